Context: an optimization exercise on an open-source flow, tuned for a short achievable clock period and few clock cycles. The choices shown serve that exercise and are no tape-out recipe.
In this exercise RTL edits were held to simulation tests only and were not proved equivalent to the original.
Runs are listed by start time; runs that overlapped did not see each other's results, and the first one shown may already differ from the original design.
Not every run is shown, and edits may drop behaviour that the tests do not exercise.
Power is estimated from default activity; no workload was simulated.

==> flow/design.v <==
module core (
    input  logic CLK, RST_N,
    input  logic Empty, Full,
    input  logic [7:0] fifo_data_out,
    output logic RE_fifo, WE_fifo,
    output logic [7:0] fifo_data_in
);
    function automatic logic [31:0] rom(input logic [5:0] a);
        case (a)
            6'd0:  rom = 32'h3fc00493;
            6'd1:  rom = 32'h0004a183;
            6'd2:  rom = 32'h0004a203;
            6'd3:  rom = 32'h0004a283;
            6'd4:  rom = 32'h0004a303;
            6'd5:  rom = 32'h00821213;
            6'd6:  rom = 32'h004181b3;
            6'd7:  rom = 32'h01029293;
            6'd8:  rom = 32'h005181b3;
            6'd9:  rom = 32'h01831313;
            6'd10: rom = 32'h006181b3;
            6'd11: rom = 32'h00000413;
            6'd12: rom = 32'h0004a203;
            6'd13: rom = 32'h0004a283;
            6'd14: rom = 32'h0004a303;
            6'd15: rom = 32'h0004a383;
            6'd16: rom = 32'h00829293;
            6'd17: rom = 32'h00520233;
            6'd18: rom = 32'h01031313;
            6'd19: rom = 32'h00620233;
            6'd20: rom = 32'h01839393;
            6'd21: rom = 32'h00720233;
            6'd22: rom = 32'h10442023;
            6'd23: rom = 32'h00440413;
            6'd24: rom = 32'hfc8198e3;
            6'd25: rom = 32'h00000213;
            6'd26: rom = 32'h00000293;
            6'd27: rom = 32'h00000313;
            6'd28: rom = 32'h00000393;
            6'd29: rom = 32'h00000413;
            6'd30: rom = 32'h00000493;
            6'd31: rom = 32'h0840006f;
            default: rom = 32'h00000000;
        endcase
    endfunction
    logic [31:0] imem [0:63];    
    logic [31:0] dmem [0:31];    
    logic [31:0] rf   [1:31];    
    logic       lre_q;           
    logic       lgot_q;          
    logic [8:0] pcnt_q;          
    logic [8:0] rcnt_q;          
    logic [8:0] nlen_q;          
    logic       ldone;           
    logic       lpop;
    logic [8:0] pcnt_n;
    logic [9:0] lim;
    assign ldone  = ~lre_q & ~lgot_q;
    assign lpop   = lre_q & ~Empty;
    assign pcnt_n = pcnt_q + {8'd0, lpop};
    assign lim    = {1'b0, nlen_q} + 10'd4;
    always_ff @(posedge CLK or negedge RST_N) begin
        if (!RST_N) begin
            lre_q  <= 1'b1;
            lgot_q <= 1'b0;
            pcnt_q <= 9'd0;
            rcnt_q <= 9'd0;
            nlen_q <= 9'd0;
        end else begin
            lgot_q <= lpop;
            pcnt_q <= pcnt_n;
            if (lre_q)
                lre_q <= (pcnt_n < 9'd8) || ({1'b0, pcnt_n} < lim);
            if (lgot_q) begin
                rcnt_q <= rcnt_q + 9'd1;
                if (rcnt_q == 9'd0) nlen_q[7:0] <= fifo_data_out;
                if (rcnt_q == 9'd1) nlen_q[8]   <= fifo_data_out[0];
            end
        end
    end
    logic [6:0]  pc_q;           
    logic [31:0] iw;
    logic        fv;             
    assign iw = pc_q[6] ? imem[pc_q[5:0]] : rom(pc_q[5:0]);
    assign fv = ~pc_q[6] | ldone | ({2'b00, pc_q[5:0]} + 8'd1 < {1'b0, rcnt_q[8:2]});
    logic [4:0] opc;
    logic [2:0] f3;
    logic [4:0] rs1, rs2, rd;
    assign opc = iw[6:2];
    assign f3  = iw[14:12];
    assign rs1 = iw[19:15];
    assign rs2 = iw[24:20];
    assign rd  = iw[11:7];
    logic d_lui, d_auipc, d_jal, d_jalr, d_br, d_ld, d_st, d_opi, d_op;
    assign d_lui   = (opc == 5'b01101);
    assign d_auipc = (opc == 5'b00101);
    assign d_jal   = (opc == 5'b11011);
    assign d_jalr  = (opc == 5'b11001);
    assign d_br    = (opc == 5'b11000);
    assign d_ld    = (opc == 5'b00000);
    assign d_st    = (opc == 5'b01000);
    assign d_opi   = (opc == 5'b00100);
    assign d_op    = (opc == 5'b01100);
    logic [31:0] imm_i, imm_s, imm_u;
    assign imm_i = {{21{iw[31]}}, iw[30:20]};
    assign imm_s = {{21{iw[31]}}, iw[30:25], iw[11:7]};
    assign imm_u = {iw[31:12], 12'd0};
    logic        ex_fwd;
    logic [4:0]  ex_rd;
    logic [31:0] ex_res;
    logic [31:0] r1, r2;
    always_comb begin
        r1 = (rs1 == 5'd0) ? 32'd0 : rf[rs1];
        r2 = (rs2 == 5'd0) ? 32'd0 : rf[rs2];
        if (ex_fwd && ex_rd == rs1) r1 = ex_res;
        if (ex_fwd && ex_rd == rs2) r2 = ex_res;
    end
    logic       if_pred;
    logic [6:0] if_off, if_tgt, if_next;
    assign if_pred = d_br & iw[31];
    assign if_off  = d_jal ? iw[28:22] : {iw[28:25], iw[11:9]};
    assign if_tgt  = pc_q + if_off;
    assign if_next = (d_jal | if_pred) ? if_tgt : pc_q + 7'd1;
    logic c_sub, c_sra;
    logic s_add, s_slt, s_sltu, s_sll, s_sr, s_xor, s_or, s_and, s_link, s_ld;
    logic alu_rr;
    assign alu_rr = d_op | d_opi;
    always_comb begin
        s_add  = d_lui | d_auipc | (alu_rr & f3 == 3'b000);
        s_slt  = alu_rr & (f3 == 3'b010);
        s_sltu = alu_rr & (f3 == 3'b011);
        s_xor  = alu_rr & (f3 == 3'b100);
        s_or   = alu_rr & (f3 == 3'b110);
        s_and  = alu_rr & (f3 == 3'b111);
        s_sll  = alu_rr & (f3 == 3'b001);
        s_sr   = alu_rr & (f3 == 3'b101);
        s_link = d_jal | d_jalr;
        s_ld   = d_ld;
        c_sub  = d_br | s_slt | s_sltu | (d_op & f3 == 3'b000 & iw[30]);
        c_sra  = iw[30];
    end
    logic [31:0] a_n, b_n;
    assign a_n = d_lui ? 32'd0 : d_auipc ? {23'd0, pc_q, 2'b00} : r1;
    assign b_n = (d_op | d_br) ? r2 :
                 (d_lui | d_auipc) ? imm_u :
                 d_st ? imm_s : imm_i;
    logic        ex_v, ex_wen, ex_br, ex_pred, ex_jalr, ex_ld, ex_st, ex_sub, ex_sra;
    logic        ex_add, ex_slt, ex_sltu, ex_sll, ex_sr, ex_xor, ex_or, ex_and, ex_link;
    logic [2:0]  ex_f3;
    logic [6:0]  ex_tgt;
    logic [7:0]  ex_pcn;
    logic [31:0] ex_a, ex_b, ex_sd;
    logic        cgot_q;         
    logic [31:0] bx, sum, sll_r, sr_r;
    logic [32:0] sum33;
    logic        eq, lts, ltu, cond, taken;
    assign bx    = ex_sub ? ~ex_b : ex_b;
    assign sum33 = {1'b0, ex_a} + {1'b0, bx} + {32'd0, ex_sub};
    assign sum   = sum33[31:0];
    assign ltu   = ~sum33[32];
    assign lts   = (ex_a[31] ^ ex_b[31]) ? ex_a[31] : sum[31];
    assign eq    = (ex_a == ex_b);
    assign sll_r = ex_a << ex_b[4:0];
    assign sr_r  = 32'($signed({ex_sra & ex_a[31], ex_a}) >>> ex_b[4:0]);
    assign cond  = ex_f3[2] ? (ex_f3[1] ? ltu : lts) : eq;
    assign taken = cond ^ ex_f3[0];
    logic is_uart, is_dm, is_im;
    assign is_uart = (sum[9:2] == 8'hff);
    assign is_dm   = sum[9] & ~is_uart;
    assign is_im   = (sum[9:8] == 2'b01);
    logic [31:0] ld_val;
    assign ld_val = is_uart ? {24'd0, fifo_data_out} : dmem[sum[6:2]];
    always_comb begin
        ex_res = 32'd0;
        if (ex_add)  ex_res = ex_res | sum;
        if (ex_slt)  ex_res = ex_res | {31'd0, lts};
        if (ex_sltu) ex_res = ex_res | {31'd0, ltu};
        if (ex_sll)  ex_res = ex_res | sll_r;
        if (ex_sr)   ex_res = ex_res | sr_r;
        if (ex_xor)  ex_res = ex_res | (ex_a ^ ex_b);
        if (ex_or)   ex_res = ex_res | (ex_a | ex_b);
        if (ex_and)  ex_res = ex_res | (ex_a & ex_b);
        if (ex_link) ex_res = ex_res | {22'd0, ex_pcn, 2'b00};
        if (ex_ld)   ex_res = ex_res | ld_val;
    end
    localparam int QD = 8;
    logic [7:0] oq [0:QD-1];
    logic [3:0] oq_cnt;
    logic       oq_ne, oq_full, oq_pop, oq_push, wr_direct;
    logic u_rd, u_wr, ex_stall, adv, redirect;
    logic [6:0] rtgt;
    assign u_rd     = ex_v & ex_ld & is_uart;
    assign u_wr     = ex_v & ex_st & is_uart;
    assign oq_ne    = (oq_cnt != 4'd0);
    assign oq_full  = (oq_cnt == 4'(QD));
    assign oq_pop   = ldone & oq_ne & ~Full;
    assign wr_direct = u_wr & ldone & ~oq_ne & ~Full;
    assign oq_push  = u_wr & ~wr_direct & ~oq_full;
    assign ex_stall = (u_rd & ~cgot_q) | (u_wr & ~wr_direct & oq_full) | (ex_v & ex_st & is_im & ~ldone);
    assign adv      = ~ex_stall;
    assign ex_fwd   = ex_v & ex_wen;
    assign redirect = ex_v & (ex_jalr | (ex_br & (taken ^ ex_pred)));
    assign rtgt     = ex_jalr ? sum[8:2] : taken ? ex_tgt : ex_pcn[6:0];
    assign RE_fifo      = lre_q | (u_rd & ~cgot_q & ldone & ~oq_ne);
    assign WE_fifo      = oq_pop | wr_direct;
    assign fifo_data_in = oq_ne ? oq[0] : ex_sd[7:0];
    always_ff @(posedge CLK or negedge RST_N) begin
        if (!RST_N) begin
            cgot_q <= 1'b0;
            oq_cnt <= 4'd0;
        end else begin
            cgot_q <= u_rd & ~cgot_q & ldone & ~oq_ne & ~Empty;
            oq_cnt <= oq_cnt + {3'd0, oq_push} - {3'd0, oq_pop};
        end
    end
    always_ff @(posedge CLK) begin
        for (int i = 0; i < QD; i++) begin
            if (oq_push && 4'(i) == oq_cnt - {3'd0, oq_pop})
                oq[i] <= ex_sd[7:0];
            else if (oq_pop && i < QD - 1)
                oq[i] <= oq[i + 1];
        end
    end
    always_ff @(posedge CLK or negedge RST_N) begin
        if (!RST_N) begin
            pc_q    <= 7'h40;
            ex_v    <= 1'b0;
            ex_wen  <= 1'b0;
            ex_br   <= 1'b0;
            ex_pred <= 1'b0;
            ex_jalr <= 1'b0;
            ex_ld   <= 1'b0;
            ex_st   <= 1'b0;
            ex_sub  <= 1'b0;
            ex_sra  <= 1'b0;
            ex_add  <= 1'b0;
            ex_slt  <= 1'b0;
            ex_sltu <= 1'b0;
            ex_sll  <= 1'b0;
            ex_sr   <= 1'b0;
            ex_xor  <= 1'b0;
            ex_or   <= 1'b0;
            ex_and  <= 1'b0;
            ex_link <= 1'b0;
            ex_f3   <= 3'd0;
            ex_rd   <= 5'd0;
            ex_tgt  <= 7'd0;
            ex_pcn  <= 8'd0;
            ex_a    <= 32'd0;
            ex_b    <= 32'd0;
            ex_sd   <= 32'd0;
        end else if (adv) begin
            if (redirect) begin
                pc_q <= rtgt;
                ex_v <= 1'b0;
            end else if (fv) begin
                pc_q <= if_next;
                ex_v <= 1'b1;
            end else begin
                ex_v <= 1'b0;
            end
            ex_wen  <= (d_lui | d_auipc | d_jal | d_jalr | d_ld | d_opi | d_op) & (rd != 5'd0);
            ex_br   <= d_br;
            ex_pred <= if_pred;
            ex_jalr <= d_jalr;
            ex_ld   <= d_ld;
            ex_st   <= d_st;
            ex_sub  <= c_sub;
            ex_sra  <= c_sra;
            ex_add  <= s_add;
            ex_slt  <= s_slt;
            ex_sltu <= s_sltu;
            ex_sll  <= s_sll;
            ex_sr   <= s_sr;
            ex_xor  <= s_xor;
            ex_or   <= s_or;
            ex_and  <= s_and;
            ex_link <= s_link;
            ex_f3   <= f3;
            ex_rd   <= rd;
            ex_tgt  <= if_tgt;
            ex_pcn  <= {1'b0, pc_q} + 8'd1;
            ex_a    <= a_n;
            ex_b    <= b_n;
            ex_sd   <= r2;
        end
    end
    logic rf_we;
    assign rf_we = ex_fwd & adv;
    always_ff @(posedge CLK or negedge RST_N) begin
        if (!RST_N) begin
            for (int i = 1; i < 32; i++)
                rf[i] <= (i == 2) ? 32'd1016 : 32'd0;
        end else begin
            if (rf_we)
                rf[ex_rd] <= ex_res;
            if (lgot_q && rcnt_q[8:2] == 7'd0)
                rf[3][8*rcnt_q[1:0] +: 8] <= fifo_data_out;
        end
    end
    logic [5:0] lw_idx;
    assign lw_idx = rcnt_q[7:2] - 6'd1;
    always_ff @(posedge CLK) begin
        if (lgot_q && rcnt_q[8:2] != 7'd0)
            imem[lw_idx][8*rcnt_q[1:0] +: 8] <= fifo_data_out;
        else if (ex_v && ex_st && is_im && ldone)
            imem[sum[7:2]] <= ex_sd;
    end
    always_ff @(posedge CLK) begin
        if (ex_v && ex_st && is_dm)
            dmem[sum[6:2]] <= ex_sd;
    end
endmodule
==> flow/run.sh <==
#!/bin/bash
# synth_recipe.tcl (not shown) runs the flow's synth.tcl, then flattens the netlist and writes it again
# the make line also repeats each setting of config.mk as NAME=value (left out here)
make -C /OpenROAD-flow-scripts/flow DESIGN_CONFIG=/design/flow/config.mk WORK_HOME=/design/flow/orfs CLKGATE_MAP_FILE= SYNTH_SCRIPT=/design/flow/synth_recipe.tcl finish
==> flow/config.mk <==
export PLATFORM = sky130hd
export DESIGN_NAME = core
export DESIGN_NICKNAME = core
export VERILOG_FILES = /design/flow/design.v
export SDC_FILE = /design/flow/constraint.sdc
export NUM_CORES = 4
export LEC_CHECK = 0
export CAP_MARGIN = 20
export CORE_MARGIN = 2
export CORE_UTILIZATION = 25
export PLACE_DENSITY = 0.4
export SLEW_MARGIN = 20
==> flow/constraint.sdc <==
create_clock -name core_clock -period 14.5 [get_ports {CLK}]
set_input_delay 2.9000 -clock core_clock [delete_from_list [all_inputs] [get_ports {CLK}]]
set_output_delay 2.9000 -clock core_clock [all_outputs]
set_load 0.01 [all_outputs]
==> results of run 1 <==
-- power by group through the flow --
stage | Combinational (W) | Sequential (W) | Clock (W)
after floorplan | 0.0131 | 0.0156 | 0
after global placement | 0.0248 | 0.0167 | 0
after detailed placement | 0.0248 | 0.0166 | 0
final | 0.0255 | 0.0165 | 0.0118
after CTS | 0.0249 | 0.0164 | 0.0120
after global routing | 0.0260 | 0.0166 | 0.0124
-- layout make-up --
cell class	count	area (sq um)	share of cell area, %
clock inverter	235	2230	1.05
sequential	4178	120000	56.0
tap	9827	12300	5.76
timing repair buffer	583	4770	2.23
antenna	28	70.1	0.0328
multi-input combinational	7421	61300	28.7
inverter	150	578	0.271
clock buffer	619	12600	5.91
-- metrics by stage --
step	setup slack (ps)	util, %	hold slack [ps]	cells
after global placement	5820	27.0	474	22154
after detailed placement	5830	27.0	472	22158
final	5300	29.1	492	23041
after floorplan	6670	-	440	12767
after CTS	5090	29.0	487	23012
after global routing	5020	29.1	525	23021
-- worst max-delay path by stage --
| stage | cells past startpoint | slack (ps) | to | from |
|---|---|---|---|---|
| 3_3_place_gp | 4 | 5820 | WE_fifo | Full |
| 5_1_grt | 15 | 5020 | WE_fifo | ex_b[0] |
| 3_5_place_dp | 4 | 5830 | WE_fifo | Full |
| 4_1_cts | 15 | 5090 | WE_fifo | ex_b[0] |
| 2_1_floorplan | 19 | 6670 | imem[0][10] | ex_b[1] |
| 6_report | 15 | 5300 | WE_fifo | ex_b[0] |
-- synthesized netlist by cell type, types with 27 or more instances --
library cell	n	area, sq um
a221o_1	53	531
a21o_1	39	293
or3_1	51	319
dfrtp_1	1161	29100
nor4_1	70	438
a211oi_1	37	278
o22ai_1	188	1180
edfxtp_1	3008	90300
nor3_1	135	676
o31ai_1	48	360
nand2b_1	27	169
o211ai_1	39	293
a21oi_1	999	5000
and3_1	59	369
nand2_1	563	2110
buf_4	71	533
nor2b_1	28	175
a211o_1	33	289
o21ai_1	28	140
a31oi_1	43	269
buf_2	222	1110
a22o_1	178	1560
a22oi_1	350	2630
ha_1	151	1890
mux2i_1	347	3470
o21a_1	28	210
and2_1	29	181
o21ai_0	255	1280
inv_1	140	526
o221ai_1	103	902
a221oi_1	207	1810
clkbuf_1	589	2210
buf_1	98	368
nand3_1	206	1030
a32o_1	59	591
nand4_1	120	751
xor2_1	52	455
xnor2_1	51	447
mux2_2	358	4030
nor2_1	1364	5120
a32oi_1	76	666
mux4_2	721	16200
-- state kept, by name, summed over array words and instances (netlist names), 32 cells and up --
name	cells
ex_sd	32
ex_b	32
rf	992
ex_a	32
imem	1920
oq	64
dmem	1024
-- worst max-delay path, stage by stage (launching register included) --
cell	delay, ps
dfrtp_4	880
mux2_2	460
inv_1	80
fa_1	350
nor2b_1	130
o2111a_1	260
o21ai_1	370
nand4_1	200
nor2_1	130
buf_4	240
nand3_1	140
nor3_1	170
buf_4	200
nand3_1	90
a21boi_1	790
clkdlybuf4s50_1	700
-- cells by family (layout without fill, tap and decap cells) --
family / count (synthesis) / count (layout) / synth area share [%]
flops: 4178 / 4178 / 65.0
compound gates: 2975 / 2975 / 11.0
simple gates: 2759 / 2759 / 6.69
mux: 1430 / 1430 / 12.9
buf+inv: 1168 / 1587 / 2.86
fa+ha+maj: 154 / 154 / 1.06
xor+xnor: 103 / 103 / 0.490
other cells: 0 / 28 / 0
-- layout by cell type, fill, tap and decap left out, types with 195 or more instances in the layout --
master,count
clkbuf_16,468
nand3_1,195
nor2_1,1286
o21ai_0,251
edfxtp_1,3008
a221oi_1,203
mux4_2,721
buf_4,535
mux2_2,358
dfrtp_1,1137
nand2_1,555
mux2i_1,347
a21oi_1,985
a22oi_1,350
-- layer usage --
layer  up-vias  share of wire, %
li1      50358                 -
met1     66808                42
met2      7219                43
met3      2092               9.0
met4        42               6.0
met5         -             0.049
==> results.py, run 1 <==
metrics = {
    "pwr": {
        "p_leak_nw": 77.1,
        "switching_share_pct": 46.5,
        "cellPowerDensity_nw_per_um2": 252,
        "pwr-share-seq_pct": 30.7,
        "power_frac_comb_pct": 47.4,
        "p_total_w": 0.0538,
        "irDropWorstVdd_mv": 0.367,
        "power.internal_w": 0.0288,
        "p_switching_w": 0.0250,
        "pwr-share-clk_pct": 21.9,
    },
    "die": {
        "die_y_microns": 862,
        "std_cell_rows": 315,
        "io_pins": 22,
        "start_util_pct": 25.1,
        "dieWidth_microns": 862,
        "core_region_area_sq_um": 735000,
        "die_area_sq_um": 743000,
    },
    "place": {
        "place_area_sq_um": 199000,
        "dpl.hpwl_mm": 529,
        "portBuffers": 21,
        "gp_congestion": 0.973,
    },
    "status": {
        "status": "no timing/DRC/antenna violations",
    },
    "cts": {
        "clockBufferDepth": 4,
        "clk_pin_slew_worst_paths_ps": 60,
        "htreeDepth": 5,
        "clk_latency_ps": 1090,
        "numCtsBuffers": 465,
        "tritoncts": "done",
        "postCtsSetupBuffers": 0,
        "cts_sinks": 4178,
        "hold_buffers": 0,
        "post_cts_resized": 0,
        "root_buffer": "clkbuf_16",
    },
    "routing": {
        "wl_per_cell_microns": 36.0,
        "antenna_left": 0,
        "drt-vias-per-instance": 5.49,
        "drcViolationCount": 0,
        "wl_mm": 830,
        "num_vias": 126519,
        "first_pass_iters": 9,
        "dr.first_iter.drc_count": 18560,
    },
    "timing": {
        "slew_headroom_pct": 11.1,
        "fin_setup_tns_ps": 0,
        "hold_violations": 0,
        "layout_worst_path_cycle_share_pct": 63.5,
        "rsz0062_at_grt": "no",
        "setup_viol": 0,
        "max_freq_mhz": 109,
        "finalMaxSlewViolations": 0,
        "min_period_ps": 9200,
        "skew_ps": 96.4,
        "worst_slew_pin_slew_ps": 1330,
    },
    "yosys": {
        "async_reset_ff_share_pct": 28.0,
        "synth_cell_types": 104,
        "synthFlopType": "edfxtp_1",
        "yosysWarnings": 3,
        "synth_enable_flop_cells": 3008,
        "syn_area_sq_um": 184000,
        "ys_seq_area_share_pct": 65.0,
        "ys_ff_latch": 4178,
        "syn_inst": 12767,
        "syn_area_per_cell_sq_um": 14.4,
        "syn_nets": 12933,
    },
    "hold_path": {
        "hold_start": "ex_tgt[4]",
        "hp-class": "reg2reg",
        "hold_depth": 2,
        "holdPathEnd": "ex_tgt[4]",
    },
    "worst_setup_path": {
        "critical_path_class": "reg2out",
        "rr_endpoint": "ex_sd[2]",
        "cp.required_ps": 11600,
        "start_kind": "flip-flop",
        "arrival_ps": 6300,
        "ff2ff_setup_slack_ps": 5880,
        "cp_max_fo": 39,
        "reg2regPathDepth": 17,
        "reg2reg_from": "pc_q[0]",
        "cp-end-kind": "output port",
    },
    "global_routing": {
        "grt_usage_pct": 21.6,
        "met1_usage_pct": 29.2,
        "antenna_found_initial": 64,
        "grt_pass1_vias": 123474,
        "grt_pass1_wl_mm": 1120,
        "grt_max_degree": 154,
        "use_met2_pct": 32.4,
        "grtUsageMet3_pct": 5.41,
        "grt.busiest_layer": "met2",
        "grt_overflow": 0,
    },
    "layout": {
        "fillers": 74173,
        "drive_above_1_share_pct": 20.3,
        "num-nets-final": 12965,
        "area_growth_pct": 16.0,
        "postLayoutCellArea_sq_um": 213000,
    },
    "run": {
        "maxCapViolCount": 0,
    },
}
Testbench counts, summed over its fixed seeds: cycles 35,766.
==> run 2: changes to the inputs <==
--- a/flow/design.v
+++ b/flow/design.v
@@ -50,10 +50,12 @@
     logic [8:0] pcnt_q;          
     logic [8:0] rcnt_q;          
     logic [8:0] nlen_q;          
+    logic       pdone;           
     logic       ldone;           
     logic       lpop;
     logic [8:0] pcnt_n;
     logic [9:0] lim;
+    assign pdone  = ~lre_q;
     assign ldone  = ~lre_q & ~lgot_q;
     assign lpop   = lre_q & ~Empty;
     assign pcnt_n = pcnt_q + {8'd0, lpop};
@@ -82,14 +84,25 @@
     logic        fv;             
     assign iw = pc_q[6] ? imem[pc_q[5:0]] : rom(pc_q[5:0]);
     assign fv = ~pc_q[6] | ldone | ({2'b00, pc_q[5:0]} + 8'd1 < {1'b0, rcnt_q[8:2]});
+    logic       f_jal, f_br, f_pred;
+    logic [6:0] f_off, f_tgt, f_next;
+    assign f_jal  = (iw[6:2] == 5'b11011);
+    assign f_br   = (iw[6:2] == 5'b11000);
+    assign f_pred = f_jal | (f_br & iw[31]);
+    assign f_off  = f_jal ? iw[28:22] : {iw[28:25], iw[11:9]};
+    assign f_tgt  = pc_q + f_off;
+    assign f_next = f_pred ? f_tgt : pc_q + 7'd1;
+    logic        id_v, id_pred;
+    logic [31:0] id_ir;
+    logic [6:0]  id_pc, id_tgt;
     logic [4:0] opc;
     logic [2:0] f3;
     logic [4:0] rs1, rs2, rd;
-    assign opc = iw[6:2];
-    assign f3  = iw[14:12];
-    assign rs1 = iw[19:15];
-    assign rs2 = iw[24:20];
-    assign rd  = iw[11:7];
+    assign opc = id_ir[6:2];
+    assign f3  = id_ir[14:12];
+    assign rs1 = id_ir[19:15];
+    assign rs2 = id_ir[24:20];
+    assign rd  = id_ir[11:7];
     logic d_lui, d_auipc, d_jal, d_jalr, d_br, d_ld, d_st, d_opi, d_op;
     assign d_lui   = (opc == 5'b01101);
     assign d_auipc = (opc == 5'b00101);
@@ -101,9 +114,9 @@
     assign d_opi   = (opc == 5'b00100);
     assign d_op    = (opc == 5'b01100);
     logic [31:0] imm_i, imm_s, imm_u;
-    assign imm_i = {{21{iw[31]}}, iw[30:20]};
-    assign imm_s = {{21{iw[31]}}, iw[30:25], iw[11:7]};
-    assign imm_u = {iw[31:12], 12'd0};
+    assign imm_i = {{21{id_ir[31]}}, id_ir[30:20]};
+    assign imm_s = {{21{id_ir[31]}}, id_ir[30:25], id_ir[11:7]};
+    assign imm_u = {id_ir[31:12], 12'd0};
     logic        ex_fwd;
     logic [4:0]  ex_rd;
     logic [31:0] ex_res;
@@ -114,14 +127,10 @@
         if (ex_fwd && ex_rd == rs1) r1 = ex_res;
         if (ex_fwd && ex_rd == rs2) r2 = ex_res;
     end
-    logic       if_pred;
-    logic [6:0] if_off, if_tgt, if_next;
-    assign if_pred = d_br & iw[31];
-    assign if_off  = d_jal ? iw[28:22] : {iw[28:25], iw[11:9]};
-    assign if_tgt  = pc_q + if_off;
-    assign if_next = (d_jal | if_pred) ? if_tgt : pc_q + 7'd1;
-    logic c_sub, c_sra;
-    logic s_add, s_slt, s_sltu, s_sll, s_sr, s_xor, s_or, s_and, s_link, s_ld;
+    logic [9:0] maddr;
+    assign maddr = r1[9:0] + (d_st ? imm_s[9:0] : imm_i[9:0]);
+    logic c_sub;
+    logic s_add, s_slt, s_sltu, s_sll, s_sr, s_xor, s_or, s_and;
     logic alu_rr;
     assign alu_rr = d_op | d_opi;
     always_comb begin
@@ -133,18 +142,17 @@
         s_and  = alu_rr & (f3 == 3'b111);
         s_sll  = alu_rr & (f3 == 3'b001);
         s_sr   = alu_rr & (f3 == 3'b101);
-        s_link = d_jal | d_jalr;
-        s_ld   = d_ld;
-        c_sub  = d_br | s_slt | s_sltu | (d_op & f3 == 3'b000 & iw[30]);
-        c_sra  = iw[30];
+        c_sub  = d_br | s_slt | s_sltu | (d_op & f3 == 3'b000 & id_ir[30]);
     end
     logic [31:0] a_n, b_n;
-    assign a_n = d_lui ? 32'd0 : d_auipc ? {23'd0, pc_q, 2'b00} : r1;
+    assign a_n = d_lui ? 32'd0 : d_auipc ? {23'd0, id_pc, 2'b00} : r1;
     assign b_n = (d_op | d_br) ? r2 :
                  (d_lui | d_auipc) ? imm_u :
                  d_st ? imm_s : imm_i;
     logic        ex_v, ex_wen, ex_br, ex_pred, ex_jalr, ex_ld, ex_st, ex_sub, ex_sra;
     logic        ex_add, ex_slt, ex_sltu, ex_sll, ex_sr, ex_xor, ex_or, ex_and, ex_link;
+    logic        ex_uart, ex_dm, ex_im;
+    logic [5:0]  ex_idx;
     logic [2:0]  ex_f3;
     logic [6:0]  ex_tgt;
     logic [7:0]  ex_pcn;
@@ -163,12 +171,8 @@
     assign sr_r  = 32'($signed({ex_sra & ex_a[31], ex_a}) >>> ex_b[4:0]);
     assign cond  = ex_f3[2] ? (ex_f3[1] ? ltu : lts) : eq;
     assign taken = cond ^ ex_f3[0];
-    logic is_uart, is_dm, is_im;
-    assign is_uart = (sum[9:2] == 8'hff);
-    assign is_dm   = sum[9] & ~is_uart;
-    assign is_im   = (sum[9:8] == 2'b01);
     logic [31:0] ld_val;
-    assign ld_val = is_uart ? {24'd0, fifo_data_out} : dmem[sum[6:2]];
+    assign ld_val = ex_uart ? {24'd0, fifo_data_out} : dmem[ex_idx[4:0]];
     always_comb begin
         ex_res = 32'd0;
         if (ex_add)  ex_res = ex_res | sum;
@@ -188,19 +192,19 @@
     logic       oq_ne, oq_full, oq_pop, oq_push, wr_direct;
     logic u_rd, u_wr, ex_stall, adv, redirect;
     logic [6:0] rtgt;
-    assign u_rd     = ex_v & ex_ld & is_uart;
-    assign u_wr     = ex_v & ex_st & is_uart;
-    assign oq_ne    = (oq_cnt != 4'd0);
-    assign oq_full  = (oq_cnt == 4'(QD));
-    assign oq_pop   = ldone & oq_ne & ~Full;
-    assign wr_direct = u_wr & ldone & ~oq_ne & ~Full;
-    assign oq_push  = u_wr & ~wr_direct & ~oq_full;
-    assign ex_stall = (u_rd & ~cgot_q) | (u_wr & ~wr_direct & oq_full) | (ex_v & ex_st & is_im & ~ldone);
-    assign adv      = ~ex_stall;
-    assign ex_fwd   = ex_v & ex_wen;
-    assign redirect = ex_v & (ex_jalr | (ex_br & (taken ^ ex_pred)));
-    assign rtgt     = ex_jalr ? sum[8:2] : taken ? ex_tgt : ex_pcn[6:0];
-    assign RE_fifo      = lre_q | (u_rd & ~cgot_q & ldone & ~oq_ne);
+    assign u_rd      = ex_v & ex_ld & ex_uart;
+    assign u_wr      = ex_v & ex_st & ex_uart;
+    assign oq_ne     = (oq_cnt != 4'd0);
+    assign oq_full   = (oq_cnt == 4'(QD));
+    assign oq_pop    = pdone & oq_ne & ~Full;
+    assign wr_direct = u_wr & pdone & ~oq_ne & ~Full;
+    assign oq_push   = u_wr & ~wr_direct & ~oq_full;
+    assign ex_stall  = (u_rd & ~cgot_q) | (u_wr & oq_full) | (ex_v & ex_st & ex_im & ~ldone);
+    assign adv       = ~ex_stall;
+    assign ex_fwd    = ex_v & ex_wen;
+    assign redirect  = ex_v & (ex_jalr | (ex_br & (taken ^ ex_pred)));
+    assign rtgt      = ex_jalr ? sum[8:2] : taken ? ex_tgt : ex_pcn[6:0];
+    assign RE_fifo      = lre_q | (u_rd & ~cgot_q & pdone & ~oq_ne);
     assign WE_fifo      = oq_pop | wr_direct;
     assign fifo_data_in = oq_ne ? oq[0] : ex_sd[7:0];
     always_ff @(posedge CLK or negedge RST_N) begin
@@ -208,7 +212,7 @@
             cgot_q <= 1'b0;
             oq_cnt <= 4'd0;
         end else begin
-            cgot_q <= u_rd & ~cgot_q & ldone & ~oq_ne & ~Empty;
+            cgot_q <= u_rd & ~cgot_q & pdone & ~oq_ne & ~Empty;
             oq_cnt <= oq_cnt + {3'd0, oq_push} - {3'd0, oq_pop};
         end
     end
@@ -223,6 +227,29 @@
     always_ff @(posedge CLK or negedge RST_N) begin
         if (!RST_N) begin
             pc_q    <= 7'h40;
+            id_v    <= 1'b0;
+            id_pred <= 1'b0;
+            id_ir   <= 32'd0;
+            id_pc   <= 7'd0;
+            id_tgt  <= 7'd0;
+        end else if (adv) begin
+            if (redirect) begin
+                pc_q <= rtgt;
+                id_v <= 1'b0;
+            end else if (fv) begin
+                pc_q <= f_next;
+                id_v <= 1'b1;
+            end else begin
+                id_v <= 1'b0;
+            end
+            id_pred <= f_pred;
+            id_ir   <= iw;
+            id_pc   <= pc_q;
+            id_tgt  <= f_tgt;
+        end
+    end
+    always_ff @(posedge CLK or negedge RST_N) begin
+        if (!RST_N) begin
             ex_v    <= 1'b0;
             ex_wen  <= 1'b0;
             ex_br   <= 1'b0;
@@ -241,6 +268,10 @@
             ex_or   <= 1'b0;
             ex_and  <= 1'b0;
             ex_link <= 1'b0;
+            ex_uart <= 1'b0;
+            ex_dm   <= 1'b0;
+            ex_im   <= 1'b0;
+            ex_idx  <= 6'd0;
             ex_f3   <= 3'd0;
             ex_rd   <= 5'd0;
             ex_tgt  <= 7'd0;
@@ -249,23 +280,15 @@
             ex_b    <= 32'd0;
             ex_sd   <= 32'd0;
         end else if (adv) begin
-            if (redirect) begin
-                pc_q <= rtgt;
-                ex_v <= 1'b0;
-            end else if (fv) begin
-                pc_q <= if_next;
-                ex_v <= 1'b1;
-            end else begin
-                ex_v <= 1'b0;
-            end
+            ex_v    <= id_v & ~redirect;
             ex_wen  <= (d_lui | d_auipc | d_jal | d_jalr | d_ld | d_opi | d_op) & (rd != 5'd0);
             ex_br   <= d_br;
-            ex_pred <= if_pred;
+            ex_pred <= id_pred;
             ex_jalr <= d_jalr;
             ex_ld   <= d_ld;
             ex_st   <= d_st;
             ex_sub  <= c_sub;
-            ex_sra  <= c_sra;
+            ex_sra  <= id_ir[30];
             ex_add  <= s_add;
             ex_slt  <= s_slt;
             ex_sltu <= s_sltu;
@@ -274,11 +297,15 @@
             ex_xor  <= s_xor;
             ex_or   <= s_or;
             ex_and  <= s_and;
-            ex_link <= s_link;
+            ex_link <= d_jal | d_jalr;
+            ex_uart <= (maddr[9:2] == 8'hff);
+            ex_dm   <= maddr[9] & (maddr[9:2] != 8'hff);
+            ex_im   <= (maddr[9:8] == 2'b01);
+            ex_idx  <= maddr[7:2];
             ex_f3   <= f3;
             ex_rd   <= rd;
-            ex_tgt  <= if_tgt;
-            ex_pcn  <= {1'b0, pc_q} + 8'd1;
+            ex_tgt  <= id_tgt;
+            ex_pcn  <= {1'b0, id_pc} + 8'd1;
             ex_a    <= a_n;
             ex_b    <= b_n;
             ex_sd   <= r2;
@@ -302,11 +329,11 @@
     always_ff @(posedge CLK) begin
         if (lgot_q && rcnt_q[8:2] != 7'd0)
             imem[lw_idx][8*rcnt_q[1:0] +: 8] <= fifo_data_out;
-        else if (ex_v && ex_st && is_im && ldone)
-            imem[sum[7:2]] <= ex_sd;
+        else if (ex_v && ex_st && ex_im && ldone)
+            imem[ex_idx] <= ex_sd;
     end
     always_ff @(posedge CLK) begin
-        if (ex_v && ex_st && is_dm)
-            dmem[sum[6:2]] <= ex_sd;
+        if (ex_v && ex_st && ex_dm)
+            dmem[ex_idx[4:0]] <= ex_sd;
     end
 endmodule
==> flow/flow/run.sh (new file) <==
#!/bin/bash
# The standard layout, with timing repair asked to leave 8.5 ns of setup slack
# at the design's 14.5 ns clock, so that the layout is optimised for speed.
set -euo pipefail
export SETUP_SLACK_MARGIN=8.5
bash standard.sh > standard_make.log 2>&1
==> flow/standard.sh (new file) <==
#!/bin/bash
# synth_recipe.tcl (not shown) runs the flow's synth.tcl, then flattens the netlist and writes it again
# the make line also repeats each setting of config.mk as NAME=value (left out here)
make -C /OpenROAD-flow-scripts/flow DESIGN_CONFIG=/design/flow/config.mk WORK_HOME=/design/flow/orfs CLKGATE_MAP_FILE= SYNTH_SCRIPT=/design/flow/synth_recipe.tcl "${@:-finish}"
--- a/flow/config.mk
+++ b/flow/config.mk
@@ -5,8 +5,9 @@
 export SDC_FILE = /design/flow/constraint.sdc
 export NUM_CORES = 4
 export LEC_CHECK = 0
+export ABC_CLOCK_PERIOD_IN_PS = 4000
 export CAP_MARGIN = 20
 export CORE_MARGIN = 2
-export CORE_UTILIZATION = 25
-export PLACE_DENSITY = 0.4
+export CORE_UTILIZATION = 40
+export PLACE_DENSITY = 0.55
 export SLEW_MARGIN = 20
removed: flow/run.sh
==> run 2 against run 1 <==
  * Fmax up 47%
  * Non-clock buffer count decreased by 119
  * Area after synthesis fell by 0.20%
  * Die area down 37%
  * Global-route usage rose by 7.1 points
  * Critical path type is now in2out
  * Worst setup slack improved by 2900 ps
  * Cell area is 2.8% lower
  * Sequential cell count rose by 55
  * Routed wire length fell by 18%
  * First-iteration DRC count rose by 8.6%
==> results.py, run 2 <==
metrics = {
    "cts": {
        "hold_buffers": 0,
        "clk_pin_slew_worst_paths_ps": 60,
        "htreeDepth": 5,
        "root_buffer": "clkbuf_16",
        "numCtsBuffers": 434,
        "clockBufferDepth": 4,
        "clk_latency_ps": 1060,
        "tritoncts": "done",
        "cts_sinks": 4233,
    },
    "die": {
        "core_region_area_sq_um": 457000,
        "io_pins": 22,
        "die_area_sq_um": 465000,
        "start_util_pct": 40.2,
        "std_cell_rows": 248,
        "dieWidth_microns": 682,
        "die_y_microns": 682,
    },
    "timing": {
        "min_period_ps": 6280,
        "slew_headroom_pct": 11.8,
        "holdWs_ps": 474,
        "skew_ps": 101,
        "rsz0062_at_grt": "yes",
        "finalMaxSlewViolations": 0,
        "fin_setup_tns_ps": 0,
        "hold_violations": 0,
        "max_freq_mhz": 159,
        "layout_worst_path_cycle_share_pct": 43.3,
        "setup_viol": 0,
        "setup_ws_ps": 8220,
        "worst_slew_pin_slew_ps": 1310,
    },
    "worst_setup_path": {
        "cp.required_ps": 11600,
        "critPathSlowestCell": "a21boi_4",
        "worst_path_largest_cell_delay_ps": 170,
        "critical_path_class": "in2out",
        "crit_path_cell_trace": "buf_6 -> nor2_4 -> a21boi_4 -> buf_2",
        "arrival_ps": 3380,
        "crit_buf_inv": 2,
        "cp_max_fo": 2,
        "start_kind": "input pin",
        "cp-end-kind": "output port",
        "crit_family": "buffers and inverters",
    },
    "yosys": {
        "synth_largest_area_cell": "edfxtp_1",
        "synthXorXnorAreaFrac_pct": 0.552,
        "synthFlopType": "edfxtp_1",
        "async_reset_ff_share_pct": 28.9,
        "synth_enable_flop_cells": 3008,
        "yosysWarnings": 3,
        "synthSimpleGateAreaFrac_pct": 7.01,
        "synth_top_area_share_pct": 49.2,
        "yosysMostFrequentCell": "edfxtp_1",
        "syn_nets": 13490,
        "synth_compound_area_share_pct": 12.3,
        "synthAdderAreaFrac_pct": 1.13,
        "ys_seq_area_share_pct": 65.9,
        "synth_cell_types": 103,
        "ys_ff_latch": 4233,
        "synth_common_cells": "3008 x edfxtp_1, 1407 x nor2_1, 1216 x dfrtp_1, 1136 x a21oi_1, 872 x nand2_1",
        "syn_area_per_cell_sq_um": 13.8,
        "synth_top_family_by_area": "compound AO/OA/AOI/OAI gates",
        "syn_inst": 13314,
        "synthMuxAreaShare_pct": 10.5,
        "syn_area_sq_um": 184000,
        "synth_area_leaders": "edfxtp_1 49%, dfrtp_1 17%, mux4_2 7.1%",
    },
    "routing": {
        "wl_per_cell_microns": 34.7,
        "first_pass_iters": 10,
        "antenna_left": 0,
        "wl_mm": 684,
        "dr.first_iter.drc_count": 20164,
        "drcViolationCount": 0,
        "drt-vias-per-instance": 6.41,
        "num_vias": 126339,
    },
    "layout": {
        "area_growth_pct": 12.9,
        "final_cell_mix": "3008 x edfxtp_1, 1293 x nor2_1, 1186 x dfrtp_1",
        "drive_above_1_share_pct": 15.3,
        "num-nets-final": 13358,
        "mostFrequentLayoutCell": "edfxtp_1",
        "fillers": 40788,
        "largest_reg_flops": 1920,
        "fin_util_pct": 45.4,
    },
    "hold_path": {
        "hp-class": "reg2reg",
    },
    "global_routing": {
        "grt_max_degree": 180,
        "grt_pass1_vias": 120924,
        "grt_pass1_wl_mm": 952,
        "antenna_found_initial": 31,
        "grt_usage_pct": 28.7,
        "grt_overflow": 0,
    },
    "status": {
        "status": "no timing/DRC/antenna violations",
    },
    "place": {
        "dp_slack_ps": 7400,
        "dpl.hpwl_mm": 408,
        "portBuffers": 21,
        "gp_congestion": 0.976,
    },
    "run": {
        "maxCapViolCount": 0,
    },
    "pwr": {
        "irDropWorstVdd_mv": 0.174,
        "p_leak_nw": 70.5,
        "cellPowerDensity_nw_per_um2": 216,
    },
}
-- run 2: layer usage --
layer,share of wire (%),up-vias,GRT usage [%]
li1,-,51531,-
met1,39,64477,38.9
met2,44,8168,43.0
met3,11,2137,7.57
met4,5.7,26,13.7
met5,0.040,-,0.146
-- run 2: timing repair --
item | in CTS | in global routing
gates cloned | 1 | 2
buffers inserted | 10 | 21
pin swaps | 6 | 5
hold endpoints to repair | 0 | 0
resized for setup | 45 | 44
setup endpoints to repair | 320 | 15
-- run 2: power breakdown --
| group | switching (W) | leakage, nW | internal [W] |
|---|---|---|---|
| sequential | 0.00180 | 40.5 | 0.0148 |
| combinational | 0.0114 | 23.0 | 0.00545 |
| clock | 0.00492 | 7.01 | 0.00651 |
-- run 2: worst reg2reg max path, stage by stage, from the launching register on --
cell	delay, ps
dfrtp_2	630
buf_8	380
nand2_8	380
buf_12	350
o221ai_1	1070
o22ai_1	150
a21oi_1	290
o21ai_0	300
or3_1	520
a31oi_1	220
ha_1	300
a21o_1	200
a21oi_1	220
o21bai_1	90
a21oi_1	190
xor2_1	260
nor2_1	70
a21oi_1	130
o221a_2	190
-- run 2: final cells by class --
class,count,area [sq um],share of cell area (%)
clock buffers,571,11800,5.68
inverters,119,468,0.226
multi-input cells,7930,59800,28.8
well taps,6125,7660,3.69
repair buffers,464,4080,1.97
flip-flops and latches,4233,121000,58.4
clock inverters,236,2520,1.22
diodes,20,50.0,0.0241
-- run 2: logic make-up (layout without fill, tap and decap cells) --
| family | Yosys count | count (layout) |
|---|---|---|
| AO/OA/AOI/OAI | 3438 | 3438 |
| XOR/XNOR | 115 | 115 |
| adder cells (fa/ha/maj) | 164 | 164 |
| buffers and inverters | 1151 | 1390 |
| flip-flops | 4233 | 4233 |
| multiplexers | 1196 | 1196 |
| other | 0 | 20 |
| AND/OR/NAND/NOR | 3017 | 3017 |
-- run 2: through the flow --
stage	power [W]	cell area (sq um)	std cells
after floorplan	0.0261	184000	13314
after global placement	0.0328	192000	18831
after detailed placement	0.0329	192000	18835
after CTS	0.0443	207000	19653
after global routing	0.0463	207000	19680
final	0.0449	207000	19698
-- run 2: path summary, 6_finish.rpt --
path | start | end | slack [ps] | depth (start not counted)
worst max-delay path | Full | WE_fifo | 8220 | 4
worst min-delay path | id_tgt[1] | ex_tgt[1] | 470 | 2
worst max register to register | pc_q[2] | pc_q[6] | 8510 | 18
worst min register to register | id_tgt[1] | ex_tgt[1] | 470 | 2
max in group asynchronous | RST_N | rf[14][3] | 9620 | 4
min in group asynchronous | RST_N | ex_b[13] | 1890 | 1
Testbench counts for the RTL of run 2, summed over its fixed seeds: cycles 35,944.
==> run 3: changes to the inputs <==
--- a/flow/design.v
+++ b/flow/design.v
@@ -52,7 +52,7 @@
     logic [8:0] nlen_q;          
     logic       pdone;           
     logic       ldone;           
-    logic       lpop;
+    logic       lpop, lre_n;
     logic [8:0] pcnt_n;
     logic [9:0] lim;
     assign pdone  = ~lre_q;
@@ -70,8 +70,7 @@
         end else begin
             lgot_q <= lpop;
             pcnt_q <= pcnt_n;
-            if (lre_q)
-                lre_q <= (pcnt_n < 9'd8) || ({1'b0, pcnt_n} < lim);
+            lre_q  <= lre_n;
             if (lgot_q) begin
                 rcnt_q <= rcnt_q + 9'd1;
                 if (rcnt_q == 9'd0) nlen_q[7:0] <= fifo_data_out;
@@ -204,25 +203,51 @@
     assign ex_fwd    = ex_v & ex_wen;
     assign redirect  = ex_v & (ex_jalr | (ex_br & (taken ^ ex_pred)));
     assign rtgt      = ex_jalr ? sum[8:2] : taken ? ex_tgt : ex_pcn[6:0];
-    assign RE_fifo      = lre_q | (u_rd & ~cgot_q & pdone & ~oq_ne);
-    assign WE_fifo      = oq_pop | wr_direct;
-    assign fifo_data_in = oq_ne ? oq[0] : ex_sd[7:0];
+    logic       re_q, we_q;
+    logic [7:0] dout_q;
+    assign RE_fifo      = re_q;
+    assign WE_fifo      = we_q & ~Full;
+    assign fifo_data_in = dout_q;
+    logic       cgot_n, ex_v_n, ex_st_n, ex_ld_n, ex_uart_n;
+    logic [7:0] ex_sd7_n;
+    logic [3:0] oq_cnt_n;
+    logic [7:0] oq_n [0:QD-1];
+    assign lre_n     = lre_q & ((pcnt_n < 9'd8) || ({1'b0, pcnt_n} < lim));
+    assign cgot_n    = u_rd & ~cgot_q & pdone & ~oq_ne & ~Empty;
+    assign oq_cnt_n  = oq_cnt + {3'd0, oq_push} - {3'd0, oq_pop};
+    assign ex_v_n    = adv ? (id_v & ~redirect) : ex_v;
+    assign ex_st_n   = adv ? d_st : ex_st;
+    assign ex_ld_n   = adv ? d_ld : ex_ld;
+    assign ex_uart_n = adv ? (maddr[9:2] == 8'hff) : ex_uart;
+    assign ex_sd7_n  = adv ? r2[7:0] : ex_sd[7:0];
+    always_comb begin
+        for (int i = 0; i < QD; i++) begin
+            if (oq_push && 4'(i) == oq_cnt - {3'd0, oq_pop})
+                oq_n[i] = ex_sd[7:0];
+            else if (oq_pop && i < QD - 1)
+                oq_n[i] = oq[i + 1];
+            else
+                oq_n[i] = oq[i];
+        end
+    end
     always_ff @(posedge CLK or negedge RST_N) begin
         if (!RST_N) begin
             cgot_q <= 1'b0;
             oq_cnt <= 4'd0;
+            re_q   <= 1'b1;
+            we_q   <= 1'b0;
+            dout_q <= 8'd0;
         end else begin
-            cgot_q <= u_rd & ~cgot_q & pdone & ~oq_ne & ~Empty;
-            oq_cnt <= oq_cnt + {3'd0, oq_push} - {3'd0, oq_pop};
+            cgot_q <= cgot_n;
+            oq_cnt <= oq_cnt_n;
+            re_q   <= lre_n | (ex_v_n & ex_ld_n & ex_uart_n & ~cgot_n & ~lre_n & (oq_cnt_n == 4'd0));
+            we_q   <= ~lre_n & ((oq_cnt_n != 4'd0) | (ex_v_n & ex_st_n & ex_uart_n));
+            dout_q <= (oq_cnt_n != 4'd0) ? oq_n[0] : ex_sd7_n;
         end
     end
     always_ff @(posedge CLK) begin
-        for (int i = 0; i < QD; i++) begin
-            if (oq_push && 4'(i) == oq_cnt - {3'd0, oq_pop})
-                oq[i] <= ex_sd[7:0];
-            else if (oq_pop && i < QD - 1)
-                oq[i] <= oq[i + 1];
-        end
+        for (int i = 0; i < QD; i++)
+            oq[i] <= oq_n[i];
     end
     always_ff @(posedge CLK or negedge RST_N) begin
         if (!RST_N) begin
==> flow/flow/run.sh (replaced) <==
#!/bin/bash
# The standard layout, with timing repair asked to leave 8.5 ns of setup slack
# at the design's 14.5 ns clock, so that the layout is optimised for speed,
# and with Full and WE_fifo placed next to each other.
set -euo pipefail
export SETUP_SLACK_MARGIN=8.5
export IO_CONSTRAINTS="$PWD/flow/io.tcl"
bash standard.sh > standard_make.log 2>&1
==> flow/flow/io.tcl (new file) <==
# Keep Full and WE_fifo side by side: WE_fifo is Full gated by one register,
# and this input-to-output path sets the clock period.
set_io_pin_constraint -group -order -pin_names {Full WE_fifo}
==> run 3 against run 2 <==
  * Clock-buffer cell count increased by 9
  * Via count increased by 0.96%
  * Final cell count increased by 1.2%
  * Fmax increased by 2.4%
  * Power decreased by 1.3%
  * Non-clock buffer count increased by 24
==> results.py, run 3 <==
metrics = {
    "place": {
        "place_area_sq_um": 193000,
        "gp_congestion": 0.986,
        "portBuffers": 21,
        "dpl.hpwl_mm": 409,
    },
    "timing": {
        "setup_viol": 0,
        "holdWs_ps": 458,
        "layout_worst_path_cycle_share_pct": 42.3,
        "skew_ps": 130,
        "hold_violations": 0,
        "min_period_ps": 6130,
        "max_freq_mhz": 163,
        "finalMaxSlewViolations": 0,
        "rsz0062_at_grt": "yes",
        "slew_headroom_pct": 15.5,
        "fin_setup_tns_ps": 0,
        "worst_slew_pin_slew_ps": 1260,
    },
    "yosys": {
        "synth_area_leaders": "edfxtp_1 49%, dfrtp_1 17%, mux4_2 6.8%",
        "async_reset_ff_share_pct": 29.1,
        "synthFlopType": "edfxtp_1",
        "ys_ff_latch": 4243,
        "ys_seq_area_share_pct": 65.7,
        "synth_cell_types": 99,
        "yosysWarnings": 4,
        "yosysMostFrequentCell": "edfxtp_1",
        "synth_largest_area_cell": "edfxtp_1",
        "syn_area_sq_um": 185000,
        "synth_common_cells": "3000 x edfxtp_1, 1267 x nand2_1, 1225 x dfrtp_1, 1087 x nor2_1, 881 x a21oi_1",
        "synth_enable_flop_cells": 3000,
        "synth_top_area_share_pct": 48.8,
        "syn_area_per_cell_sq_um": 13.7,
        "syn_inst": 13514,
        "syn_nets": 13690,
    },
    "global_routing": {
        "grt_overflow": 0,
        "grtUsageMet3_pct": 7.43,
        "grt_max_degree": 166,
        "grt_pass1_vias": 121814,
        "use_met2_pct": 42.2,
        "met1_usage_pct": 39.4,
        "antenna_found_initial": 28,
        "grt.busiest_layer": "met2",
        "grt_usage_pct": 28.7,
        "grt_pass1_wl_mm": 960,
    },
    "worst_setup_path": {
        "reg2reg_from": "id_ir[18]",
        "arrival_ps": 3230,
        "ff2ff_setup_slack_ps": 8510,
        "cp-end-kind": "output port",
        "reg2regPathDepth": 19,
        "rr_endpoint": "we_q",
        "cp.required_ps": 11600,
        "start_kind": "input pin",
        "critical_path_class": "in2out",
        "cp_max_fo": 2,
    },
    "cts": {
        "clockBufferDepth": 4,
        "htreeDepth": 5,
        "clk_pin_slew_worst_paths_ps": 60,
        "tritoncts": "done",
        "hold_buffers": 0,
        "root_buffer": "clkbuf_16",
        "clk_latency_ps": 1090,
        "numCtsBuffers": 435,
        "cts_sinks": 4243,
    },
    "layout": {
        "final_cell_mix": "3000 x edfxtp_1, 1242 x nand2_1, 1199 x dfrtp_1",
        "postLayoutCellArea_sq_um": 209000,
        "drive_above_1_share_pct": 15.4,
        "fin_util_pct": 45.4,
        "area_growth_pct": 13.2,
        "mostFrequentLayoutCell": "edfxtp_1",
        "fillers": 40635,
        "largest_reg_flops": 1920,
        "num-nets-final": 13560,
    },
    "pwr": {
        "irDropWorstVdd_mv": 0.196,
        "p_switching_w": 0.0178,
        "power_frac_comb_pct": 36.8,
        "switching_share_pct": 40.1,
        "cellPowerDensity_nw_per_um2": 212,
        "pwr-share-clk_pct": 26.0,
        "power.internal_w": 0.0265,
        "p_leak_nw": 70.9,
        "pwr-share-seq_pct": 37.2,
    },
    "die": {
        "core_region_area_sq_um": 460000,
        "die_area_sq_um": 467000,
        "die_y_microns": 683,
        "std_cell_rows": 249,
        "start_util_pct": 40.2,
        "dieWidth_microns": 683,
        "io_pins": 22,
    },
    "routing": {
        "wl_mm": 689,
        "dr.first_iter.drc_count": 19807,
        "drt-vias-per-instance": 6.40,
        "wl_per_cell_microns": 34.6,
        "antenna_left": 0,
        "first_pass_iters": 12,
        "num_vias": 127552,
        "drcViolationCount": 0,
    },
    "hold_path": {
        "hp-class": "reg2reg",
        "holdPathEnd": "ex_tgt[6]",
        "hold_depth": 2,
        "hold_start": "id_tgt[6]",
    },
    "status": {
        "status": "no timing/DRC/antenna violations",
    },
    "run": {
        "maxCapViolCount": 0,
    },
}
[run 3: cell types whose count changed after synthesis, sizes merged, moves of 35 or more]
cell	delta
a21oi	-256
a22oi	-61
mux2i	+35
nand2	+395
nand3	+42
nor2	-319
o21ai	+313
o221ai	-46
[run 3: power by group through the flow]
stage	clock, W	combinational, W	sequential, W
6_report	0.0115	0.0163	0.0165
3_3_place_gp	0	0.0153	0.0167
3_5_place_dp	0	0.0154	0.0167
5_1_grt	0.0121	0.0171	0.0166
4_1_cts	0.0116	0.0157	0.0164
2_1_floorplan	0	0.00949	0.0159
[run 3: per-stage QoR]
step	setup WS [ps]	total power [W]	std cells
detailed placement	6320	0.0320	19045
floorplan	8060	0.0254	13514
finish	8370	0.0443	19926
global route	8350	0.0458	19910
global placement	6230	0.0320	19043
CTS	8370	0.0438	19880
[run 3: worst max-delay path: stages]
cell     delay [ps]
buf_12          100
nor2b_1          90
buf_2           140
[run 3: logic make-up (layout without fill, tap and decap cells)]
logic type	Yosys count	count (layout)	synth area share, %
xor gates and xnor gates	106	106	0.507
buffers and inverters	1191	1434	2.69
DFF	4243	4243	65.7
other	0	18	0
muxes	1230	1230	10.6
adders and majority gates	164	164	1.12
AOI/OAI and AO/OA	3488	3489	12.3
and+or+nand+nor	3092	3093	7.13
[run 3: worst max path at each step]
| stage | endpoint | cells after the start | start | slack, ps |
|---|---|---|---|---|
| after floorplan | imem[0][28] | 2 | fifo_data_out[4] | 8060 |
| after global placement | we_q | 18 | fifo_data_out[4] | 6230 |
| after detailed placement | we_q | 18 | fifo_data_out[4] | 6320 |
| after CTS | WE_fifo | 3 | Full | 8370 |
| after global routing | WE_fifo | 3 | Full | 8350 |
| final | WE_fifo | 3 | Full | 8370 |
[run 3: routing by layer]
| layer | wire length (microns) | vias to the layer above | part of all wire (%) |
|---|---|---|---|
| li1 | - | 52060 | - |
| met4 | 42800 | 22 | 6.2 |
| met3 | 75700 | 2093 | 11 |
| met5 | 194 | - | 0.028 |
| met1 | 274000 | 65128 | 40 |
| met2 | 297000 | 8249 | 43 |
[run 3: layout make-up]
| cell class | count | area (sq um) | share of cell area, % |
|---|---|---|---|
| Timing Repair Buffer | 488 | 4430 | 2.12 |
| Inverter | 134 | 517 | 0.247 |
| Clock buffer | 580 | 12000 | 5.74 |
| Sequential cell | 4243 | 121000 | 58.1 |
| Multi-Input combinational cell | 8082 | 60400 | 28.9 |
| Antenna cell | 18 | 45.0 | 0.0216 |
| Tap cell | 6149 | 7690 | 3.68 |
| Clock inverter | 232 | 2510 | 1.20 |
[run 3: what timing repair did]
| action | 4_1_cts | 5_1_grt |
|---|---|---|
| buffers inserted | 18 | 22 |
| pin swaps | 1 | 5 |
| cloned | 5 | 4 |
| endpoints found under the setup margin | 425 | 24 |
| resized for setup | 88 | 57 |
Testbench counts for the RTL of run 3, summed over its fixed seeds: cycles 35,944.
==> run 4: changes to the inputs <==
--- a/flow/design.v
+++ b/flow/design.v
@@ -143,6 +143,14 @@
         s_sr   = alu_rr & (f3 == 3'b101);
         c_sub  = d_br | s_slt | s_sltu | (d_op & f3 == 3'b000 & id_ir[30]);
     end
+    logic       hz, p_v;
+    logic [4:0] p_rd;
+    assign p_v  = pend_v | u_rd;
+    assign p_rd = pend_v ? pend_rd : ex_rd;
+    assign hz   = id_v & p_v & (p_rd != 5'd0) &
+                  ((~(d_lui | d_auipc | d_jal) & rs1 == p_rd) |
+                   ((d_op | d_st | d_br) & rs2 == p_rd) |
+                   ((d_lui | d_auipc | d_jal | d_jalr | d_ld | d_opi | d_op) & rd == p_rd));
     logic [31:0] a_n, b_n;
     assign a_n = d_lui ? 32'd0 : d_auipc ? {23'd0, id_pc, 2'b00} : r1;
     assign b_n = (d_op | d_br) ? r2 :
@@ -157,6 +165,8 @@
     logic [7:0]  ex_pcn;
     logic [31:0] ex_a, ex_b, ex_sd;
     logic        cgot_q;         
+    logic        pend_v;         
+    logic [4:0]  pend_rd;        
     logic [31:0] bx, sum, sll_r, sr_r;
     logic [32:0] sum33;
     logic        eq, lts, ltu, cond, taken;
@@ -171,7 +181,7 @@
     assign cond  = ex_f3[2] ? (ex_f3[1] ? ltu : lts) : eq;
     assign taken = cond ^ ex_f3[0];
     logic [31:0] ld_val;
-    assign ld_val = ex_uart ? {24'd0, fifo_data_out} : dmem[ex_idx[4:0]];
+    assign ld_val = dmem[ex_idx[4:0]];
     always_comb begin
         ex_res = 32'd0;
         if (ex_add)  ex_res = ex_res | sum;
@@ -196,11 +206,11 @@
     assign oq_ne     = (oq_cnt != 4'd0);
     assign oq_full   = (oq_cnt == 4'(QD));
     assign oq_pop    = pdone & oq_ne & ~Full;
-    assign wr_direct = u_wr & pdone & ~oq_ne & ~Full;
-    assign oq_push   = u_wr & ~wr_direct & ~oq_full;
-    assign ex_stall  = (u_rd & ~cgot_q) | (u_wr & oq_full) | (ex_v & ex_st & ex_im & ~ldone);
+    assign wr_direct = u_wr & ~pend_v & pdone & ~oq_ne & ~Full;
+    assign oq_push   = u_wr & ~pend_v & ~wr_direct & ~oq_full;
+    assign ex_stall  = (u_rd & pend_v) | (u_wr & (pend_v | oq_full)) | (ex_v & ex_st & ex_im & ~ldone);
     assign adv       = ~ex_stall;
-    assign ex_fwd    = ex_v & ex_wen;
+    assign ex_fwd    = ex_v & ex_wen & ~(ex_ld & ex_uart);
     assign redirect  = ex_v & (ex_jalr | (ex_br & (taken ^ ex_pred)));
     assign rtgt      = ex_jalr ? sum[8:2] : taken ? ex_tgt : ex_pcn[6:0];
     logic       re_q, we_q;
@@ -208,14 +218,15 @@
     assign RE_fifo      = re_q;
     assign WE_fifo      = we_q & ~Full;
     assign fifo_data_in = dout_q;
-    logic       cgot_n, ex_v_n, ex_st_n, ex_ld_n, ex_uart_n;
+    logic       cgot_n, pend_v_n, ex_v_n, ex_st_n, ex_ld_n, ex_uart_n;
     logic [7:0] ex_sd7_n;
     logic [3:0] oq_cnt_n;
     logic [7:0] oq_n [0:QD-1];
     assign lre_n     = lre_q & ((pcnt_n < 9'd8) || ({1'b0, pcnt_n} < lim));
-    assign cgot_n    = u_rd & ~cgot_q & pdone & ~oq_ne & ~Empty;
+    assign cgot_n    = re_q & ~lre_q & ~Empty;
+    assign pend_v_n  = (pend_v & ~cgot_q) | (u_rd & ~pend_v);
     assign oq_cnt_n  = oq_cnt + {3'd0, oq_push} - {3'd0, oq_pop};
-    assign ex_v_n    = adv ? (id_v & ~redirect) : ex_v;
+    assign ex_v_n    = adv ? (id_v & ~redirect & ~hz) : ex_v;
     assign ex_st_n   = adv ? d_st : ex_st;
     assign ex_ld_n   = adv ? d_ld : ex_ld;
     assign ex_uart_n = adv ? (maddr[9:2] == 8'hff) : ex_uart;
@@ -233,15 +244,19 @@
     always_ff @(posedge CLK or negedge RST_N) begin
         if (!RST_N) begin
             cgot_q <= 1'b0;
+            pend_v <= 1'b0;
+            pend_rd <= 5'd0;
             oq_cnt <= 4'd0;
             re_q   <= 1'b1;
             we_q   <= 1'b0;
             dout_q <= 8'd0;
         end else begin
             cgot_q <= cgot_n;
+            pend_v <= pend_v_n;
+            if (u_rd & ~pend_v) pend_rd <= ex_rd;
             oq_cnt <= oq_cnt_n;
-            re_q   <= lre_n | (ex_v_n & ex_ld_n & ex_uart_n & ~cgot_n & ~lre_n & (oq_cnt_n == 4'd0));
-            we_q   <= ~lre_n & ((oq_cnt_n != 4'd0) | (ex_v_n & ex_st_n & ex_uart_n));
+            re_q   <= lre_n | ((pend_v_n | (ex_v_n & ex_ld_n & ex_uart_n)) & ~cgot_n & ~lre_n & (oq_cnt_n == 4'd0));
+            we_q   <= ~lre_n & ((oq_cnt_n != 4'd0) | (ex_v_n & ex_st_n & ex_uart_n & ~pend_v_n));
             dout_q <= (oq_cnt_n != 4'd0) ? oq_n[0] : ex_sd7_n;
         end
     end
@@ -261,16 +276,14 @@
             if (redirect) begin
                 pc_q <= rtgt;
                 id_v <= 1'b0;
-            end else if (fv) begin
-                pc_q <= f_next;
-                id_v <= 1'b1;
-            end else begin
-                id_v <= 1'b0;
+            end else if (!hz) begin
+                pc_q    <= fv ? f_next : pc_q;
+                id_v    <= fv;
+                id_pred <= f_pred;
+                id_ir   <= iw;
+                id_pc   <= pc_q;
+                id_tgt  <= f_tgt;
             end
-            id_pred <= f_pred;
-            id_ir   <= iw;
-            id_pc   <= pc_q;
-            id_tgt  <= f_tgt;
         end
     end
     always_ff @(posedge CLK or negedge RST_N) begin
@@ -305,7 +318,7 @@
             ex_b    <= 32'd0;
             ex_sd   <= 32'd0;
         end else if (adv) begin
-            ex_v    <= id_v & ~redirect;
+            ex_v    <= id_v & ~redirect & ~hz;
             ex_wen  <= (d_lui | d_auipc | d_jal | d_jalr | d_ld | d_opi | d_op) & (rd != 5'd0);
             ex_br   <= d_br;
             ex_pred <= id_pred;
@@ -345,6 +358,8 @@
         end else begin
             if (rf_we)
                 rf[ex_rd] <= ex_res;
+            if (cgot_q && pend_rd != 5'd0)
+                rf[pend_rd] <= {24'd0, fifo_data_out};
             if (lgot_q && rcnt_q[8:2] == 7'd0)
                 rf[3][8*rcnt_q[1:0] +: 8] <= fifo_data_out;
         end
==> run 4 against run 3 <==
  * Largest power group is now combinational cells
  * Clock power is essentially flat
  * Still clean
  * Critical path depth is the same
  * Register-to-register slack lost 80 ps
  * Synthesized cell count grew 3.2%
  * Die area grew 2.5%
  * Critical path type unchanged
  * Clock skew grew 5.6 ps
==> results.py, run 4 <==
metrics = {
    "layout": {
        "postLayoutCellArea_sq_um": 214000,
        "drive_above_1_share_pct": 16.1,
        "num-nets-final": 13897,
        "final_cell_mix": "3000 x edfxtp_1, 1441 x nor2_1, 1207 x dfrtp_1",
        "mostFrequentLayoutCell": "edfxtp_1",
        "fin_util_pct": 45.4,
        "largest_reg_flops": 1920,
        "area_growth_pct": 13.1,
    },
    "yosys": {
        "synth_top_area_share_pct": 47.6,
        "synth_enable_flop_cells": 3000,
        "syn_inst": 13949,
        "yosysWarnings": 4,
        "ys_ff_latch": 4249,
        "synth_cell_types": 97,
        "syn_nets": 14122,
        "syn_area_sq_um": 189000,
        "synth_common_cells": "3000 x edfxtp_1, 1587 x nor2_1, 1231 x dfrtp_1, 1024 x nand2_1, 879 x clkbuf_1",
        "yosysMostFrequentCell": "edfxtp_1",
        "ys_seq_area_share_pct": 64.1,
        "synth_largest_area_cell": "edfxtp_1",
        "async_reset_ff_share_pct": 29.2,
        "synth_area_leaders": "edfxtp_1 48%, dfrtp_1 16%, mux4_2 7.7%",
        "syn_area_per_cell_sq_um": 13.6,
        "synthFlopType": "edfxtp_1",
    },
    "worst_setup_path": {
        "crit_path_cell_trace": "buf_12 -> nor2b_4 -> buf_6",
        "arrival_ps": 3200,
        "critical_path_class": "in2out",
        "cp-end-kind": "output port",
        "reg2reg_from": "id_ir[17]",
        "start_kind": "input pin",
        "crit_buf_inv": 2,
        "cp.required_ps": 11600,
        "critPathSlowestCell": "buf_12",
        "cp_max_fo": 2,
        "worstSetupStartpoint": "Full",
        "worst_path_largest_cell_delay_ps": 100,
        "crit_family": "buffers and inverters",
    },
    "timing": {
        "layout_worst_path_cycle_share_pct": 42.1,
        "max_freq_mhz": 164,
        "min_period_ps": 6100,
        "slew_headroom_pct": 8.13,
        "finalMaxSlewViolations": 0,
        "holdWs_ps": 480,
        "rsz0062_at_grt": "yes",
        "skew_ps": 136,
        "fin_setup_tns_ps": 0,
        "hold_violations": 0,
        "setup_viol": 0,
        "worst_slew_pin_slew_ps": 1370,
    },
    "cts": {
        "clockBufferDepth": 4,
        "numCtsBuffers": 449,
        "tritoncts": "done",
        "root_buffer": "clkbuf_16",
        "clk_latency_ps": 1080,
        "htreeDepth": 5,
        "cts_sinks": 4249,
        "clk_pin_slew_worst_paths_ps": 60,
    },
    "routing": {
        "drt-vias-per-instance": 6.65,
        "wl_mm": 747,
        "topRoutingLayerUsed": "met5",
        "drcViolationCount": 0,
        "route.met3.wl_mm": 92.9,
        "num_vias": 135421,
        "wl_met2_mm": 313,
        "dr.first_iter.drc_count": 23928,
        "wl_per_cell_microns": 36.7,
        "first_pass_iters": 13,
        "antenna_left": 0,
        "met1_length_mm": 292,
    },
    "global_routing": {
        "grt_usage_pct": 30.3,
        "antenna_found_initial": 37,
        "grt_overflow": 0,
        "grt_pass1_wl_mm": 1030,
        "grt_pass1_vias": 127613,
        "grt_max_degree": 161,
    },
    "pwr": {
        "p_total_w": 0.0451,
        "p_leak_nw": 72.7,
        "irDropWorstVdd_mv": 0.172,
        "cellPowerDensity_nw_per_um2": 211,
    },
    "status": {
        "status": "no timing/DRC/antenna violations",
    },
    "place": {
        "portBuffers": 21,
        "place_area_sq_um": 198000,
        "dpl.hpwl_mm": 428,
        "gp_congestion": 0.984,
    },
    "die": {
        "die_area_sq_um": 478000,
        "core_region_area_sq_um": 471000,
        "std_cell_rows": 252,
        "start_util_pct": 40.2,
        "dieWidth_microns": 692,
        "io_pins": 22,
        "die_y_microns": 692,
    },
    "run": {
        "maxCapViolCount": 0,
    },
    "hold_path": {
        "hold_start": "ex_tgt[3]",
        "hp-class": "reg2reg",
    },
}
-- run 4: per-stage QoR --
stage	instances	setup WS [ps]
6_report	20363	8400
5_1_grt	20329	8380
4_1_cts	20305	8360
3_5_place_dp	19463	6810
3_3_place_gp	19456	6710
2_1_floorplan	13949	7820
-- run 4: area by class of cell --
class | instances | area (sq um)
repair buffers | 481 | 4340
diodes | 37 | 92.6
fillers | 41860 | 257000
clock inverters | 244 | 2590
flip-flops and latches | 4249 | 121000
multi-input cells | 8418 | 64900
clock buffers | 586 | 12400
inverters | 125 | 479
well taps | 6223 | 7790
-- run 4: tightest hold or removal path: stages (launching register included) --
cell	delay, ps
dfrtp_1	350
nand2_1	50
nand2_1	50
-- run 4: what timing repair did --
action	CTS	global route
setup buffers	7	10
resized for setup	46	45
pin swaps	0	4
gates cloned	5	4
endpoints found under the setup margin	47	56
hold buffers	0	0
-- run 4: where the power goes --
part	leakage, nW	internal [W]	switching, W
logic	22.6	0.00548	0.0112
clock network	7.34	0.00676	0.00503
registers	42.7	0.0148	0.00186
-- run 4: per-layer routing --
layer  vias to the layer above  track usage (%)
met5                         -            0.890
met4                        24             15.6
met3                      2660             10.1
met2                      9886             42.9
met1                     68990             41.4
li1                      53861                -
-- run 4: cells by family (layout without fill, tap and decap cells) --
family	after synthesis	after routing	synth area share [%]
AO/OA/AOI/OAI	3406	3406	12.6
XOR/XNOR	131	131	0.610
adder cells (fa/ha/maj)	161	161	1.08
buffers and inverters	1285	1436	2.74
flip-flops	4249	4249	64.1
multiplexers	1297	1297	11.2
other	0	37	0
AND/OR/NAND/NOR	3420	3423	7.65
-- run 4: final timing paths --
kind,endpoint,slack (ps),depth (start not counted)
worst max-delay path,WE_fifo,8400,3
worst min-delay path,ex_tgt[3],480,2
worst max register to register,ex_dm,8430,19
worst min register to register,ex_tgt[3],480,2
max in group asynchronous,rf[22][4],9560,4
min in group asynchronous,ex_b[17],1920,1
Testbench counts for the RTL of run 4, summed over its fixed seeds: cycles 35,627.
==> run 5: changes to the inputs <==
--- a/flow/design.v
+++ b/flow/design.v
@@ -198,17 +198,19 @@
     localparam int QD = 8;
     logic [7:0] oq [0:QD-1];
     logic [3:0] oq_cnt;
-    logic       oq_ne, oq_full, oq_pop, oq_push, wr_direct;
+    logic       oq_ne, oq_full, oq_pop, oq_push, wr_direct, oq_blk;
+    logic [3:0] pre_cnt;
     logic u_rd, u_wr, ex_stall, adv, redirect;
     logic [6:0] rtgt;
     assign u_rd      = ex_v & ex_ld & ex_uart;
     assign u_wr      = ex_v & ex_st & ex_uart;
     assign oq_ne     = (oq_cnt != 4'd0);
     assign oq_full   = (oq_cnt == 4'(QD));
-    assign oq_pop    = pdone & oq_ne & ~Full;
+    assign oq_blk    = pend_v & ~cgot_q & (pre_cnt == 4'd0);
+    assign oq_pop    = pdone & oq_ne & ~oq_blk & ~Full;
     assign wr_direct = u_wr & ~pend_v & pdone & ~oq_ne & ~Full;
-    assign oq_push   = u_wr & ~pend_v & ~wr_direct & ~oq_full;
-    assign ex_stall  = (u_rd & pend_v) | (u_wr & (pend_v | oq_full)) | (ex_v & ex_st & ex_im & ~ldone);
+    assign oq_push   = u_wr & ~wr_direct & ~oq_full;
+    assign ex_stall  = (u_rd & pend_v) | (u_wr & oq_full) | (ex_v & ex_st & ex_im & ~ldone);
     assign adv       = ~ex_stall;
     assign ex_fwd    = ex_v & ex_wen & ~(ex_ld & ex_uart);
     assign redirect  = ex_v & (ex_jalr | (ex_br & (taken ^ ex_pred)));
@@ -218,13 +220,16 @@
     assign RE_fifo      = re_q;
     assign WE_fifo      = we_q & ~Full;
     assign fifo_data_in = dout_q;
-    logic       cgot_n, pend_v_n, ex_v_n, ex_st_n, ex_ld_n, ex_uart_n;
+    logic       cgot_n, pend_v_n, oq_blk_n, ex_v_n, ex_st_n, ex_ld_n, ex_uart_n;
     logic [7:0] ex_sd7_n;
-    logic [3:0] oq_cnt_n;
+    logic [3:0] oq_cnt_n, pre_cnt_n;
     logic [7:0] oq_n [0:QD-1];
     assign lre_n     = lre_q & ((pcnt_n < 9'd8) || ({1'b0, pcnt_n} < lim));
     assign cgot_n    = re_q & ~lre_q & ~Empty;
     assign pend_v_n  = (pend_v & ~cgot_q) | (u_rd & ~pend_v);
+    assign pre_cnt_n = (u_rd & ~pend_v) ? oq_cnt - {3'd0, oq_pop} :
+                       (pre_cnt != 4'd0) ? pre_cnt - {3'd0, oq_pop} : pre_cnt;
+    assign oq_blk_n  = pend_v_n & ~cgot_n & (pre_cnt_n == 4'd0);
     assign oq_cnt_n  = oq_cnt + {3'd0, oq_push} - {3'd0, oq_pop};
     assign ex_v_n    = adv ? (id_v & ~redirect & ~hz) : ex_v;
     assign ex_st_n   = adv ? d_st : ex_st;
@@ -245,6 +250,7 @@
         if (!RST_N) begin
             cgot_q <= 1'b0;
             pend_v <= 1'b0;
+            pre_cnt <= 4'd0;
             pend_rd <= 5'd0;
             oq_cnt <= 4'd0;
             re_q   <= 1'b1;
@@ -253,10 +259,12 @@
         end else begin
             cgot_q <= cgot_n;
             pend_v <= pend_v_n;
+            pre_cnt <= pre_cnt_n;
             if (u_rd & ~pend_v) pend_rd <= ex_rd;
             oq_cnt <= oq_cnt_n;
-            re_q   <= lre_n | ((pend_v_n | (ex_v_n & ex_ld_n & ex_uart_n)) & ~cgot_n & ~lre_n & (oq_cnt_n == 4'd0));
-            we_q   <= ~lre_n & ((oq_cnt_n != 4'd0) | (ex_v_n & ex_st_n & ex_uart_n & ~pend_v_n));
+            re_q   <= lre_n | (((pend_v_n & (pre_cnt_n == 4'd0)) | (ex_v_n & ex_ld_n & ex_uart_n & (oq_cnt_n == 4'd0)))
+                               & ~cgot_n & ~lre_n);
+            we_q   <= ~lre_n & (((oq_cnt_n != 4'd0) & ~oq_blk_n) | (ex_v_n & ex_st_n & ex_uart_n & ~pend_v_n));
             dout_q <= (oq_cnt_n != 4'd0) ? oq_n[0] : ex_sd7_n;
         end
     end
==> run 5 against run 4 <==
  * Final cell count is 0.20% lower
  * Clock skew is 13 ps higher
  * Fmax is 0.61% lower
  * Die area hardly changed
  * Clock-buffer cell count is 14 higher
  * Area after synthesis hardly changed
  * Global-route usage is 0.29 points higher
  * Routed wire length is 1.3% higher
  * Largest cell class unchanged
==> results.py, run 5 <==
metrics = {
    "timing": {
        "finalMaxSlewViolations": 0,
        "setup_ws_ps": 8360,
        "min_period_ps": 6140,
        "layout_worst_path_cycle_share_pct": 42.3,
        "skew_ps": 148,
        "setup_viol": 0,
        "holdWs_ps": 474,
        "slew_headroom_pct": 9.47,
        "worst_slew_pin_slew_ps": 1350,
        "rsz0062_at_grt": "yes",
        "fin_setup_tns_ps": 0,
        "hold_violations": 0,
        "max_freq_mhz": 163,
    },
    "yosys": {
        "yosysWarnings": 4,
        "syn_area_sq_um": 189000,
        "async_reset_ff_share_pct": 29.3,
        "ys_seq_area_share_pct": 64.2,
        "syn_inst": 13879,
        "syn_area_per_cell_sq_um": 13.6,
        "synth_largest_area_cell": "edfxtp_1",
        "yosysMostFrequentCell": "edfxtp_1",
        "synth_area_leaders": "edfxtp_1 48%, dfrtp_1 16%, mux4_2 7.3%",
        "synth_common_cells": "3000 x edfxtp_1, 1692 x nor2_1, 1235 x dfrtp_1, 841 x clkbuf_1, 715 x nand2_1",
        "syn_nets": 14054,
        "synth_cell_types": 95,
        "ys_ff_latch": 4253,
        "synth_top_area_share_pct": 47.6,
        "synthFlopType": "edfxtp_1",
        "synth_enable_flop_cells": 3000,
    },
    "die": {
        "core_region_area_sq_um": 471000,
        "start_util_pct": 40.2,
        "io_pins": 22,
        "die_y_microns": 692,
        "std_cell_rows": 252,
        "dieWidth_microns": 692,
        "die_area_sq_um": 479000,
    },
    "global_routing": {
        "antenna_found_initial": 61,
        "grt_overflow": 0,
        "grt_usage_pct": 30.6,
        "grt_max_degree": 162,
        "grt_pass1_wl_mm": 1040,
        "grt_pass1_vias": 128408,
    },
    "routing": {
        "num_vias": 135891,
        "wl_mm": 757,
        "drt-vias-per-instance": 6.69,
        "wl_per_cell_microns": 37.2,
        "antenna_left": 0,
        "drcViolationCount": 0,
        "first_pass_iters": 14,
        "dr.first_iter.drc_count": 23440,
    },
    "pwr": {
        "p_total_w": 0.0454,
        "irDropWorstVdd_mv": 0.156,
        "p_leak_nw": 70.6,
        "cellPowerDensity_nw_per_um2": 212,
    },
    "place": {
        "gp_congestion": 1.01,
        "dp_slack_ps": 7230,
        "portBuffers": 21,
        "dpl.hpwl_mm": 445,
        "place_area_sq_um": 198000,
    },
    "cts": {
        "tritoncts": "done",
        "cts_sinks": 4253,
        "htreeDepth": 5,
        "clk_latency_ps": 1130,
        "hold_buffers": 0,
        "clk_pin_slew_worst_paths_ps": 60,
        "root_buffer": "clkbuf_16",
        "clockBufferDepth": 4,
        "numCtsBuffers": 448,
    },
    "worst_setup_path": {
        "worstSetupStartpoint": "ex_v",
        "reg2reg_from": "ex_v",
        "start_kind": "flip-flop",
        "critical_path_class": "reg2reg",
        "arrival_ps": 6770,
        "cp-end-kind": "flip-flop",
        "cp.required_ps": 15140,
        "cp_max_fo": 35,
    },
    "layout": {
        "final_cell_mix": "3000 x edfxtp_1, 1520 x nor2_1, 1210 x dfrtp_1",
        "drive_above_1_share_pct": 16.1,
        "postLayoutCellArea_sq_um": 214000,
        "num-nets-final": 13860,
        "largest_reg_flops": 1920,
        "area_growth_pct": 13.1,
        "mostFrequentLayoutCell": "edfxtp_1",
    },
    "hold_path": {
        "hp-class": "reg2reg",
        "hold_start": "ex_tgt[3]",
    },
    "status": {
        "status": "no timing/DRC/antenna violations",
    },
    "run": {
        "maxCapViolCount": 0,
    },
}
run 5: cell count changes after synthesis, moves of 34 or more:
cell,previous run,this run
a211oi_1,647,612
a21oi_1,512,546
buf_2,90,137
clkbuf_1,879,841
mux2_2,129,94
mux2i_1,520,634
nand2_1,1024,715
nor2_1,1587,1692
nor3_1,234,311
o21ai_0,597,514
run 5: final timing paths:
path / end / slack, ps / depth (start not counted)
worst max-delay path: imem[13][16] / 8360 / 8
worst min-delay path: ex_tgt[3] / 470 / 2
worst max register to register: imem[13][16] / 8360 / 8
worst min register to register: ex_tgt[3] / 470 / 2
max in group asynchronous: rf[15][8] / 9680 / 4
min in group asynchronous: rf[20][12] / 1850 / 1
run 5: logic make-up after synthesis:
| family | after synthesis | synth area share, % |
|---|---|---|
| mux | 1354 | 11.3 |
| compound gates | 3412 | 12.7 |
| buf+inv | 1296 | 2.75 |
| simple gates | 3274 | 7.39 |
| flops | 4253 | 64.2 |
| fa+ha+maj | 163 | 1.09 |
| xor+xnor | 127 | 0.599 |
run 5: worst max-delay path, stage by stage (launching register included):
cell	delay, ps
dfrtp_1	920
nand3_1	320
nor3_2	880
buf_4	590
nand3b_1	230
o21ai_0	160
nor2b_1	810
nand2_1	850
nor2_1	900
run 5: area by class of cell:
class / count / area [sq um]
multi-input combinational: 8330 / 64900
clock inverter: 216 / 2280
clock buffer: 600 / 12300
sequential: 4253 / 121000
tap: 6223 / 7790
inverter: 128 / 492
timing repair buffer: 524 / 4760
antenna: 49 / 123
fill: 41949 / 257000
run 5: through the flow:
step	utilization, %	std cells
4_1_cts	45.3	20250
3_5_place_dp	42.1	19418
3_3_place_gp	42.1	19417
6_report	45.4	20323
2_1_floorplan	-	13879
5_1_grt	45.4	20287
run 5: power breakdown:
group          total, W  internal [W]  switching, W
combinational    0.0171       0.00558        0.0115
sequential       0.0167        0.0149       0.00189
clock            0.0116       0.00651       0.00505
run 5: what timing repair did:
action                                  in CTS  in global routing
endpoints found under the setup margin     117                130
pin swaps                                    1                  6
buffers inserted                            13                 15
gates resized for setup                     71                 84
cloned                                       3                  5
run 5: layer usage:
metal | up-vias | global-route usage (%) | part of all wire, % | wire length [microns]
met1 | 68975 | 39.4 | 38 | 284000
met3 | 3041 | 10.8 | 12 | 93000
met2 | 9963 | 44.8 | 43 | 324000
met4 | 42 | 17.3 | 7.2 | 54300
li1 | 53870 | - | - | -
met5 | - | 1.35 | 0.15 | 1150
Testbench counts for the RTL of run 5, summed over its fixed seeds: cycles 35,171.
==> run 6: changes to the inputs <==
--- a/flow/design.v
+++ b/flow/design.v
@@ -143,14 +143,17 @@
         s_sr   = alu_rr & (f3 == 3'b101);
         c_sub  = d_br | s_slt | s_sltu | (d_op & f3 == 3'b000 & id_ir[30]);
     end
-    logic       hz, p_v;
-    logic [4:0] p_rd;
-    assign p_v  = pend_v | u_rd;
-    assign p_rd = pend_v ? pend_rd : ex_rd;
-    assign hz   = id_v & p_v & (p_rd != 5'd0) &
-                  ((~(d_lui | d_auipc | d_jal) & rs1 == p_rd) |
-                   ((d_op | d_st | d_br) & rs2 == p_rd) |
-                   ((d_lui | d_auipc | d_jal | d_jalr | d_ld | d_opi | d_op) & rd == p_rd));
+    logic        hz;
+    logic [31:0] rdp;            
+    always_comb begin
+        rdp = rpend;
+        if (u_rd) rdp[ex_rd] = 1'b1;
+        if (cgot_q) rdp[got_rd] = 1'b1;
+        rdp[0] = 1'b0;
+    end
+    assign hz = id_v & ((~(d_lui | d_auipc | d_jal) & rdp[rs1]) |
+                        ((d_op | d_st | d_br) & rdp[rs2]) |
+                        ((d_lui | d_auipc | d_jal | d_jalr | d_ld | d_opi | d_op) & rdp[rd]));
     logic [31:0] a_n, b_n;
     assign a_n = d_lui ? 32'd0 : d_auipc ? {23'd0, id_pc, 2'b00} : r1;
     assign b_n = (d_op | d_br) ? r2 :
@@ -165,8 +168,8 @@
     logic [7:0]  ex_pcn;
     logic [31:0] ex_a, ex_b, ex_sd;
     logic        cgot_q;         
-    logic        pend_v;         
-    logic [4:0]  pend_rd;        
+    logic [4:0]  got_rd;         
+    logic [31:0] rpend;          
     logic [31:0] bx, sum, sll_r, sr_r;
     logic [32:0] sum33;
     logic        eq, lts, ltu, cond, taken;
@@ -195,22 +198,26 @@
         if (ex_link) ex_res = ex_res | {22'd0, ex_pcn, 2'b00};
         if (ex_ld)   ex_res = ex_res | ld_val;
     end
-    localparam int QD = 8;
-    logic [7:0] oq [0:QD-1];
-    logic [3:0] oq_cnt;
-    logic       oq_ne, oq_full, oq_pop, oq_push, wr_direct, oq_blk;
-    logic [3:0] pre_cnt;
+    localparam int QD = 16;
+    logic       uq_r [0:QD-1];   
+    logic [7:0] uq_d [0:QD-1];   
+    logic [4:0] uq_cnt;
+    logic       uq_ne, uq_full, h_wr, h_rd, wr_direct, rd_direct, deq, enq;
     logic u_rd, u_wr, ex_stall, adv, redirect;
     logic [6:0] rtgt;
+    logic       cpu_re;
     assign u_rd      = ex_v & ex_ld & ex_uart;
     assign u_wr      = ex_v & ex_st & ex_uart;
-    assign oq_ne     = (oq_cnt != 4'd0);
-    assign oq_full   = (oq_cnt == 4'(QD));
-    assign oq_blk    = pend_v & ~cgot_q & (pre_cnt == 4'd0);
-    assign oq_pop    = pdone & oq_ne & ~oq_blk & ~Full;
-    assign wr_direct = u_wr & ~pend_v & pdone & ~oq_ne & ~Full;
-    assign oq_push   = u_wr & ~wr_direct & ~oq_full;
-    assign ex_stall  = (u_rd & pend_v) | (u_wr & oq_full) | (ex_v & ex_st & ex_im & ~ldone);
+    assign uq_ne     = (uq_cnt != 5'd0);
+    assign uq_full   = (uq_cnt == 5'(QD));
+    assign cpu_re    = re_q & ~lre_q;                  
+    assign h_wr      = uq_ne & ~uq_r[0] & pdone & ~Full;
+    assign h_rd      = uq_ne & uq_r[0] & cpu_re & ~Empty;
+    assign wr_direct = u_wr & ~uq_ne & pdone & ~Full;
+    assign rd_direct = u_rd & ~uq_ne & cpu_re & ~Empty;
+    assign deq       = h_wr | h_rd;
+    assign enq       = ((u_wr & ~wr_direct) | (u_rd & ~rd_direct)) & ~uq_full;
+    assign ex_stall  = ((u_rd | u_wr) & uq_full) | (ex_v & ex_st & ex_im & ~ldone);
     assign adv       = ~ex_stall;
     assign ex_fwd    = ex_v & ex_wen & ~(ex_ld & ex_uart);
     assign redirect  = ex_v & (ex_jalr | (ex_br & (taken ^ ex_pred)));
@@ -220,57 +227,60 @@
     assign RE_fifo      = re_q;
     assign WE_fifo      = we_q & ~Full;
     assign fifo_data_in = dout_q;
-    logic       cgot_n, pend_v_n, oq_blk_n, ex_v_n, ex_st_n, ex_ld_n, ex_uart_n;
+    logic       cgot_n, ex_v_n, ex_st_n, ex_ld_n, ex_uart_n;
     logic [7:0] ex_sd7_n;
-    logic [3:0] oq_cnt_n, pre_cnt_n;
-    logic [7:0] oq_n [0:QD-1];
+    logic [4:0] uq_cnt_n;
+    logic       uq_r_n [0:QD-1];
+    logic [7:0] uq_d_n [0:QD-1];
+    logic [7:0] enq_d;
     assign lre_n     = lre_q & ((pcnt_n < 9'd8) || ({1'b0, pcnt_n} < lim));
-    assign cgot_n    = re_q & ~lre_q & ~Empty;
-    assign pend_v_n  = (pend_v & ~cgot_q) | (u_rd & ~pend_v);
-    assign pre_cnt_n = (u_rd & ~pend_v) ? oq_cnt - {3'd0, oq_pop} :
-                       (pre_cnt != 4'd0) ? pre_cnt - {3'd0, oq_pop} : pre_cnt;
-    assign oq_blk_n  = pend_v_n & ~cgot_n & (pre_cnt_n == 4'd0);
-    assign oq_cnt_n  = oq_cnt + {3'd0, oq_push} - {3'd0, oq_pop};
+    assign cgot_n    = h_rd | rd_direct;
+    assign uq_cnt_n  = uq_cnt + {4'd0, enq} - {4'd0, deq};
     assign ex_v_n    = adv ? (id_v & ~redirect & ~hz) : ex_v;
     assign ex_st_n   = adv ? d_st : ex_st;
     assign ex_ld_n   = adv ? d_ld : ex_ld;
     assign ex_uart_n = adv ? (maddr[9:2] == 8'hff) : ex_uart;
     assign ex_sd7_n  = adv ? r2[7:0] : ex_sd[7:0];
+    assign enq_d     = u_rd ? {3'd0, ex_rd} : ex_sd[7:0];
     always_comb begin
         for (int i = 0; i < QD; i++) begin
-            if (oq_push && 4'(i) == oq_cnt - {3'd0, oq_pop})
-                oq_n[i] = ex_sd[7:0];
-            else if (oq_pop && i < QD - 1)
-                oq_n[i] = oq[i + 1];
-            else
-                oq_n[i] = oq[i];
+            if (enq && 5'(i) == uq_cnt - {4'd0, deq}) begin
+                uq_r_n[i] = u_rd;
+                uq_d_n[i] = enq_d;
+            end else if (deq && i < QD - 1) begin
+                uq_r_n[i] = uq_r[i + 1];
+                uq_d_n[i] = uq_d[i + 1];
+            end else begin
+                uq_r_n[i] = uq_r[i];
+                uq_d_n[i] = uq_d[i];
+            end
         end
     end
     always_ff @(posedge CLK or negedge RST_N) begin
         if (!RST_N) begin
             cgot_q <= 1'b0;
-            pend_v <= 1'b0;
-            pre_cnt <= 4'd0;
-            pend_rd <= 5'd0;
-            oq_cnt <= 4'd0;
+            got_rd <= 5'd0;
+            rpend  <= 32'd0;
+            uq_cnt <= 5'd0;
             re_q   <= 1'b1;
             we_q   <= 1'b0;
             dout_q <= 8'd0;
         end else begin
             cgot_q <= cgot_n;
-            pend_v <= pend_v_n;
-            pre_cnt <= pre_cnt_n;
-            if (u_rd & ~pend_v) pend_rd <= ex_rd;
-            oq_cnt <= oq_cnt_n;
-            re_q   <= lre_n | (((pend_v_n & (pre_cnt_n == 4'd0)) | (ex_v_n & ex_ld_n & ex_uart_n & (oq_cnt_n == 4'd0)))
-                               & ~cgot_n & ~lre_n);
-            we_q   <= ~lre_n & (((oq_cnt_n != 4'd0) & ~oq_blk_n) | (ex_v_n & ex_st_n & ex_uart_n & ~pend_v_n));
-            dout_q <= (oq_cnt_n != 4'd0) ? oq_n[0] : ex_sd7_n;
+            got_rd <= rd_direct ? ex_rd : uq_d[0][4:0];
+            if (cgot_q) rpend[got_rd] <= 1'b0;
+            if (u_rd & ~rd_direct & ~uq_full) rpend[ex_rd] <= 1'b1;
+            uq_cnt <= uq_cnt_n;
+            re_q   <= lre_n | (~lre_n & ((uq_cnt_n != 5'd0) ? uq_r_n[0] : (ex_v_n & ex_ld_n & ex_uart_n)));
+            we_q   <= ~lre_n & ((uq_cnt_n != 5'd0) ? ~uq_r_n[0] : (ex_v_n & ex_st_n & ex_uart_n));
+            dout_q <= (uq_cnt_n != 5'd0) ? uq_d_n[0] : ex_sd7_n;
         end
     end
     always_ff @(posedge CLK) begin
-        for (int i = 0; i < QD; i++)
-            oq[i] <= oq_n[i];
+        for (int i = 0; i < QD; i++) begin
+            uq_r[i] <= uq_r_n[i];
+            uq_d[i] <= uq_d_n[i];
+        end
     end
     always_ff @(posedge CLK or negedge RST_N) begin
         if (!RST_N) begin
@@ -366,8 +376,8 @@
         end else begin
             if (rf_we)
                 rf[ex_rd] <= ex_res;
-            if (cgot_q && pend_rd != 5'd0)
-                rf[pend_rd] <= {24'd0, fifo_data_out};
+            if (cgot_q && got_rd != 5'd0)
+                rf[got_rd] <= {24'd0, fifo_data_out};
             if (lgot_q && rcnt_q[8:2] == 7'd0)
                 rf[3][8*rcnt_q[1:0] +: 8] <= fifo_data_out;
         end
==> run 6 against run 5 <==
  * Global-route usage increased by 0.50 points
  * Routed wire length up 5.7%
  * Die area up 3.9%
  * Non-clock buffer count grew 36
  * Clock skew is 25 ps lower
  * Area after synthesis rose by 4.0%
  * Sequential share of layout area decreased by 0.76 points
  * Largest cell class unchanged
  * Largest power group unchanged
==> results.py, run 6 <==
metrics = {
    "timing": {
        "rsz0062_at_grt": "yes",
        "worst_slew_pin_slew_ps": 1380,
        "slew_headroom_pct": 6.96,
        "skew_ps": 123,
        "max_freq_mhz": 159,
        "setup_ws_ps": 8190,
        "hold_violations": 0,
        "setup_viol": 0,
        "min_period_ps": 6310,
        "finalMaxSlewViolations": 0,
        "fin_setup_tns_ps": 0,
        "layout_worst_path_cycle_share_pct": 43.5,
    },
    "cts": {
        "tritoncts": "done",
        "clockBufferDepth": 4,
        "hold_buffers": 0,
        "cts_sinks": 4360,
        "root_buffer": "clkbuf_16",
        "numCtsBuffers": 453,
        "clk_latency_ps": 1130,
        "clk_pin_slew_worst_paths_ps": 60,
        "htreeDepth": 5,
    },
    "yosys": {
        "synth_common_cells": "3079 x edfxtp_1, 1529 x nor2_1, 1262 x dfrtp_1, 1085 x nand2_1, 969 x clkbuf_1",
        "syn_nets": 14908,
        "yosysWarnings": 6,
        "syn_area_per_cell_sq_um": 13.4,
        "synthFlopType": "edfxtp_1",
        "synth_area_leaders": "edfxtp_1 47%, dfrtp_1 16%, mux4_2 8.0%",
        "synth_largest_area_cell": "edfxtp_1",
        "ys_ff_latch": 4360,
        "yosysMostFrequentCell": "edfxtp_1",
        "syn_inst": 14723,
        "synth_enable_flop_cells": 3079,
        "ys_seq_area_share_pct": 63.3,
        "synth_cell_types": 105,
        "syn_area_sq_um": 197000,
        "synth_top_area_share_pct": 47.0,
        "async_reset_ff_share_pct": 29.2,
    },
    "routing": {
        "drt-vias-per-instance": 6.65,
        "drcViolationCount": 0,
        "num_vias": 142327,
        "first_pass_iters": 10,
        "wl_mm": 800,
        "dr.first_iter.drc_count": 22244,
        "antenna_left": 0,
        "wl_per_cell_microns": 37.4,
    },
    "layout": {
        "postLayoutCellArea_sq_um": 222000,
        "num-nets-final": 14671,
        "largest_reg_flops": 1920,
        "mostFrequentLayoutCell": "edfxtp_1",
        "fillers": 43674,
        "final_cell_mix": "3079 x edfxtp_1, 1423 x nor2_1, 1231 x dfrtp_1",
        "drive_above_1_share_pct": 16.1,
        "area_growth_pct": 13.1,
    },
    "place": {
        "place_area_sq_um": 206000,
        "dpl.hpwl_mm": 480,
        "portBuffers": 21,
        "dp_slack_ps": 6380,
        "gp_congestion": 1.00,
    },
    "worst_setup_path": {
        "arrival_ps": 7250,
        "critical_path_class": "reg2reg",
        "start_kind": "flip-flop",
        "reg2reg_from": "id_ir[15]",
        "worstSetupStartpoint": "id_ir[15]",
        "cp-end-kind": "flip-flop",
        "cp_max_fo": 43,
        "reg2regPathDepth": 19,
        "rr_endpoint": "ex_dm",
        "ff2ff_setup_slack_ps": 8190,
        "crit_end": "ex_dm",
        "cp.required_ps": 15440,
    },
    "die": {
        "io_pins": 22,
        "die_y_microns": 705,
        "die_area_sq_um": 498000,
        "core_region_area_sq_um": 490000,
        "start_util_pct": 40.2,
        "dieWidth_microns": 705,
        "std_cell_rows": 257,
    },
    "run": {
        "maxCapViolCount": 0,
    },
    "global_routing": {
        "grt_max_degree": 160,
        "grt_pass1_vias": 134379,
        "grt_usage_pct": 31.1,
        "grt_pass1_wl_mm": 1100,
        "antenna_found_initial": 64,
        "grt_overflow": 0,
    },
    "pwr": {
        "irDropWorstVdd_mv": 0.231,
        "p_leak_nw": 72.6,
        "p_total_w": 0.0452,
        "cellPowerDensity_nw_per_um2": 203,
    },
    "status": {
        "status": "no timing/DRC/antenna violations",
    },
    "hold_path": {
        "hp-class": "reg2reg",
    },
}
## run 6: cell count changes in the layout (fill, tap and decap cells not counted), sizes merged, moves of 79 or more
cell,before,now
mux4,616,701
nor3,311,214
a21oi,549,636
nand2,715,1085
o21ai,551,808
nor2,1692,1530
a22oi,513,593
a22o,219,130
edfxtp,3000,3079
## run 6: power by group
part / switching, W / internal, W / total [W] / leakage (nW)
clock: 0.00515 / 0.00663 / 0.0118 / 7.23
combinational: 0.0115 / 0.00539 / 0.0169 / 24.4
sequential: 0.00163 / 0.0149 / 0.0165 / 40.9
total: 0.0183 / 0.0269 / 0.0452 / 72.6
## run 6: per-layer routing
| metal | vias to the layer above | GRT usage [%] | share of wire [%] |
|---|---|---|---|
| met5 | - | 0.634 | 0.088 |
| met4 | 38 | 16.9 | 6.9 |
| met3 | 2925 | 10.5 | 12 |
| met2 | 10113 | 45.8 | 43 |
| met1 | 72479 | 40.5 | 38 |
| li1 | 56772 | - | - |
## run 6: critical path: stages, from the launching register on
cell and delay, ps:
dfrtp_2 350, buf_6 350, or3b_2 630, nor2_4 360, buf_4 440, buf_4 500
a22o_1 220, a221oi_1 50, nand4_1 170, nor3_2 130, or3_1 420, o21ai_1 440
ha_1 410, nand2b_1 210, o221a_2 260, o41ai_2 50, a41oi_1 120, and2_1 230
or4_1 510, a31o_1 210
## run 6: through the flow
stage | hold WS, ps | util (%) | instances
2_1_floorplan | 425 | - | 14723
3_3_place_gp | 459 | 42.0 | 20444
3_5_place_dp | 464 | 42.0 | 20446
4_1_cts | 473 | 45.2 | 21330
5_1_grt | 494 | 45.4 | 21372
6_report | 477 | 45.4 | 21416
## run 6: cell families after synthesis
group           after synthesis  synth area share, %
compound gates             3746                 12.9
xor+xnor                    115                0.512
flops                      4360                 63.3
mux                        1387                 11.6
simple gates               3519                 7.74
buf+inv                    1423                 2.86
fa+ha+maj                   173                 1.11
## run 6: what timing repair did
action / 4_1_cts / 5_1_grt
setup buffers: 27 / 12
cloned: 11 / 7
pin swaps: 6 / 6
setup endpoints to repair: 311 / 104
gates resized for setup: 110 / 56
## run 6: final cells by class
class	count	area, sq um	share of cell area [%]
flip-flops and latches	4360	125000	56.0
multi-input cells	8943	68900	31.0
clock buffers	611	12500	5.60
well taps	6475	8100	3.64
repair buffers	560	5270	2.37
clock inverters	235	2330	1.05
inverters	168	674	0.303
diodes	64	160	0.0720
## run 6: worst min path at each step
| stage | from | slack, ps | cells past startpoint | endpoint |
|---|---|---|---|---|
| finish | ex_tgt[3] | 480 | 2 | ex_tgt[3] |
| global route | rpend[25] | 490 | 2 | rpend[25] |
| CTS | id_pred | 470 | 2 | ex_pred |
| detailed placement | id_pred | 460 | 2 | ex_pred |
| global placement | id_pred | 460 | 2 | ex_pred |
| floorplan | uq_d[0][0] | 420 | 2 | got_rd[0] |
Testbench counts for the RTL of run 6, summed over its fixed seeds: cycles 35,008.
==> run 7: changes to the inputs <==
--- a/flow/design.v
+++ b/flow/design.v
@@ -126,8 +126,14 @@
         if (ex_fwd && ex_rd == rs1) r1 = ex_res;
         if (ex_fwd && ex_rd == rs2) r2 = ex_res;
     end
-    logic [9:0] maddr;
-    assign maddr = r1[9:0] + (d_st ? imm_s[9:0] : imm_i[9:0]);
+    logic [9:0] maddr, ma, mb, mz, mc;
+    logic       m_uart;
+    assign ma    = r1[9:0];
+    assign mb    = d_st ? imm_s[9:0] : imm_i[9:0];
+    assign maddr = ma + mb;
+    assign mz     = ma ^ mb ^ 10'h3fc;
+    assign mc     = {(ma[8:0] & mb[8:0]) | ((ma[8:0] ^ mb[8:0]) & ~9'h1fc), 1'b0};
+    assign m_uart = (mz == mc);
     logic c_sub;
     logic s_add, s_slt, s_sltu, s_sll, s_sr, s_xor, s_or, s_and;
     logic alu_rr;
@@ -239,7 +245,7 @@
     assign ex_v_n    = adv ? (id_v & ~redirect & ~hz) : ex_v;
     assign ex_st_n   = adv ? d_st : ex_st;
     assign ex_ld_n   = adv ? d_ld : ex_ld;
-    assign ex_uart_n = adv ? (maddr[9:2] == 8'hff) : ex_uart;
+    assign ex_uart_n = adv ? m_uart : ex_uart;
     assign ex_sd7_n  = adv ? r2[7:0] : ex_sd[7:0];
     assign enq_d     = u_rd ? {3'd0, ex_rd} : ex_sd[7:0];
     always_comb begin
@@ -354,8 +360,8 @@
             ex_or   <= s_or;
             ex_and  <= s_and;
             ex_link <= d_jal | d_jalr;
-            ex_uart <= (maddr[9:2] == 8'hff);
-            ex_dm   <= maddr[9] & (maddr[9:2] != 8'hff);
+            ex_uart <= m_uart;
+            ex_dm   <= maddr[9];
             ex_im   <= (maddr[9:8] == 2'b01);
             ex_idx  <= maddr[7:2];
             ex_f3   <= f3;
@@ -391,7 +397,7 @@
             imem[ex_idx] <= ex_sd;
     end
     always_ff @(posedge CLK) begin
-        if (ex_v && ex_st && ex_dm)
+        if (ex_v && ex_st && ex_dm && !ex_uart)
             dmem[ex_idx[4:0]] <= ex_sd;
     end
 endmodule
--- a/flow/config.mk
+++ b/flow/config.mk
@@ -8,6 +8,6 @@
 export ABC_CLOCK_PERIOD_IN_PS = 4000
 export CAP_MARGIN = 20
 export CORE_MARGIN = 2
-export CORE_UTILIZATION = 40
-export PLACE_DENSITY = 0.55
+export CORE_UTILIZATION = 35
+export PLACE_DENSITY = 0.5
 export SLEW_MARGIN = 20
==> run 7 against run 6 <==
  * First-iteration DRC count fell by 0.95%
  * Die area rose by 13%
  * Sequential share of layout area rose by 0.18 points
  * Critical endpoint is now WE_fifo
  * Highest routed layer unchanged
==> results.py, run 7 <==
metrics = {
    "place": {
        "dpl.hpwl_mm": 469,
        "portBuffers": 21,
        "gp_congestion": 0.961,
        "dp_slack_ps": 7220,
    },
    "layout": {
        "num-nets-final": 14280,
        "mostFrequentLayoutCell": "edfxtp_1",
        "area_growth_pct": 13.5,
        "largest_reg_flops": 1920,
        "multiInputGateArea_sq_um": 67400,
        "fillers": 51756,
        "drive_above_1_share_pct": 16.0,
        "final_cell_mix": "3079 x edfxtp_1, 1275 x nor2_1, 1232 x dfrtp_1",
        "seq_area_sq_um": 125000,
    },
    "cts": {
        "numCtsBuffers": 468,
        "clockBufferDepth": 4,
        "cts_sinks": 4360,
        "root_buffer": "clkbuf_16",
        "clk_pin_slew_worst_paths_ps": 60,
        "clk_latency_ps": 1100,
        "hold_buffers": 0,
        "htreeDepth": 5,
        "tritoncts": "done",
    },
    "yosys": {
        "syn_area_sq_um": 195000,
        "synth_area_leaders": "edfxtp_1 47%, dfrtp_1 16%, mux4_2 8.3%",
        "yosysWarnings": 6,
        "synthFlopType": "edfxtp_1",
        "synth_top_family_by_area": "compound AO/OA/AOI/OAI gates",
        "ys_seq_area_share_pct": 63.7,
        "syn_area_per_cell_sq_um": 13.6,
        "synth_common_cells": "3079 x edfxtp_1, 1371 x nor2_1, 1262 x dfrtp_1, 1163 x nand2_1, 967 x clkbuf_1",
        "async_reset_ff_share_pct": 29.2,
        "synth_compound_area_share_pct": 12.9,
        "ys_ff_latch": 4360,
        "syn_inst": 14322,
        "syn_nets": 14516,
        "synth_enable_flop_cells": 3079,
        "synthAdderAreaFrac_pct": 1.20,
        "yosysMostFrequentCell": "edfxtp_1",
        "synthSimpleGateAreaFrac_pct": 7.17,
        "synth_top_area_share_pct": 47.3,
        "synthMuxAreaShare_pct": 11.6,
        "synth_largest_area_cell": "edfxtp_1",
        "synthXorXnorAreaFrac_pct": 0.556,
        "synth_cell_types": 101,
    },
    "worst_setup_path": {
        "cp.required_ps": 11600,
        "reg2reg_from": "id_ir[20]",
        "start_kind": "input pin",
        "cp_max_fo": 2,
        "ff2ff_setup_slack_ps": 8410,
        "reg2regPathDepth": 12,
        "worstSetupStartpoint": "Full",
        "critical_path_class": "in2out",
        "rr_endpoint": "dout_q[4]",
        "cp-end-kind": "output port",
        "arrival_ps": 3200,
    },
    "routing": {
        "wl_mm": 805,
        "first_pass_iters": 11,
        "drt-vias-per-instance": 6.32,
        "dr.first_iter.drc_count": 22032,
        "antenna_left": 0,
        "drcViolationCount": 0,
        "num_vias": 138755,
        "wl_per_cell_microns": 36.6,
    },
    "timing": {
        "setup_viol": 0,
        "min_period_ps": 6100,
        "max_freq_mhz": 164,
        "slew_headroom_pct": 11.8,
        "finalMaxSlewViolations": 0,
        "fin_setup_tns_ps": 0,
        "skew_ps": 99.8,
        "setup_ws_ps": 8400,
        "hold_violations": 0,
        "layout_worst_path_cycle_share_pct": 42.1,
        "worst_slew_pin_slew_ps": 1320,
        "rsz0062_at_grt": "yes",
    },
    "global_routing": {
        "antenna_found_initial": 41,
        "grt_max_degree": 166,
        "grt_pass1_vias": 132461,
        "grt_pass1_wl_mm": 1100,
        "grt_overflow": 0,
        "grt_usage_pct": 27.6,
    },
    "pwr": {
        "p_switching_w": 0.0166,
        "pwr-share-seq_pct": 38.8,
        "pwr-share-clk_pct": 27.7,
        "power_frac_comb_pct": 33.4,
        "switching_share_pct": 38.4,
        "power.internal_w": 0.0267,
        "p_leak_nw": 75.9,
        "irDropWorstVdd_mv": 0.132,
        "cellPowerDensity_nw_per_um2": 195,
    },
    "die": {
        "core_region_area_sq_um": 556000,
        "start_util_pct": 35.1,
        "io_pins": 22,
        "std_cell_rows": 274,
        "dieWidth_microns": 751,
        "die_area_sq_um": 564000,
        "die_y_microns": 751,
    },
    "hold_path": {
        "holdPathEnd": "ex_pred",
        "hold_depth": 2,
        "hp-class": "reg2reg",
        "hold_start": "id_pred",
    },
    "run": {
        "maxCapViolCount": 0,
    },
    "status": {
        "status": "no timing/DRC/antenna violations",
    },
}
## run 7: cell types whose count changed in the layout (fill, tap and decap cells not counted), moves of 29 or more
cell	before	now
a211oi_1	686	733
a21oi_1	627	428
a22oi_1	593	671
buf_4	454	423
diode_2	64	35
mux2_1	35	0
nand2_1	1066	1151
nand4_1	148	119
nor2_1	1423	1275
nor3_1	191	148
o21ai_0	790	708
## run 7: timing repair
item                                    in CTS  in global routing
resized for setup                           62                 63
setup buffers                               20                 22
pin swaps                                    6                  7
cloned                                       7                  4
endpoints found under the setup margin      91                164
## run 7: kinds of logic (layout without fill, tap and decap cells)
kind of cell | count (synthesis) | count (layout)
other | 0 | 35
muxes | 1350 | 1350
adders and majority gates | 182 | 182
AOI/OAI and AO/OA | 3617 | 3617
DFF | 4360 | 4360
buffers and inverters | 1395 | 1547
xor gates and xnor gates | 124 | 124
and+or+nand+nor | 3294 | 3298
## run 7: power groups by stage
| stage | Sequential [W] | Combinational (W) | Clock, W |
|---|---|---|---|
| 4_1_cts | 0.0167 | 0.0138 | 0.0121 |
| 2_1_floorplan | 0.0161 | 0.00862 | 0 |
| 6_report | 0.0168 | 0.0145 | 0.0120 |
| 5_1_grt | 0.0169 | 0.0150 | 0.0126 |
| 3_3_place_gp | 0.0170 | 0.0134 | 0 |
| 3_5_place_dp | 0.0170 | 0.0134 | 0 |
## run 7: worst max path at each step
stage / to / slack (ps) / cells past startpoint
detailed placement: re_q / 7220 / 20
floorplan: imem[0][24] / 7820 / 3
CTS: WE_fifo / 8360 / 3
finish: WE_fifo / 8400 / 3
global route: WE_fifo / 8370 / 3
global placement: we_q / 7100 / 19
## run 7: stage by stage
| stage | total power [W] | util (%) | hold WS, ps | instances | cell area, sq um |
|---|---|---|---|---|---|
| finish | 0.0433 | 39.9 | 478 | 21965 | 222000 |
| global route | 0.0445 | 39.8 | 503 | 21935 | 222000 |
| CTS | 0.0426 | 39.7 | 484 | 21900 | 221000 |
| detailed placement | 0.0305 | 36.9 | 461 | 21011 | 205000 |
| global placement | 0.0304 | 36.9 | 459 | 21009 | 205000 |
| floorplan | 0.0247 | - | 425 | 14322 | 196000 |
## run 7: final cells by class
| class | instances | area share, % |
|---|---|---|
| clock inverters | 243 | 1.08 |
| inverters | 174 | 0.307 |
| repair buffers | 511 | 2.11 |
| flip-flops and latches | 4360 | 56.2 |
| clock buffers | 619 | 5.70 |
| diodes | 35 | 0.0395 |
| multi-input cells | 8571 | 30.4 |
| well taps | 7452 | 4.20 |
## run 7: layer usage
metal  vias to the layer above  wire [microns]  track usage [%]
met5                         -             381            0.429
met4                        18           53900             14.9
met3                      2650           88900             8.13
met2                      9312          343000             40.3
met1                     71320          319000             37.1
li1                      55455               -                -
## run 7: critical path, cell delays in order
cell	delay, ps
buf_12	100
nor2b_4	100
buf_6	100
Testbench counts for the RTL of run 7, summed over its fixed seeds: cycles 35,008.

==> separate check: timing with driven ports <==
No port has a modelled driver above. Below, the same layouts with a new extraction and two added sets of constraints. Step 1, drivers: a clkbuf_16 drives CLK and a buf_2 each remaining input, both assumed. Step 2, shift: input delay + t, output delay - t, t = (earliest + latest rising clock arrival at the registers) / 2. This alone moves slack from input paths to output paths. Three values: no drivers, after step 1, after step 2; two values: the first two.
run	t, ns	setup slack, ns	clock arrival spread, ns	worst register clock-pin slew, ns	cell pins on the clock port's net
run 1	1.183	5.298 / 5.159 / 5.876	0.108 / 0.108	0.08 / 0.08	1
run 2	1.126	8.222 / 8.190 / 7.578	0.116 / 0.116	0.07 / 0.07	1
run 3	1.141	8.372 / 8.321 / 7.566	0.130 / 0.130	0.07 / 0.07	1
run 4	1.138	8.400 / 8.355 / 7.626	0.139 / 0.139	0.07 / 0.07	1
run 5	1.163	8.363 / 8.350 / 7.588	0.157 / 0.157	0.07 / 0.07	1
run 6	1.200	8.194 / 8.194 / 7.787	0.125 / 0.125	0.07 / 0.07	1
run 7	1.185	8.399 / 8.352 / 7.781	0.109 / 0.108	0.07 / 0.07	1
After both steps setup and hold are still met in every run listed. The setup slack of run 3, which loses most, moves by -0.051 ns with the drivers and by -0.806 ns with both steps.
